Background: an optimization exercise with open tools, aiming at small area. Do not read the settings as production practice.
Function was checked by simulation only, so behaviour that the tests miss may differ from the original.
Order is by start time. A run may have started before the one above it ended, and the first run may already hold edits.
Some runs may be left out. An edit can pass the tests and still lose a function that they never use.
In runs 12 to 14 the design's own scripts or RTL, not TritonCTS, make the clock network.
The clock port is modelled as an ideal driver, which makes a skipped or thinned clock tree look cheaper than it is; a real chip needs a root buffer or a tree.
Power and IR drop assume default switching activity.

--- flow/config.mk ---
export PLATFORM = sky130hd
export DESIGN_NAME = si570_compute
export DESIGN_NICKNAME = si570_compute
export VERILOG_FILES = /design/flow/design.v
export SDC_FILE = /design/flow/constraint.sdc
export NUM_CORES = 4
export LEC_CHECK = 0
export CAP_MARGIN = 20
export CORE_MARGIN = 2
export CORE_UTILIZATION = 30
export SLEW_MARGIN = 20
--- flow/constraint.sdc ---
create_clock -name core_clock -period 20.0 [get_ports {clk}]
set_input_delay 4.0000 -clock core_clock [delete_from_list [all_inputs] [get_ports {clk}]]
set_output_delay 4.0000 -clock core_clock [all_outputs]
set_load 0.01 [all_outputs]
--- flow/design.v ---
module si570_compute
(
    input         clk, resetn,
    input  [47:0] si570_regs_in,
    input         start,
    output        idle,
    output [47:0] si570_regs_out
);
    wire [2:0]  hs_reg = si570_regs_in[47:45];
    wire [6:0]  n1_reg = si570_regs_in[44:38];
    wire [37:0] rf     = si570_regs_in[37:0];
    reg        busy;
    reg [37:0] ring;           
    reg        carry;
    reg [5:0]  ph;             
    reg [5:0]  st;             
    reg [6:0]  rem1;           
    reg [3:0]  rem2;           
    wire pass1   = (st[5:1] == 5'd0);
    wire mask    = (st == 6'd1) && (ph >= 6'd32);
    wire ex      = ring[37];
    wire tap     = ring[32] & ~mask;
    wire step    = (ph == 6'd0) && (st >= 6'd2);
    wire wr      = (st >= 6'd3);
    wire [2:0] ridx = 3'd5 - st[2:0];    
    wire b = (st == 6'd2)  ? carry :
             (st <= 6'd40) ? ex    : rf[ridx];
    wire [7:0] t1  = {rem1, b};
    wire [8:0] d1  = {1'b0, t1} - {2'b0, n1_reg} - 9'd1;
    wire       q1  = ~d1[8];
    wire [6:0] r1n = q1 ? d1[6:0] : t1[6:0];
    wire [4:0] t2  = {rem2, q1};
    wire [5:0] d2  = {1'b0, t2} - {3'b0, hs_reg} - 6'd4;
    wire       q   = ~d2[5];
    wire [3:0] r2n = q ? d2[3:0] : t2[3:0];
    wire sum  = ex ^ tap ^ carry;
    wire cout = (ex & tap) | (ex & carry) | (tap & carry);
    wire ent = pass1 ? sum : (step && wr) ? q : ex;
    integer i;
    always @(posedge clk) begin
        if (!resetn) begin
            busy <= 1'b0;
        end else if (!busy) begin
            if (start) begin
                busy  <= 1'b1;
                for (i = 0; i < 38; i = i + 1) ring[37 - i] <= rf[i];
                carry <= 1'b0;
                ph    <= 6'd36;
                st    <= 6'd0;
                rem1  <= 7'd0;
                rem2  <= 4'd0;
            end
        end else begin
            ring  <= {ring[36:0], ent};
            carry <= cout;
            if (ph == 6'd36) begin
                ph <= 6'd0;
                st <= st + 6'd1;
            end else begin
                ph <= ph + 6'd1;
            end
            if (step) begin
                rem1 <= r1n;
                rem2 <= r2n;
                if (st == 6'd45) busy <= 1'b0;
            end
        end
    end
    assign idle = ~busy;
    genvar p;
    assign si570_regs_out[0] = ring[0];
    generate for (p = 1; p < 38; p = p + 1) begin : g_out
        assign si570_regs_out[p] = ring[38 - p];
    end endgenerate
    assign si570_regs_out[47:38] = {3'd0, 7'd3};
endmodule
--- flow/run.sh ---
#!/bin/bash
# synth_recipe.tcl (not shown) runs the flow's synth.tcl, then flattens the netlist and writes it again
# the make line also repeats each setting of config.mk as NAME=value (left out here)
make -C /OpenROAD-flow-scripts/flow DESIGN_CONFIG=/design/flow/config.mk WORK_HOME=/design/flow/orfs CLKGATE_MAP_FILE= SYNTH_SCRIPT=/design/flow/synth_recipe.tcl finish
==> metrics.cfg, run 1 <==
[finish]
multi_input_area_um2 = 1500
layout_commonest_cell = clkdlybuf4s50_1
seqCellArea_um2 = 1880
fin_area_um2 = 4870
fin_nets = 454
final_cells = 529
layout_common_cells = clkdlybuf4s50_1 (89), edfxtp_1 (62), mux2_2 (37)
fin_util_pct = 42.1
fillers = 1113
drive_gt1_share_pct = 16.8
area_growth_pct = 35.5
insertedDiodeCount = 0

[power_and_ir_drop]
switching_power_mw = 0.0962
ir_drop_uv = 48.9
leakage_nw = 1.80
power_frac_comb_pct = 16.6
p_int_mw = 0.290
pwr-share-seq_pct = 42.3
sw_frac_of_total_pct = 24.9
p_per_area_nw_per_um2 = 79.2
clkPwrFrac_pct = 41.1

[worst_setup_path]
path_cells = clkdlybuf4s50_1, mux4_2, nand2b_1, o211ai_1, nand2_1, ha_1, inv_1, fa_1, nor2b_1, o31a_1, o211a_1, nor2_1, ha_1, inv_1, ha_1, inv_1, fa_1, or2b_2, nand2_1, a211o_1, o2111ai_1, o311ai_1
startpoint = si570_regs_in[0]
worst_path_max_delay_cell = mux4_2
max_stage_delay_ns = 0.48
crit_path_end_kind = flop
regToRegSetupSlack_ns = 15.32
start_kind = input pin
cp_max_fo = 7
crit_buf_inv = 4
crit_type = input pin to flop
path_delay_family = compound AO/OA/AOI/OAI gates
r2r_start = st[1]$_SDFFCE_PN0P_
worstPathArrival_ns = 8.13
crit_required_ns = 20.06

[placed_design]
place_congestion = 0.810
portBuffers = 89
dp_hpwl_mm = 5.71
dp_slack_ns = 11.57
dp_cells = 513
postPlaceCellArea_um2 = 4560

[route]
ant_nets = 0
vias = 2512
drt_first_pass_iters = 4
detail_route.wl_per_cell_um = 14.9
drc = 0
first_iter_violations = 103
wl_mm = 7.88
vias_per_cell = 4.75

[timing]
fin_ws_ns = 11.93
worst_slew_pin_slew_ns = 0.701
fin_crit_sh_pct = 40.3
slew_headroom_pct = 53.2
skew_ns = 0.00880
rsz0062_at_grt = false
maxSlewViolCount = 0
timing.fmax_ghz = 0.124
tns_ns = 0
fin_crit_ns = 8.07
setup_violations = 0
finalHoldViolations = 0

[floorplan]
ios = 100
die_y_um = 113
core-area_um2 = 11600
dieWidth_um = 113
placementRows = 39
fp.dieArea_um2 = 12900
start_util_pct = 31.1

[clock_network]
htree_levels = 3
cts_sinks = 63
cts.reportedPaths.clkPinSlew_ns = 0.06
postCtsSetupRepairBufs = 0
cts-root-buf = clkbuf_16
cts.repair.resized = 0
clockBufferDepth = 2
worstSkewPairLatency_ns = 0.33
cts_buffers = 9
cts_tree = built
hold_buffers = 0

[worst_hold_path]
hold_class = flop to flop
hold_start = ring[22]$_DFFE_PP_

[global_routing]
globalRoute.totalOverflow = 0
grt_max_degree = 49
grt_pass1_vias = 2578
antenna_found_initial = 0
grt_pass1_wl_mm = 12.8
grt_use_total_pct = 12.8

[synthesis]
synthCells = 291
ys_types = 48
ys_warn_count = 1
ys.flop_type = edfxtp_1
synth_top_area_share_pct = 51.8
synth_area_leaders = edfxtp_1 (52%), mux2_2 (12%), ha_1 (6.6%)
yosysTopAreaCell = edfxtp_1
ys_seq_area_share_pct = 52.3
synth_area_um2 = 3590
ys_async_sr_fraction_pct = 0
synth_edf_count = 62
syn_avg_cell_area_um2 = 12.4
synth-seq-cells = 63

[run]
cap_violations = 0

[outcome]
status = complete, no violations

-- cell type report --
| cell class | instances | area share [%] |
|---|---|---|
| Timing Repair Buffer | 92 | 18.8 |
| Clock inverter | 7 | 1.64 |
| Tap cell | 143 | 3.67 |
| Multi-Input combinational cell | 191 | 30.8 |
| Sequential cell | 63 | 38.7 |
| Inverter | 24 | 1.85 |
| Clock buffer | 9 | 4.62 |
-- flip-flops by register name, summed over array words and instances, names as in the netlist --
name / cells
busy: 1
rem1: 7
st: 6
rem2: 4
carry: 1
ring: 38
ph: 6
-- kinds of logic after synthesis --
logic type               count (synthesis)  synth area share, %
AO/OA/AOI/OAI                           43                 7.69
XOR/XNOR                                11                 2.68
adder cells (fa/ha/maj)                 22                 8.28
buffers and inverters                   45                 6.79
flip-flops                              63                 52.3
multiplexers                            39                 12.8
other                                    2                0.209
AND/OR/NAND/NOR                         66                 9.15
-- routing by layer --
layer	vias up	wire, µm	global-route usage, %
met5	-	0	0
met3	8	717	5.69
met2	95	3560	19.5
met4	0	85	4.39
li1	1218	-	-
met1	1191	3520	16.2
-- cell usage after synthesis, types with 2 or more instances --
master and instances:
nand3_1 8, buf_4 11, a21oi_1 15, a211oi_1 2
edfxtp_1 62, and2_1 4, nor2_1 22, mux2_2 37
nand2_1 14, nand4_1 3, nor3_1 4, o21a_1 3
ha_1 19, xnor2_1 5, fa_1 3, conb_1 2
clkbuf_2 2, clkbuf_8 3, o21ai_0 11, nor4_1 2
xor2_1 6, inv_1 24, clkbuf_1 3, mux4_2 2
-- metrics by stage --
stage          hold WS [ns]  total power [mW]
3_3_place_gp          0.560             0.230
2_1_floorplan         0.559             0.203
6_report              0.577             0.386
3_5_place_dp          0.571             0.230
5_1_grt               0.603             0.404
4_1_cts               0.582             0.392
-- power by group through the flow --
| stage | clock [mW] | combinational, mW | sequential (mW) |
|---|---|---|---|
| finish | 0.158 | 0.0641 | 0.163 |
| global route | 0.168 | 0.0708 | 0.165 |
| CTS | 0.164 | 0.0648 | 0.163 |
| detailed placement | 0 | 0.0645 | 0.166 |
| global placement | 0 | 0.0639 | 0.166 |
| floorplan | 0 | 0.0366 | 0.166 |
-- worst paths after layout --
kind / to / cells after the start
worst max-delay path: ring[0]$_DFFE_PP_ / 22
worst min-delay path: ring[23]$_DFFE_PP_ / 1
worst max register to register: ring[0]$_DFFE_PP_ / 23
worst min register to register: ring[23]$_DFFE_PP_ / 1
==> inputs of run 2 (changes only) <==
==> flow/flow/run.sh (new file) <==
#!/bin/bash
set -euo pipefail
bash standard.sh synth > synth.log 2>&1
bash standard.sh \
  "BUFFER_PORTS_ARGS=-buffer_cell sky130_fd_sc_hd__buf_1" \
  "CTS_ARGS=-sink_clustering_enable -repair_clock_nets -dont_use_dummy_load -buf_list sky130_fd_sc_hd__clkbuf_4 -sink_clustering_size 20 -sink_clustering_max_diameter 60" \
  finish > layout.log 2>&1
==> flow/standard.sh (new file) <==
#!/bin/bash
# synth_recipe.tcl (not shown) runs the flow's synth.tcl, then flattens the netlist and writes it again
# the make line also repeats each setting of config.mk as NAME=value (left out here)
make -C /OpenROAD-flow-scripts/flow DESIGN_CONFIG=/design/flow/config.mk WORK_HOME=/design/flow/orfs CLKGATE_MAP_FILE= SYNTH_SCRIPT=/design/flow/synth_recipe.tcl "${@:-finish}"
removed: flow/run.sh
==> metrics.cfg, run 2 <==
[worst_hold_path]
worstHoldPathCells = 1  ; unchanged
hold_start = ring[13]$_DFFE_PP_
hold_class = flop to flop
holdPathEnd = ring[14]$_DFFE_PP_

[timing]
slew_headroom_pct = 53.6  ; +0.46 points
setup_violations = 0  ; unchanged
skew_ns = 0.0284  ; +0.0195 ns
tns_ns = 0  ; unchanged
worst_slew_pin_slew_ns = 0.695  ; -0.00693 ns
timing.fmax_ghz = 0.130  ; +5.0%
fin_crit_ns = 7.69  ; -0.383 ns
rsz0062_at_grt = false
finalHoldViolations = 0  ; unchanged
fin_crit_sh_pct = 38.4  ; -1.9 points
maxSlewViolCount = 0  ; unchanged

[clock_network]
cts.repair.resized = 0  ; unchanged
cts-root-buf = clkbuf_4
cts_buffers = 9  ; unchanged
postCtsSetupRepairBufs = 0  ; unchanged
clockBufferDepth = 2  ; unchanged
cts.reportedPaths.clkPinSlew_ns = 0.12  ; +0.06 ns
htree_levels = 3  ; unchanged
cts_tree = built
worstSkewPairLatency_ns = 0.40  ; +0.07 ns
cts_sinks = 63  ; unchanged
hold_buffers = 0  ; unchanged

[route]
detail_route.wl_per_cell_um = 14.1  ; -5.3%
drt_first_pass_iters = 4  ; unchanged
ant_nets = 0  ; unchanged
first_iter_violations = 113  ; +9.7%
wl_mm = 7.36  ; -6.5%
vias_per_cell = 4.75  ; +0.13%
vias = 2482  ; -1.2%
drc = 0  ; unchanged

[power_and_ir_drop]
totalPowerFinal_mw = 0.275  ; -29%
p_per_area_nw_per_um2 = 67.6  ; -15%
ir_drop_uv = 39.9  ; -18%
leakage_nw = 1.46  ; -19%

[finish]
drive_gt1_share_pct = 15.3  ; -1.5 points
fillers = 1153  ; +3.6%
multi_input_area_um2 = 1500  ; unchanged
layout_commonest_cell = buf_1
area_growth_pct = 13.4
layout_common_cells = buf_1 (89), edfxtp_1 (62), mux2_2 (37)
seqCellArea_um2 = 1880  ; unchanged
fin_nets = 454  ; unchanged
insertedDiodeCount = 0  ; unchanged
largest_reg_flops = 38  ; unchanged
regMostFlops = ring
largest_registers = ring: 38 flops, rem1: 7 flops

[synthesis]
ys_seq_area_share_pct = 52.3  ; unchanged
synthCells = 291  ; unchanged
synth-seq-cells = 63  ; unchanged
synth_edf_count = 62  ; unchanged
synth_most_common_cell = edfxtp_1
ys_types = 48  ; unchanged
ys.flop_type = edfxtp_1
ys_warn_count = 1  ; unchanged
syn_avg_cell_area_um2 = 12.4  ; unchanged
synth_top_area_share_pct = 51.8  ; unchanged
ys_async_sr_fraction_pct = 0  ; unchanged
synth_area_leaders = edfxtp_1 (52%), mux2_2 (12%), ha_1 (6.6%)
synth_common_cells = edfxtp_1 (62), mux2_2 (37), inv_1 (24), nor2_1 (22), ha_1 (19)
synth_area_um2 = 3590  ; unchanged
yosysTopAreaCell = edfxtp_1

[floorplan]
ios = 100  ; unchanged
start_util_pct = 31.1  ; unchanged
placementRows = 39  ; unchanged
core-area_um2 = 11600  ; unchanged
dieWidth_um = 113  ; unchanged
die_y_um = 113  ; unchanged
fp.dieArea_um2 = 12900  ; unchanged

[worst_setup_path]
start_kind = input pin
worst_path_max_delay_cell = mux4_2
max_stage_delay_ns = 0.46  ; -0.02 ns
crit_path_end_kind = flop
r2r_start = st[1]$_SDFFCE_PN0P_
path_cells = buf_1, mux4_2, nand2b_1, o211ai_1, nand2_1, ha_1, inv_1, fa_1, nor2b_1, o31a_1, o211a_1, nor2_1, ha_1, inv_1, ha_1, inv_1, fa_1, or2b_2, nand2_1, a211o_1, o2111ai_1, o311ai_1
worstPathArrival_ns = 7.80  ; -0.33 ns
worst_r2r_endpoint = ring[0]$_DFFE_PP_
crit_type = input pin to flop
regToRegSetupSlack_ns = 15.29  ; -0.03 ns
cp_max_fo = 7  ; unchanged
worstRegToRegCells = 23  ; unchanged
crit_required_ns = 20.11  ; +0.05 ns

[global_routing]
antenna_found_initial = 0  ; unchanged
grt_util_met1_pct = 16.5  ; +0.29 points
globalRoute.totalOverflow = 0  ; unchanged
grt_use_total_pct = 11.7  ; -1.1 points
grt_pass1_wl_mm = 11.9  ; -6.9%
gr-max-usage-layer = met2
met2_usage_pct = 17.5  ; -2.0 points
grtUsageMet3_pct = 2.60  ; -3.1 points
grt_max_degree = 49  ; unchanged
grt_pass1_vias = 2436  ; -5.5%

[run]
cap_violations = 0  ; unchanged

[placed_design]
dp_hpwl_mm = 5.40  ; -5.6%
portBuffers = 89  ; unchanged
place_congestion = 0.799  ; -1.4%

[outcome]
status = complete, no violations

[run 2: cell counts after synthesis]
Identical to the previous run, type by type.
[run 2: cell families after synthesis]
kind of cell | after synthesis | share of synthesized area [%]
fa+ha+maj | 22 | 8.28
buf+inv | 45 | 6.79
mux | 39 | 12.8
compound gates | 43 | 7.69
other cells | 2 | 0.209
xor+xnor | 11 | 2.68
simple gates | 66 | 9.15
flops | 63 | 52.3
[run 2: per-stage QoR]
stage	cells	utilization (%)	instance area (µm²)	hold slack (ns)	setup WS, ns
2_1_floorplan	299	-	3620	0.559	12.47
3_3_place_gp	513	34.7	4010	0.562	12.07
3_5_place_dp	513	34.7	4010	0.563	11.94
4_1_cts	522	35.2	4080	0.579	12.36
5_1_grt	522	35.2	4080	0.598	11.96
6_report	522	35.2	4080	0.583	12.31
[run 2: how the worst max path moves through the flow]
stage,start,endpoint
after floorplan,si570_regs_in[2],ring[0]$_DFFE_PP_
final,si570_regs_in[0],ring[0]$_DFFE_PP_
after CTS,si570_regs_in[0],ring[0]$_DFFE_PP_
after global placement,si570_regs_in[0],ring[0]$_DFFE_PP_
after detailed placement,si570_regs_in[0],ring[0]$_DFFE_PP_
after global routing,si570_regs_in[0],ring[0]$_DFFE_PP_
[run 2: layout make-up]
class / count / area share (%)
Clock buffer: 9 / 1.66
Inverter: 24 / 2.21
Multi-Input combinational cell: 191 / 36.8
Sequential cell: 63 / 46.2
Tap cell: 143 / 4.39
Timing Repair Buffer: 92 / 8.75
[run 2: worst max-delay path, delay by kind of cell]
kind,cells,cell delay [ns]
buffers and inverters,4,0.29
multiplexers,1,0.46
AND/OR/NAND/NOR,6,0.81
adder cells (fa/ha/maj),5,0.96
AO/OA/AOI/OAI,6,1.26
[run 2: metal layers]
metal	vias up	part of all wire [%]
li1	1208	-
met1	1175	49
met2	89	44
met3	10	5.3
met4	0	1.7
met5	-	0
[run 2: report_power, final]
part | switching, mW | total [mW] | internal [mW]
sequential | 0.00613 | 0.163 | 0.157
combinational | 0.0289 | 0.0513 | 0.0224
clock | 0.0403 | 0.0612 | 0.0209
==> inputs of run 3 (changes only) <==
==> flow/design.v (replaced) <==
module si570_compute
(
    input         clk, resetn,
    input  [47:0] si570_regs_in,
    input         start,
    output        idle,
    output [47:0] si570_regs_out
);
    wire [2:0]  hs_reg = si570_regs_in[47:45];
    wire [6:0]  n1_reg = si570_regs_in[44:38];
    wire [37:0] rf     = si570_regs_in[37:0];
    reg        busy;
    reg [37:0] ring;           
    reg        carry;
    reg [5:0]  ph;             
    reg [5:0]  st;             
    reg [6:0]  rem1;           
    reg [3:0]  rem2;           
    wire p1step = (ph == 6'd1) && (st != 6'd0) && (st <= 6'd38);     
    wire mask   = (st >= 6'd34);
    wire pb     = ((st == 6'd39) && (ph != 6'd0)) || ((st == 6'd40) && (ph <= 6'd7));    
    wire first  = (st == 6'd39) && (ph == 6'd1);                       
    wire wr     = pb && !first;
    wire port   = (st == 6'd40) && (ph >= 6'd3);
    wire done   = (st == 6'd40) && (ph == 6'd7);
    wire ex  = ring[37];
    wire tap = ring[4] & ~mask;
    wire b = first ? carry : port ? rf[~ph[2:0]] : ex;
    wire [7:0] t1 = {rem1, b};
    wire [7:0] y1 = {1'b1, ~n1_reg};
    wire [8:0] c1;
    wire [7:0] s1;
    assign c1[0] = 1'b0;
    genvar i;
    generate for (i = 0; i < 8; i = i + 1) begin : g_div1
        assign s1[i]   = t1[i] ^ y1[i] ^ c1[i];
        assign c1[i+1] = (t1[i] & y1[i]) | (t1[i] & c1[i]) | (y1[i] & c1[i]);
    end endgenerate
    wire       q1  = c1[8];
    wire [6:0] r1n = q1 ? s1[6:0] : t1[6:0];
    wire [4:0] t2 = {rem2, q1};
    wire [4:0] y2 = {1'b1, ~hs_reg[2], hs_reg[2], ~hs_reg[1], ~hs_reg[0]};
    wire [5:0] c2;
    wire [4:0] s2;
    assign c2[0] = 1'b1;
    generate for (i = 0; i < 5; i = i + 1) begin : g_div2
        assign s2[i]   = t2[i] ^ y2[i] ^ c2[i];
        assign c2[i+1] = (t2[i] & y2[i]) | (t2[i] & c2[i]) | (y2[i] & c2[i]);
    end endgenerate
    wire       q   = c2[5];
    wire [3:0] r2n = q ? s2[3:0] : t2[3:0];
    wire sum  = ex ^ tap ^ carry;
    wire cout = (ex & tap) | (ex & carry) | (tap & carry);
    wire ent = p1step ? sum : wr ? q : ex;
    wire ld = start & ~busy;
    wire [37:0] ring_sh = {ring[36:0], ent};
    wire [37:0] ring_n = ({38{busy}} & ring_sh) | ({38{ld}} & rf) | ({38{~busy & ~start}} & ring);
    always @(posedge clk) begin
        ring  <= ring_n;
        if (ld) carry <= 1'b0;
        else if (p1step) carry <= cout;
        if (ld || ph == 6'd36) ph <= ld ? 6'd1 : 6'd0;
        else ph <= ph + 6'd1;
        if (ld) st <= 6'd0;
        else if (ph == 6'd36) st <= st + 6'd1;
        rem1 <= pb ? r1n : 7'd0;
        rem2 <= pb ? r2n : 4'd0;
        if (!resetn) busy <= 1'b0;
        else if (ld) busy <= 1'b1;
        else if (done) busy <= 1'b0;
    end
    assign idle = ~busy;
    assign si570_regs_out[37:0] = ring;
    assign si570_regs_out[47:38] = {3'd0, 7'd3};
endmodule
--- a/flow/config.mk
+++ b/flow/config.mk
@@ -5,6 +5,7 @@
 export SDC_FILE = /design/flow/constraint.sdc
 export NUM_CORES = 4
 export LEC_CHECK = 0
+export ABC_AREA = 1
 export CAP_MARGIN = 20
 export CORE_MARGIN = 2
 export CORE_UTILIZATION = 30
==> metrics.cfg, run 3 <==
[finish]
fillers = 1151  ; -0.17%
seqCellArea_um2 = 1260  ; -33%
regMostFlops = ring
insertedDiodeCount = 0  ; unchanged
fin_nets = 589  ; +30%
largest_reg_flops = 38  ; unchanged
layout_common_cells = nand2_1 (136), buf_1 (89), dfxtp_1 (63)
multi_input_area_um2 = 1620  ; +7.8%
layout_commonest_cell = nand2_1
drive_gt1_share_pct = 5.61  ; -9.7 points
area_growth_pct = 15.0
largest_registers = ring: 38 flops, rem1: 7 flops
fin_area_um2 = 3650  ; -11%

[placed_design]
postPlaceCellArea_um2 = 3580  ; -11%
place_congestion = 0.899  ; +13%
portBuffers = 89  ; unchanged
dp_hpwl_mm = 5.88  ; +9.0%

[power_and_ir_drop]
switching_power_mw = 0.0950  ; +26%
ir_drop_uv = 51.7  ; +30%
p_per_area_nw_per_um2 = 76.5  ; +13%
pwr-share-seq_pct = 55.5  ; -3.6 points
p_int_mw = 0.184  ; -8.1%
sw_frac_of_total_pct = 34.1  ; +6.7 points
leakage_nw = 1.50  ; +2.8%
power_frac_comb_pct = 22.4  ; +3.8 points
clkPwrFrac_pct = 22.1  ; about the same

[floorplan]
ios = 100  ; unchanged
dieWidth_um = 107  ; -5.9%
fp.dieArea_um2 = 11400  ; -11%
start_util_pct = 30.8  ; -0.23 points
placementRows = 37  ; -5.1%
die_y_um = 107  ; -5.9%
core-area_um2 = 10300  ; -11%

[worst_setup_path]
start_kind = input pin
startpoint = si570_regs_in[2]
crit_required_ns = 20.29  ; +0.18 ns
crit_type = input pin to flop
r2r_start = ph[0]$_DFF_P_
regToRegSetupSlack_ns = 14.25  ; -1.04 ns
worstPathArrival_ns = 8.90  ; +1.10 ns
crit_path_end_kind = flop
cp_max_fo = 15  ; +8

[route]
wl_mm = 7.83  ; +6.3%
vias = 3001  ; +21%
vias_per_cell = 4.60  ; -3.3%
detail_route.wl_per_cell_um = 12.0  ; -15%
first_iter_violations = 157  ; +39%
ant_nets = 0  ; unchanged
drc = 0  ; unchanged
drt_first_pass_iters = 5  ; +1

[synthesis]
synth_area_leaders = dfxtp_1 (40%), nand2_1 (16%), nand3_1 (8.1%)
synth_area_um2 = 3170  ; -12%
syn_avg_cell_area_um2 = 7.32  ; -41%
synth_most_common_cell = nand2_1
ys_seq_area_share_pct = 39.8  ; -13 points
synthCells = 433  ; +49%
synth_top_area_share_pct = 39.8  ; -12 points
ys_types = 30  ; -38%
ys_async_sr_fraction_pct = 0  ; unchanged
synth_common_cells = nand2_1 (136), dfxtp_1 (63), nand3_1 (51), inv_1 (42), nor2_1 (24)
ys.flop_type = dfxtp_1
yosysTopAreaCell = dfxtp_1
ys_warn_count = 1  ; unchanged
synth_edf_count = 0  ; -100%
synth-seq-cells = 63  ; unchanged

[timing]
skew_ns = 0.0259  ; -0.00248 ns
setup_violations = 0  ; unchanged
finalHoldViolations = 0  ; unchanged
fin_crit_ns = 8.62  ; +0.929 ns
rsz0062_at_grt = false
slew_headroom_pct = 44.9  ; -8.8 points
fin_crit_sh_pct = 43.1  ; +4.6 points
timing.fmax_ghz = 0.116  ; -11%
maxSlewViolCount = 0  ; unchanged
whs_ns = 0.492  ; -0.0912 ns
worst_slew_pin_slew_ns = 0.824  ; +0.129 ns
tns_ns = 0  ; unchanged

[global_routing]
grtUsageMet3_pct = 6.63  ; +4.0 points
antenna_found_initial = 0  ; unchanged
grt_use_total_pct = 14.1  ; +2.4 points
grt_pass1_wl_mm = 12.6  ; +6.4%
gr-max-usage-layer = met2
grt_pass1_vias = 2692  ; +11%
grt_util_met1_pct = 18.5  ; +2.0 points
met2_usage_pct = 20.7  ; +3.2 points
grt_max_degree = 36  ; -27%
globalRoute.totalOverflow = 0  ; unchanged

[clock_network]
postCtsSetupRepairBufs = 0  ; unchanged
hold_buffers = 0  ; unchanged
cts.repair.resized = 0  ; unchanged
cts_sinks = 63  ; unchanged
cts-root-buf = clkbuf_4
htree_levels = 3  ; unchanged
cts.reportedPaths.clkPinSlew_ns = 0.08  ; -0.04 ns
clockBufferDepth = 2  ; unchanged
cts_tree = built
worstSkewPairLatency_ns = 0.40  ; about the same
cts_buffers = 9  ; unchanged

[outcome]
status = complete, no violations

[run]
cap_violations = 0  ; unchanged

[worst_hold_path]
hold_start = rem1[5]$_SDFF_PP0_
hold_class = flop to flop

[run 3: cell count changes in the layout (fill, tap and decap cells not counted), sizes merged, moves of 6 or more]
cell / change
a21oi: +8
dfxtp: +62
edfxtp: -62
fa: +7
ha: -10
inv: +24
mux2: -37
nand2: +126
nand3: +44
nor2: +7
xor2: -6
[run 3: cells by family (layout without fill, tap and decap cells)]
family	count (synthesis)	count (layout)	synth area share, %
compound gates	43	43	7.81
fa+ha+maj	19	19	9.87
buf+inv	72	148	10.2
simple gates	234	234	32.1
flops	63	63	39.8
other cells	2	10	0.237
[run 3: critical path, stage by stage]
cell	delay (ns)
buf_1	0.11
nand2_1	0.06
nand3_1	0.12
nand3_1	0.08
nand3b_1	0.10
nand2_1	0.08
nand2_1	0.08
ha_1	0.14
inv_1	0.05
fa_1	0.39
fa_1	0.40
fa_1	0.39
fa_1	0.39
fa_1	0.37
inv_1	0.08
fa_1	0.17
nor2_1	0.18
ha_1	0.26
fa_1	0.35
inv_1	0.07
fa_1	0.15
inv_1	0.05
fa_1	0.45
nand2_1	0.17
nor2_1	0.05
o21a_1	0.17
[run 3: worst paths after layout]
| check | end | cells past startpoint |
|---|---|---|
| worst min-delay path | rem1[6]$_SDFF_PP0_ | 2 |
| worst max-delay path | rem2[1]$_SDFF_PP0_ | 26 |
| worst max register to register | rem2[1]$_SDFF_PP0_ | 26 |
| worst min register to register | rem1[6]$_SDFF_PP0_ | 2 |
[run 3: power groups by stage]
| stage | Clock [mW] | Combinational, mW | Sequential [mW] |
|---|---|---|---|
| 5_1_grt | 0.0715 | 0.0718 | 0.157 |
| 3_3_place_gp | 0 | 0.0625 | 0.157 |
| 6_report | 0.0616 | 0.0625 | 0.155 |
| 4_1_cts | 0.0654 | 0.0631 | 0.155 |
| 3_5_place_dp | 0 | 0.0628 | 0.157 |
| 2_1_floorplan | 0 | 0.0411 | 0.157 |
[run 3: layer usage]
layer,share of wire [%],up-vias
li1,-,1525
met5,0,-
met3,8.3,9
met2,43,101
met1,47,1366
met4,1.7,0
[run 3: final cells by class]
cell class	instances	share of cell area, %
clock buffer	9	1.85
inverter	47	4.84
multi-input combinational	306	44.3
sequential	63	34.6
tap	136	4.67
timing repair buffer	92	9.78
[run 3: metrics by stage]
stage	total power [mW]	worst slack [ns]	util [%]	instances
after floorplan	0.199	11.46	-	441
after global placement	0.219	11.13	34.8	644
after detailed placement	0.220	11.01	34.8	644
after CTS	0.283	11.42	35.5	653
after global routing	0.301	11.09	35.5	653
final	0.279	11.39	35.5	653
==> inputs of run 4 (changes only) <==
==> flow/design.v (replaced) <==
module si570_compute
(
    input         clk, resetn,
    input  [47:0] si570_regs_in,
    input         start,
    output        idle,
    output [47:0] si570_regs_out
);
    wire [2:0]  hs_reg = si570_regs_in[47:45];
    wire [6:0]  n1_reg = si570_regs_in[44:38];
    wire [37:0] rf     = si570_regs_in[37:0];
    reg        busy;
    reg [37:0] ring;           
    reg        carry;
    reg [5:0]  ph;             
    reg [5:0]  st;             
    reg [6:0]  rem1n;          
    reg [3:0]  rem2n;          
    wire p2     = (st == 6'd63);
    wire e27    = (ph == 6'd27);
    wire p1step = e27 && !p2;
    wire first  = e27 && p2;
    wire mask   = (st >= 6'd58);
    wire wr     = p2 && !e27;
    wire port   = p2 && (ph[5:3] == 3'd0) && (ph[2:1] != 2'd0);
    wire done   = p2 && (ph == 6'd6);
    wire wrap   = (ph == 6'd63) && !p2;
    wire ex  = ring[37];
    wire tap = ring[4] & ~mask;
    wire b = first ? carry : port ? rf[3'd6 - ph[2:0]] : ex;
    wire [7:0] v1 = {rem1n, ~b};
    wire [7:0] y1 = {1'b0, n1_reg};
    wire [8:0] c1;
    wire [7:0] s1;
    assign c1[0] = 1'b1;
    genvar i;
    generate for (i = 0; i < 8; i = i + 1) begin : g_div1
        assign s1[i]   = v1[i] ^ y1[i] ^ c1[i];
        assign c1[i+1] = (v1[i] & y1[i]) | (v1[i] & c1[i]) | (y1[i] & c1[i]);
    end endgenerate
    wire       q1n = c1[8];
    wire [6:0] r1n = q1n ? v1[6:0] : s1[6:0];
    wire [4:0] v2 = {rem2n, q1n};
    wire [4:0] y2 = {1'b0, hs_reg[2], ~hs_reg[2], hs_reg[1], hs_reg[0]};
    wire [5:0] c2;
    wire [4:0] s2;
    assign c2[0] = 1'b0;
    generate for (i = 0; i < 5; i = i + 1) begin : g_div2
        assign s2[i]   = v2[i] ^ y2[i] ^ c2[i];
        assign c2[i+1] = (v2[i] & y2[i]) | (v2[i] & c2[i]) | (y2[i] & c2[i]);
    end endgenerate
    wire       q   = ~c2[5];
    wire [3:0] r2n = c2[5] ? v2[3:0] : s2[3:0];
    wire sum  = ex ^ tap ^ carry;
    wire cout = (ex & tap) | (ex & carry) | (tap & carry);
    wire ent = p1step ? sum : wr ? q : ex;
    wire ld = start & ~busy;
    wire [37:0] ring_sh = {ring[36:0], ent};
    wire [37:0] ring_n = ({38{busy}} & ring_sh) | ({38{ld}} & {rf[36:0], rf[37]}) | ({38{~busy & ~start}} & ring);
    always @(posedge clk) begin
        ring  <= ring_n;
        if (ld) carry <= 1'b0;
        else if (p1step) carry <= cout;
        if (ld) ph <= 6'd28;
        else ph <= (ph + 6'd1) | {1'b0, wrap, wrap, 1'b0, wrap, wrap};
        if (ld) st <= 6'd24;
        else st <= st + {5'd0, wrap};
        rem1n <= p2 ? r1n : 7'h7f;
        rem2n <= p2 ? r2n : 4'hf;
        if (!resetn) busy <= 1'b0;
        else if (ld) busy <= 1'b1;
        else if (done) busy <= 1'b0;
    end
    assign idle = ~busy;
    assign si570_regs_out[37:0] = ring;
    assign si570_regs_out[47:38] = {3'd0, 7'd3};
endmodule
==> metrics.cfg, run 4 <==
[timing]
maxSlewViolCount = 0  ; unchanged
fin_crit_sh_pct = 45.3  ; +2.3 points
finalHoldViolations = 0  ; unchanged
whs_ns = 0.494  ; +0.00186 ns
setup_violations = 0  ; unchanged
skew_ns = 0.0259  ; +0.0000159 ns
tns_ns = 0  ; unchanged
rsz0062_at_grt = false
fin_crit_ns = 9.07  ; +0.451 ns
timing.fmax_ghz = 0.110  ; -5.0%

[placed_design]
dp_hpwl_mm = 5.13  ; -13%
place_congestion = 0.799  ; -11%
portBuffers = 89  ; unchanged

[synthesis]
synth_area_leaders = dfxtp_1 (42%), nand2_1 (17%), nand3_1 (8.4%)
ys_warn_count = 1  ; unchanged
syn_avg_cell_area_um2 = 7.65  ; +4.5%
synth_common_cells = nand2_1 (137), dfxtp_1 (63), nand3_1 (50), inv_1 (36), buf_4 (15)
synth_edf_count = 0  ; unchanged
yosysTopAreaCell = dfxtp_1
synthCells = 390  ; -9.9%
synth_top_area_share_pct = 42.3  ; +2.5 points
ys.flop_type = dfxtp_1
ys_seq_area_share_pct = 42.3  ; +2.5 points
ys_types = 28  ; -6.7%
synth-seq-cells = 63  ; unchanged
synth_area_um2 = 2980  ; -5.9%
ys_async_sr_fraction_pct = 0  ; unchanged
synth_most_common_cell = nand2_1

[clock_network]
cts_buffers = 9  ; unchanged
htree_levels = 3  ; unchanged
postCtsSetupRepairBufs = 0  ; unchanged
cts-root-buf = clkbuf_4
hold_buffers = 0  ; unchanged
cts.repair.resized = 0  ; unchanged
cts.reportedPaths.clkPinSlew_ns = 0.11  ; +0.03 ns
cts_tree = built
worstSkewPairLatency_ns = 0.41  ; about the same
cts_sinks = 63  ; unchanged
clockBufferDepth = 2  ; unchanged

[worst_setup_path]
r2r_start = ph[0]$_SDFF_PP0_
start_kind = input pin
crit_path_end_kind = flop
crit_type = input pin to flop
regToRegSetupSlack_ns = 13.58  ; -0.67 ns
worstRegToRegCells = 29  ; +12%
cp_max_fo = 9  ; -6
worstPathArrival_ns = 9.41  ; +0.51 ns
worst_r2r_endpoint = ring[0]$_DFF_P_
crit_required_ns = 20.35  ; +0.06 ns

[finish]
insertedDiodeCount = 0  ; unchanged
drive_gt1_share_pct = 4.43  ; -1.2 points
regMostFlops = ring
fin_nets = 543  ; -7.8%
largest_registers = ring: 38 flops, rem1n: 7 flops
area_growth_pct = 16.3
layout_common_cells = nand2_1 (137), buf_1 (89), dfxtp_1 (63)
largest_reg_flops = 38  ; unchanged
layout_commonest_cell = nand2_1

[route]
vias_per_cell = 4.53  ; -1.4%
drc = 0  ; unchanged
vias = 2751  ; -8.3%
detail_route.wl_per_cell_um = 11.4  ; -5.0%
drt_first_pass_iters = 4  ; -1
ant_nets = 0  ; unchanged
wl_mm = 6.91  ; -12%
first_iter_violations = 117  ; -25%

[global_routing]
grt_max_degree = 49  ; +36%
grt_pass1_wl_mm = 11.6  ; -8.3%
grt_pass1_vias = 2529  ; -6.1%
antenna_found_initial = 0  ; unchanged
globalRoute.totalOverflow = 0  ; unchanged
grt_use_total_pct = 13.1  ; -1.0 points

[floorplan]
fp.dieArea_um2 = 10800  ; -5.7%
start_util_pct = 30.7  ; -0.19 points
die_y_um = 104  ; -2.9%
core-area_um2 = 9730  ; -5.3%
placementRows = 36  ; -2.7%
dieWidth_um = 104  ; -2.9%
ios = 100  ; unchanged

[run]
cap_violations = 0  ; unchanged

[power_and_ir_drop]
ir_drop_uv = 34.4  ; -33%
p_per_area_nw_per_um2 = 83.5  ; +9.2%
leakage_nw = 1.52  ; +1.7%

[worst_hold_path]
hold_start = ring[6]$_DFF_P_
worstHoldPathCells = 2  ; unchanged
hold_class = flop to flop
holdPathEnd = ring[7]$_DFF_P_

[outcome]
status = complete, no violations

[run 4: worst max-delay path by stage]
stage	startpoint	endpoint	slack [ns]	cells after the start
global route	si570_regs_in[6]	ring[0]$_DFF_P_	10.56	28
global placement	si570_regs_in[7]	ring[0]$_DFF_P_	10.61	28
floorplan	si570_regs_in[7]	ring[0]$_DFF_P_	11.08	27
finish	si570_regs_in[5]	ring[0]$_DFF_P_	10.93	28
CTS	si570_regs_in[5]	ring[0]$_DFF_P_	10.96	28
detailed placement	si570_regs_in[5]	ring[0]$_DFF_P_	10.49	28
[run 4: power by group]
part	switching, mW	internal (mW)	total (mW)
sequential	0.0154	0.143	0.158
combinational	0.0433	0.0271	0.0704
clock	0.0404	0.0209	0.0613
total	0.0990	0.191	0.290
[run 4: area by class of cell]
type / count / area [µm²]
Tap cell: 133 / 166
Multi-Input combinational cell: 272 / 1460
Timing Repair Buffer: 92 / 373
Clock buffer: 9 / 67.6
Inverter: 38 / 143
Fill cell: 1074 / 6260
Sequential cell: 63 / 1260
[run 4: through the flow]
step	worst slack, ns	util (%)	total power [mW]	cells	area (µm²)
finish	10.93	35.6	0.290	607	3470
global route	10.56	35.6	0.309	607	3470
CTS	10.96	35.4	0.293	606	3450
detailed placement	10.49	34.7	0.231	597	3380
global placement	10.61	34.6	0.229	596	3370
floorplan	11.08	-	0.208	398	3010
[run 4: cell families (layout without fill, tap and decap cells)]
family | Yosys count | in the layout | share of synthesized area, %
compound gates | 31 | 31 | 6.80
xor+xnor | 5 | 5 | 1.47
fa+ha+maj | 16 | 16 | 9.23
buf+inv | 63 | 139 | 10.1
flops | 63 | 63 | 42.3
other cells | 2 | 10 | 0.252
simple gates | 210 | 210 | 29.9
[run 4: per-layer routing]
layer,track usage (%),wire length [µm],vias to the layer above
li1,-,-,1392
met1,16.6,3250,1260
met2,21.1,3140,86
met3,4.28,425,13
met4,4.44,98,0
met5,0,0,-
[run 4: worst max-delay path: stages]
cell and delay [ns]:
buf_1 0.10, nand2_1 0.06, nand3_1 0.09, nand3_1 0.08, nand3_1 0.13, nand2_1 0.08, nand2_1 0.07, ha_1 0.13
inv_1 0.05, fa_1 0.38, fa_1 0.39, fa_1 0.39, fa_1 0.39, fa_1 0.39, fa_1 0.37, nand2_1 0.21
clkinv_1 0.27, ha_1 0.28, fa_1 0.35, inv_1 0.07, fa_1 0.15, inv_1 0.05, fa_1 0.40, nand2_1 0.20
nor3_1 0.09, o21ai_1 0.13, nand2_1 0.06, nand2_1 0.05
==> inputs of run 5 (changes only) <==
==> flow/flow/run.sh (replaced) <==
#!/bin/bash
set -euo pipefail
bash standard.sh synth > synth.log 2>&1
bash standard.sh \
  "SKIP_REPAIR_TIE_FANOUT=1" \
  "BUFFER_PORTS_ARGS=-buffer_cell sky130_fd_sc_hd__buf_1" \
  "CTS_ARGS=-sink_clustering_enable -repair_clock_nets -dont_use_dummy_load -buf_list sky130_fd_sc_hd__clkbuf_8 -sink_clustering_size 32 -sink_clustering_max_diameter 200" \
  finish > layout.log 2>&1
==> metrics.cfg, run 5 <==
[worst_setup_path]
max_stage_delay_ns = 0.40  ; about the same
regToRegSetupSlack_ns = 13.68  ; +0.10 ns
start_kind = input pin
worst_r2r_endpoint = ring[0]$_DFF_P_
r2r_start = ph[0]$_SDFF_PP0_
worstRegToRegCells = 29  ; unchanged
worst_path_most_repeated_cell = fa_1
cp_max_fo = 9  ; unchanged
startpoint = si570_regs_in[7]
crit_required_ns = 20.28  ; -0.07 ns
cp-endpoint = ring[0]$_DFF_P_
crit_buf_inv = 5  ; unchanged
path_delay_family = adder cells
crit_path_end_kind = flop
worstPathArrival_ns = 9.41  ; about the same
cp_num_cells = 28  ; unchanged
crit_type = input pin to flop
worst_path_max_delay_cell = fa_1

[route]
vias = 2676  ; -2.7%
vias_per_cell = 4.47  ; -1.3%
ant_nets = 0  ; unchanged
wl_mm = 6.98  ; +0.94%
detail_route.wl_per_cell_um = 11.7  ; +2.5%
first_iter_violations = 129  ; +10%
drt_first_pass_iters = 4  ; unchanged
drc = 0  ; unchanged

[synthesis]
ys_async_sr_fraction_pct = 0  ; unchanged
yosysTopAreaCell = dfxtp_1
synth_area_um2 = 2980  ; unchanged
ys_types = 28  ; unchanged
ys.flop_type = dfxtp_1
synth_area_leaders = dfxtp_1 (42%), nand2_1 (17%), nand3_1 (8.4%)
syn_avg_cell_area_um2 = 7.65  ; unchanged
synthCells = 390  ; unchanged
ys_seq_area_share_pct = 42.3  ; unchanged
synth-seq-cells = 63  ; unchanged
synth_most_common_cell = nand2_1
synth_top_area_share_pct = 42.3  ; unchanged
ys_warn_count = 1  ; unchanged
synth_edf_count = 0  ; unchanged
synth_common_cells = nand2_1 (137), dfxtp_1 (63), nand3_1 (50), inv_1 (36), buf_4 (15)

[timing]
fin_crit_ns = 9.13  ; +0.0654 ns
timing.fmax_ghz = 0.110  ; -0.72%
tns_ns = 0  ; unchanged
rsz0062_at_grt = false
finalHoldViolations = 0  ; unchanged
setup_violations = 0  ; unchanged
fin_ws_ns = 10.87  ; -0.0654 ns
worst_slew_pin_slew_ns = 0.677
maxSlewViolCount = 0  ; unchanged
slew_headroom_pct = 54.8
fin_crit_sh_pct = 45.7  ; +0.33 points
skew_ns = 0.0212  ; -0.00471 ns

[floorplan]
fp.dieArea_um2 = 10800  ; unchanged
start_util_pct = 30.7  ; unchanged
ios = 100  ; unchanged
core-area_um2 = 9730  ; unchanged
dieWidth_um = 104  ; unchanged
placementRows = 36  ; unchanged
die_y_um = 104  ; unchanged

[clock_network]
worstSkewPairLatency_ns = 0.34  ; -0.07 ns
cts_sinks = 63  ; unchanged
cts.repair.resized = 0  ; unchanged
clockBufferDepth = 2  ; unchanged
cts-root-buf = clkbuf_8
hold_buffers = 0  ; unchanged
htree_levels = 3  ; unchanged
cts_tree = built
cts.reportedPaths.clkPinSlew_ns = 0.07  ; -0.04 ns
postCtsSetupRepairBufs = 0  ; unchanged
cts_buffers = 9  ; unchanged

[global_routing]
antenna_found_initial = 0  ; unchanged
grt_use_total_pct = 13.2  ; +0.10 points
grt_pass1_wl_mm = 11.7  ; +0.59%
globalRoute.totalOverflow = 0  ; unchanged
grt_pass1_vias = 2464  ; -2.6%
grt_max_degree = 49  ; unchanged

[worst_hold_path]
hold_class = flop to flop
hold_start = ring[7]$_DFF_P_
worstHoldPathCells = 2  ; unchanged

[placed_design]
postPlaceCellArea_um2 = 3340  ; -1.2%
place_congestion = 0.773  ; -3.2%
dp_hpwl_mm = 5.08  ; -0.97%
dp_slack_ns = 10.46  ; -0.0245 ns
portBuffers = 89  ; unchanged

[finish]
fin_nets = 534  ; -1.7%
regMostFlops = ring
fin_util_pct = 35.9  ; +0.28 points
layout_commonest_cell = nand2_1
drive_gt1_share_pct = 4.30  ; -0.13 points
largest_registers = ring: 38 flops, rem1n: 7 flops
fin_area_um2 = 3500  ; +0.79%
largest_reg_flops = 38  ; unchanged
area_growth_pct = 17.2
insertedDiodeCount = 0  ; unchanged
layout_common_cells = nand2_1 (137), buf_1 (89), dfxtp_1 (63)

[run]
cap_violations = 0  ; unchanged

[power_and_ir_drop]
ir_drop_uv = 32.5  ; -5.6%
leakage_nw = 1.52  ; -0.29%
p_per_area_nw_per_um2 = 88.7  ; +6.3%

[outcome]
status = complete, no violations

-- run 5: cell counts after synthesis --
No cell type changed its count.
-- run 5: worst reg2reg max path, delay by kind of cell (launching register included) --
kind	cells	cell delay, ns
compound gates	1	0.13
simple gates	10	1.02
fa+ha+maj	12	4.00
flops	1	0.47
buf+inv	6	0.68
-- run 5: how the worst min path moves through the flow --
stage                             endpoint  slack [ns]
after floorplan           ph[5]$_SDFF_PP0_        0.47
after global placement    ring[28]$_DFF_P_        0.48
after detailed placement   ring[2]$_DFF_P_        0.49
after CTS                 ring[28]$_DFF_P_        0.50
after global routing      ring[28]$_DFF_P_        0.51
final                      ring[8]$_DFF_P_        0.49
-- run 5: layout make-up --
type / count / area, µm²
fillers: 1053 / 6230
well taps: 133 / 166
repair buffers: 91 / 369
multi-input cells: 264 / 1430
flip-flops and latches: 63 / 1260
inverters: 38 / 143
clock buffers: 9 / 124
-- run 5: per-stage QoR --
stage / power, mW / std cells / hold WS, ns
after floorplan: 0.208 / 390 / 0.466
after global placement: 0.229 / 588 / 0.476
after detailed placement: 0.229 / 588 / 0.486
after CTS: 0.313 / 597 / 0.500
after global routing: 0.330 / 598 / 0.508
final: 0.310 / 598 / 0.491
-- run 5: logic make-up (layout without fill, tap and decap cells) --
group,count (synthesis),count (layout),share of synthesized area (%)
other cells,2,2,0.252
compound gates,31,31,6.80
buf+inv,63,138,10.1
flops,63,63,42.3
simple gates,210,210,29.9
xor+xnor,5,5,1.47
fa+ha+maj,16,16,9.23
-- run 5: layer usage --
metal | share of wire (%) | track usage [%] | up-vias | wire, µm
li1 | - | - | 1372 | -
met1 | 46 | 16.8 | 1210 | 3240
met2 | 45 | 21.1 | 85 | 3150
met3 | 6.9 | 4.66 | 9 | 485
met4 | 1.4 | 4.34 | 0 | 99
met5 | 0 | 0 | - | 0
-- run 5: power by group --
part / internal, mW / switching [mW] / total (mW)
Clock: 0.0400 / 0.0423 / 0.0823
Sequential: 0.143 / 0.0153 / 0.158
Combinational: 0.0270 / 0.0429 / 0.0699
==> inputs of run 6 (changes only) <==
==> flow/flow/run.sh (replaced) <==
#!/bin/bash
set -euo pipefail
bash standard.sh synth > synth.log 2>&1
bash standard.sh \
  "SKIP_REPAIR_TIE_FANOUT=1" \
  "BUFFER_PORTS_ARGS=-buffer_cell sky130_fd_sc_hd__buf_1" \
  "CTS_ARGS=-sink_clustering_enable -repair_clock_nets -dont_use_dummy_load -buf_list sky130_fd_sc_hd__clkbuf_4" \
  finish > layout.log 2>&1
--- a/flow/config.mk
+++ b/flow/config.mk
@@ -8,5 +8,6 @@
 export ABC_AREA = 1
 export CAP_MARGIN = 20
 export CORE_MARGIN = 2
-export CORE_UTILIZATION = 30
+export CORE_UTILIZATION = 60
+export PLACE_DENSITY = 0.75
 export SLEW_MARGIN = 20
==> metrics.cfg, run 6 <==
[floorplan]
die_y_um = 74.5  ; -28%
ios = 100  ; unchanged
core-area_um2 = 4750  ; -51%
fp.dieArea_um2 = 5550  ; -48%
placementRows = 25  ; -31%
start_util_pct = 62.7  ; +32 points
dieWidth_um = 74.5  ; -28%

[placed_design]
postPlaceCellArea_um2 = 3260  ; -2.2%
dp_hpwl_mm = 4.73  ; -7.0%
place_congestion = 0.870  ; +12%
dp_cells = 523  ; -11%
portBuffers = 89  ; unchanged

[worst_setup_path]
crit_required_ns = 20.32  ; +0.04 ns
start_kind = input pin
worstPathArrival_ns = 9.54  ; +0.13 ns
r2r_start = ph[0]$_SDFF_PP0_
max_stage_delay_ns = 0.42  ; +0.02 ns
startpoint = si570_regs_in[7]
worst_path_max_delay_cell = fa_1
worst_path_most_repeated_cell = fa_1
crit_path_end_kind = flop
crit_type = input pin to flop
cp_max_fo = 9  ; unchanged

[finish]
largest_reg_flops = 38  ; unchanged
largest_registers = ring: 38 flops, rem1n: 7 flops
insertedDiodeCount = 0  ; unchanged
drive_gt1_share_pct = 4.30  ; unchanged
fin_area_um2 = 3330  ; -4.7%
final_cells = 532  ; -11%
regMostFlops = ring
layout_common_cells = nand2_1 (137), buf_1 (89), dfxtp_1 (63)
area_growth_pct = 11.7
fin_nets = 534  ; unchanged
layout_commonest_cell = nand2_1

[route]
vias_per_cell = 5.02  ; +12%
detail_route.wl_per_cell_um = 12.2  ; +4.2%
vias = 2673  ; -0.11%
drc = 0  ; unchanged
wl_mm = 6.47  ; -7.3%
first_iter_violations = 102  ; -21%
ant_nets = 0  ; unchanged
drt_first_pass_iters = 4  ; unchanged

[outcome]
status = complete, no violations

[synthesis]
synth_edf_count = 0  ; unchanged
yosysTopAreaCell = dfxtp_1
ys.flop_type = dfxtp_1
synth_top_area_share_pct = 42.3  ; unchanged
ys_warn_count = 1  ; unchanged
synth_area_um2 = 2980  ; unchanged
syn_avg_cell_area_um2 = 7.65  ; unchanged
ys_types = 28  ; unchanged
synth_most_common_cell = nand2_1
synth-seq-cells = 63  ; unchanged
synthCells = 390  ; unchanged
synth_area_leaders = dfxtp_1 (42%), nand2_1 (17%), nand3_1 (8.4%)
ys_seq_area_share_pct = 42.3  ; unchanged
synth_common_cells = nand2_1 (137), dfxtp_1 (63), nand3_1 (50), inv_1 (36), buf_4 (15)
ys_async_sr_fraction_pct = 0  ; unchanged

[timing]
skew_ns = 0.0320  ; +0.0108 ns
timing.fmax_ghz = 0.108  ; -1.0%
maxSlewViolCount = 0  ; unchanged
fin_crit_ns = 9.22  ; +0.0918 ns
fin_crit_sh_pct = 46.1  ; +0.46 points
rsz0062_at_grt = false
slew_headroom_pct = 30.7  ; -24 points
setup_violations = 0  ; unchanged
worst_slew_pin_slew_ns = 1.04  ; +0.361 ns
finalHoldViolations = 0  ; unchanged
tns_ns = 0  ; unchanged

[global_routing]
gr-max-usage-layer = met2
grt_use_total_pct = 24.8  ; +12 points
antenna_found_initial = 0  ; unchanged
grt_pass1_wl_mm = 10.4  ; -11%
grt_max_degree = 49  ; unchanged
grtUsageMet3_pct = 5.01  ; +0.36 points
grt_pass1_vias = 2403  ; -2.5%
grt_util_met1_pct = 32.1  ; +15 points
met2_usage_pct = 38.9  ; +18 points
globalRoute.totalOverflow = 0  ; unchanged

[power_and_ir_drop]
p_per_area_nw_per_um2 = 85.7  ; -3.5%
ir_drop_uv = 46.8  ; +44%
leakage_nw = 1.49  ; -2.1%

[clock_network]
cts-root-buf = clkbuf_4
cts_sinks = 63  ; unchanged
cts_buffers = 9  ; unchanged
hold_buffers = 0  ; unchanged
htree_levels = 3  ; unchanged
cts_tree = built
worstSkewPairLatency_ns = 0.39  ; +0.05 ns
postCtsSetupRepairBufs = 0  ; unchanged
clockBufferDepth = 2  ; unchanged
cts.repair.resized = 0  ; unchanged
cts.reportedPaths.clkPinSlew_ns = 0.11  ; +0.04 ns

[worst_hold_path]
hold_start = ring[24]$_DFF_P_
hold_class = flop to flop

[run]
cap_violations = 0  ; unchanged

run 6: changes by cell type in the layout (fill, tap and decap cells not counted):
cell and delta:
clkbuf_4 +9, buf_16 -1, nor2_4 -1, clkbuf_8 -9
buf_4 +1, nor2_2 +1
run 6: cell families after synthesis:
kind of cell | synth area share [%]
AOI/OAI and AO/OA | 6.80
xor gates and xnor gates | 1.47
adders and majority gates | 9.23
buffers and inverters | 10.1
DFF | 42.3
other | 0.252
and+or+nand+nor | 29.9
run 6: power breakdown:
part / leakage, nW / internal, mW / switching, mW
combinational: 0.923 / 0.0265 / 0.0437
sequential: 0.523 / 0.143 / 0.0146
clock: 0.0414 / 0.0209 / 0.0372
total: 1.49 / 0.190 / 0.0955
run 6: area by class of cell:
class,count,area [µm²]
flip-flops and latches,63,1260
well taps,67,83.8
repair buffers,91,349
multi-input cells,264,1430
fillers,439,1420
inverters,38,143
clock buffers,9,67.6
run 6: metrics by stage:
step	power, mW	util [%]	setup WS (ns)	hold WS [ns]
floorplan	0.208	-	11.08	0.466
global placement	0.228	68.7	10.61	0.474
detailed placement	0.230	68.7	10.44	0.479
CTS	0.288	70.1	10.85	0.476
global route	0.306	70.1	10.31	0.505
finish	0.285	70.1	10.78	0.475
run 6: routing by layer:
layer  wire length, µm  part of all wire (%)
met5                 0                     0
met4               102                   1.6
met3               452                   7.0
met2              2950                    46
met1              2970                    46
run 6: final timing paths:
kind                      endpoint  slack, ns  depth (start not counted)
setup / recovery   ring[0]$_DFF_P_      10.78                         28
hold / removal    ring[25]$_DFF_P_       0.47                          2
setup reg to reg   ring[0]$_DFF_P_      13.36                         29
hold reg to reg   ring[25]$_DFF_P_       0.47                          2
run 6: critical path, delay by kind of cell:
family	cells	cell delay, ns
adders and majority gates	11	3.68
AOI/OAI and AO/OA	1	0.14
buffers and inverters	5	0.58
and+or+nand+nor	11	1.15
==> inputs of run 7 (changes only) <==
--- a/flow/config.mk
+++ b/flow/config.mk
@@ -8,6 +8,5 @@
 export ABC_AREA = 1
 export CAP_MARGIN = 20
 export CORE_MARGIN = 2
-export CORE_UTILIZATION = 60
-export PLACE_DENSITY = 0.75
+export CORE_UTILIZATION = 30
 export SLEW_MARGIN = 20
==> metrics.cfg, run 7 <==
[worst_setup_path]
start_kind = input pin
startpoint = si570_regs_in[7]
regToRegSetupSlack_ns = 13.65  ; +0.29 ns
max_stage_delay_ns = 0.40  ; -0.02 ns
worstRegToRegCells = 29  ; unchanged
r2r_start = ph[0]$_SDFF_PP0_
worst_r2r_endpoint = ring[0]$_DFF_P_
cp_max_fo = 9  ; unchanged
crit_path_end_kind = flop
crit_required_ns = 20.34  ; +0.02 ns
worst_path_max_delay_cell = fa_1
worstPathArrival_ns = 9.43  ; -0.11 ns
worst_path_most_repeated_cell = fa_1
crit_type = input pin to flop

[finish]
regMostFlops = ring
fin_nets = 534  ; unchanged
drive_gt1_share_pct = 4.30  ; unchanged
area_growth_pct = 15.3
multi_input_area_um2 = 1430  ; +0.35%
insertedDiodeCount = 0  ; unchanged
fin_area_um2 = 3440  ; +3.2%
layout_common_cells = nand2_1 (137), buf_1 (89), dfxtp_1 (63)
largest_registers = ring: 38 flops, rem1n: 7 flops
layout_commonest_cell = nand2_1
largest_reg_flops = 38  ; unchanged
seqCellArea_um2 = 1260  ; unchanged
fillers = 1066  ; +140%

[synthesis]
synth_area_um2 = 2980  ; unchanged
synth_top_area_share_pct = 42.3  ; unchanged
ys_seq_area_share_pct = 42.3  ; unchanged
synth-seq-cells = 63  ; unchanged
synth_edf_count = 0  ; unchanged
yosysTopAreaCell = dfxtp_1
synth_most_common_cell = nand2_1
ys_types = 28  ; unchanged
synthCells = 390  ; unchanged
ys_async_sr_fraction_pct = 0  ; unchanged
synth_common_cells = nand2_1 (137), dfxtp_1 (63), nand3_1 (50), inv_1 (36), buf_4 (15)
synth_area_leaders = dfxtp_1 (42%), nand2_1 (17%), nand3_1 (8.4%)
ys_warn_count = 1  ; unchanged
syn_avg_cell_area_um2 = 7.65  ; unchanged
ys.flop_type = dfxtp_1

[timing]
tns_ns = 0  ; unchanged
slew_headroom_pct = 54.8  ; +24 points
finalHoldViolations = 0  ; unchanged
rsz0062_at_grt = false
fin_crit_ns = 9.09  ; -0.131 ns
fin_ws_ns = 10.91  ; +0.131 ns
worst_slew_pin_slew_ns = 0.676  ; -0.361 ns
skew_ns = 0.0356  ; +0.00355 ns
maxSlewViolCount = 0  ; unchanged
fin_crit_sh_pct = 45.5  ; -0.65 points
setup_violations = 0  ; unchanged
timing.fmax_ghz = 0.110  ; +1.4%

[clock_network]
postCtsSetupRepairBufs = 0  ; unchanged
cts_sinks = 63  ; unchanged
cts_tree = built
cts.repair.resized = 0  ; unchanged
hold_buffers = 0  ; unchanged
htree_levels = 3  ; unchanged
cts_buffers = 9  ; unchanged
cts-root-buf = clkbuf_4
worstSkewPairLatency_ns = 0.39  ; about the same
clockBufferDepth = 2  ; unchanged
cts.reportedPaths.clkPinSlew_ns = 0.10  ; about the same

[route]
vias_per_cell = 4.50  ; -10%
topRoutingLayerUsed = met4
wl_mm = 6.95  ; +7.4%
wl_met2_mm = 3.20  ; +8.3%
first_iter_violations = 137  ; +34%
wl_met3_um = 544  ; +20%
drt_first_pass_iters = 5  ; +1
drc = 0  ; unchanged
ant_nets = 0  ; unchanged
vias = 2690  ; +0.64%
wl_met1_mm = 3.14  ; +5.8%
detail_route.wl_per_cell_um = 11.6  ; -4.4%

[global_routing]
globalRoute.totalOverflow = 0  ; unchanged
grt_pass1_vias = 2465  ; +2.6%
grt_pass1_wl_mm = 11.6  ; +11%
grt_use_total_pct = 13.1  ; -12 points
grt_max_degree = 49  ; unchanged
antenna_found_initial = 0  ; unchanged

[power_and_ir_drop]
ir_drop_uv = 31.5  ; -33%
p_per_area_nw_per_um2 = 83.3  ; -2.7%
leakage_nw = 1.50  ; +0.55%
totalPowerFinal_mw = 0.287  ; +0.40%

[placed_design]
dp_slack_ns = 10.46  ; +0.0191 ns
dp_hpwl_mm = 5.08  ; +7.5%
portBuffers = 89  ; unchanged
postPlaceCellArea_um2 = 3340  ; +2.3%
place_congestion = 0.773  ; -11%

[floorplan]
ios = 100  ; unchanged
start_util_pct = 30.7  ; -32 points
placementRows = 36  ; +44%
die_y_um = 104  ; +39%
fp.dieArea_um2 = 10800  ; +94%
core-area_um2 = 9730  ; +100%
dieWidth_um = 104  ; +39%

[worst_hold_path]
holdPathEnd = ring[11]$_DFF_P_
worstHoldPathCells = 2  ; unchanged
hold_class = flop to flop
hold_start = ring[11]$_DFF_P_

[run]
cap_violations = 0  ; unchanged

[outcome]
status = complete, no violations

-- run 7: cell counts after synthesis --
No cell type changed its count.
-- run 7: metrics by stage --
stage	hold WS, ns	utilization (%)	std cells
final	0.499	35.4	598
after floorplan	0.466	-	390
after global placement	0.476	34.3	588
after global routing	0.512	35.4	598
after CTS	0.504	35.0	597
after detailed placement	0.486	34.3	588
-- run 7: report_power, final --
group	internal, mW	total, mW	switching, mW	leakage, nW
logic	0.0270	0.0696	0.0425	0.931
clock network	0.0209	0.0593	0.0384	0.0414
registers	0.143	0.158	0.0152	0.523
-- run 7: worst max-delay path by stage --
| stage | end | cells past startpoint |
|---|---|---|
| final | ring[0]$_DFF_P_ | 28 |
| after global routing | ring[0]$_DFF_P_ | 28 |
| after CTS | ring[0]$_DFF_P_ | 28 |
| after detailed placement | ring[0]$_DFF_P_ | 28 |
| after global placement | ring[0]$_DFF_P_ | 28 |
| after floorplan | ring[0]$_DFF_P_ | 27 |
-- run 7: area by class of cell --
class	instances	share of cell area, %
inverters	38	4.15
clock buffers	9	1.96
well taps	133	4.84
multi-input cells	264	41.7
repair buffers	91	10.7
flip-flops and latches	63	36.7
-- run 7: critical path: cells and delay by family --
| family | cells | cell delay, ns |
|---|---|---|
| AO/OA/AOI/OAI | 1 | 0.13 |
| adder cells (fa/ha/maj) | 11 | 3.62 |
| buffers and inverters | 5 | 0.56 |
| AND/OR/NAND/NOR | 11 | 1.11 |
-- run 7: kinds of logic after synthesis --
group	share of synthesized area [%]
flops	42.3
simple gates	29.9
buf+inv	10.1
compound gates	6.80
xor+xnor	1.47
other cells	0.252
fa+ha+maj	9.23
-- run 7: per-layer routing --
layer  vias to the layer above  GRT usage [%]
met5                         -              0
met4                         0           3.76
met3                         6           4.66
met2                       102           21.1
met1                      1206           16.5
li1                       1376              -
==> inputs of run 8 (changes only) <==
--- a/flow/design.v
+++ b/flow/design.v
@@ -17,18 +17,19 @@
     reg [6:0]  rem1n;          
     reg [3:0]  rem2n;          
     wire p2     = (st == 6'd63);
-    wire e27    = (ph == 6'd27);
-    wire p1step = e27 && !p2;
-    wire first  = e27 && p2;
+    wire e0f    = (ph == 6'h0f);
+    wire p1step = e0f && !p2;
+    wire first  = e0f && p2;
     wire mask   = (st >= 6'd58);
-    wire wr     = p2 && !e27;
-    wire port   = p2 && (ph[5:3] == 3'd0) && (ph[2:1] != 2'd0);
-    wire done   = p2 && (ph == 6'd6);
-    wire wrap   = (ph == 6'd63) && !p2;
+    wire wr     = p2 && !e0f;
+    wire port   = p2 && (ph == 6'h3f || ph == 6'h3e || ph == 6'h3c || ph == 6'h38 || ph == 6'h30);
+    wire done   = p2 && (ph == 6'h30);
+    wire wrap   = (ph == 6'h17) && !p2;
+    wire [5:0] ph_n = {ph[4] & ~wrap, ph[3:0], ph[5] ^ ph[4]};
     wire ex  = ring[37];
     wire tap = ring[4] & ~mask;
-    wire b = first ? carry : port ? rf[3'd6 - ph[2:0]] : ex;
-    wire [7:0] v1 = {rem1n, ~b};
+    wire b = first ? carry : port ? (ph[0] ? rf[4] : ph[1] ? rf[3] : ph[2] ? rf[2] : ph[3] ? rf[1] : rf[0]) : ex;
+    wire [7:0] v1 = {rem1n, ~(b & p2)};
     wire [7:0] y1 = {1'b0, n1_reg};
     wire [8:0] c1;
     wire [7:0] s1;
@@ -38,7 +39,7 @@
         assign s1[i]   = v1[i] ^ y1[i] ^ c1[i];
         assign c1[i+1] = (v1[i] & y1[i]) | (v1[i] & c1[i]) | (y1[i] & c1[i]);
     end endgenerate
-    wire       q1n = c1[8];
+    wire       q1n = c1[8] | ~p2;    
     wire [6:0] r1n = q1n ? v1[6:0] : s1[6:0];
     wire [4:0] v2 = {rem2n, q1n};
     wire [4:0] y2 = {1'b0, hs_reg[2], ~hs_reg[2], hs_reg[1], hs_reg[0]};
@@ -49,8 +50,9 @@
         assign s2[i]   = v2[i] ^ y2[i] ^ c2[i];
         assign c2[i+1] = (v2[i] & y2[i]) | (v2[i] & c2[i]) | (y2[i] & c2[i]);
     end endgenerate
-    wire       q   = ~c2[5];
-    wire [3:0] r2n = c2[5] ? v2[3:0] : s2[3:0];
+    wire       q2n = c2[5] | ~p2;
+    wire       q   = ~q2n;
+    wire [3:0] r2n = q2n ? v2[3:0] : s2[3:0];
     wire sum  = ex ^ tap ^ carry;
     wire cout = (ex & tap) | (ex & carry) | (tap & carry);
     wire ent = p1step ? sum : wr ? q : ex;
@@ -61,12 +63,12 @@
         ring  <= ring_n;
         if (ld) carry <= 1'b0;
         else if (p1step) carry <= cout;
-        if (ld) ph <= 6'd28;
-        else ph <= (ph + 6'd1) | {1'b0, wrap, wrap, 1'b0, wrap, wrap};
+        if (ld) ph <= 6'h1e;
+        else ph <= ph_n;
         if (ld) st <= 6'd24;
         else st <= st + {5'd0, wrap};
-        rem1n <= p2 ? r1n : 7'h7f;
-        rem2n <= p2 ? r2n : 4'hf;
+        rem1n <= r1n;
+        rem2n <= r2n;
         if (!resetn) busy <= 1'b0;
         else if (ld) busy <= 1'b1;
         else if (done) busy <= 1'b0;
--- a/flow/config.mk
+++ b/flow/config.mk
@@ -8,5 +8,6 @@
 export ABC_AREA = 1
 export CAP_MARGIN = 20
 export CORE_MARGIN = 2
-export CORE_UTILIZATION = 30
+export CORE_UTILIZATION = 60
+export PLACE_DENSITY = 0.75
 export SLEW_MARGIN = 20
==> metrics.cfg, run 8 <==
[clock_network]
cts_tree = built
clockBufferDepth = 2  ; unchanged
cts_sinks = 63  ; unchanged
cts.repair.resized = 0  ; unchanged
cts-root-buf = clkbuf_4
cts_buffers = 9  ; unchanged
worstSkewPairLatency_ns = 0.39  ; about the same
htree_levels = 3  ; unchanged
postCtsSetupRepairBufs = 0  ; unchanged
cts.reportedPaths.clkPinSlew_ns = 0.08  ; -0.02 ns
hold_buffers = 0  ; unchanged

[worst_hold_path]
hold_class = flop to flop

[route]
vias = 2518  ; -6.4%
drt_first_pass_iters = 4  ; -1
wl_mm = 5.81  ; -16%
drc = 0  ; unchanged
ant_nets = 0  ; unchanged
detail_route.wl_per_cell_um = 11.5  ; -1.2%
vias_per_cell = 4.98  ; +11%
wl_met1_mm = 2.75  ; -12%
topRoutingLayerUsed = met4
wl_met3_um = 343  ; -37%
first_iter_violations = 119  ; -13%
wl_met2_mm = 2.61  ; -18%

[synthesis]
ys_seq_area_share_pct = 43.4  ; +1.1 points
synth_adder_area_share_pct = 9.89  ; +0.66 points
ys_warn_count = 1  ; unchanged
synth_edf_count = 0  ; unchanged
synth_top_family_by_area = simple AND/OR/NAND/NOR gates
synth_area_um2 = 2910  ; -2.5%
yosysTopAreaCell = dfxtp_1
ys_types = 35  ; +25%
synth-seq-cells = 63  ; unchanged
syn_avg_cell_area_um2 = 7.80  ; +2.0%
synth_simple_gate_area_share_pct = 27.7  ; -2.2 points
ys_async_sr_fraction_pct = 0  ; unchanged
post_synth_xor_area_fraction_pct = 0.602  ; -0.87 points
synth_most_common_cell = nand2_1
synthCells = 373  ; -4.4%
muxShareOfSynthArea_pct = 1.12  ; +1.1 points
synth_common_cells = nand2_1 (141), dfxtp_1 (63), inv_1 (39), nand3_1 (30), buf_4 (11)
synth_top_area_share_pct = 43.4  ; +1.1 points
synth_area_leaders = dfxtp_1 (43%), nand2_1 (18%), fa_1 (6.9%)
ys.flop_type = dfxtp_1
synth-compound-area-share_pct = 7.10  ; +0.30 points

[global_routing]
grt_pass1_vias = 2259  ; -8.4%
globalRoute.totalOverflow = 0  ; unchanged
grt_use_total_pct = 22.6  ; +9.5 points
grt_max_degree = 32  ; -35%
antenna_found_initial = 0  ; unchanged
grt_pass1_wl_mm = 9.50  ; -18%

[finish]
insertedDiodeCount = 0  ; unchanged
fillers = 433  ; -59%
fin_util_pct = 69.8  ; +34 points
largest_reg_flops = 38  ; unchanged
drive_gt1_share_pct = 5.31  ; +1.0 points
largest_registers = ring: 38 flops, rem1n: 7 flops
area_growth_pct = 12.5
seqCellArea_um2 = 1260  ; unchanged
fin_area_um2 = 3270  ; -4.8%
fin_nets = 522  ; -2.2%
layout_common_cells = nand2_1 (141), buf_1 (89), dfxtp_1 (63)
final_cells = 506  ; -15%
regMostFlops = ring
multi_input_area_um2 = 1360  ; -5.1%
layout_commonest_cell = nand2_1

[worst_setup_path]
start_kind = input pin
crit_type = input pin to flop
crit_path_end_kind = flop
crit_required_ns = 20.27  ; -0.07 ns
crit_buf_inv = 7  ; +2
worst_path_max_delay_cell = fa_1
path_delay_family = adder cells
cp_max_fo = 10  ; +1
worstPathArrival_ns = 9.16  ; -0.27 ns
max_stage_delay_ns = 0.39  ; about the same

[floorplan]
start_util_pct = 62.0  ; +31 points
fp.dieArea_um2 = 5420  ; -50%
dieWidth_um = 73.6  ; -29%
core-area_um2 = 4690  ; -52%
die_y_um = 73.6  ; -29%
ios = 100  ; unchanged
placementRows = 25  ; -31%

[timing]
fin_crit_ns = 8.89  ; -0.202 ns
finalHoldViolations = 0  ; unchanged
fin_crit_sh_pct = 44.5  ; -1.0 points
skew_ns = 0.0393  ; +0.00373 ns
maxSlewViolCount = 0  ; unchanged
tns_ns = 0  ; unchanged
rsz0062_at_grt = false
timing.fmax_ghz = 0.112  ; +2.3%
slew_headroom_pct = 32.1  ; -23 points
fin_ws_ns = 11.11  ; +0.202 ns
worst_slew_pin_slew_ns = 1.02  ; +0.341 ns
whs_ns = 0.461  ; -0.0378 ns
setup_violations = 0  ; unchanged

[power_and_ir_drop]
ir_drop_uv = 42.9  ; +36%
p_per_area_nw_per_um2 = 78.3  ; -6.0%
leakage_nw = 1.52  ; +1.6%
totalPowerFinal_mw = 0.256  ; -11%

[placed_design]
portBuffers = 89  ; unchanged
dp_slack_ns = 10.72  ; +0.255 ns
postPlaceCellArea_um2 = 3210  ; -4.0%
dp_hpwl_mm = 4.24  ; -17%
place_congestion = 0.798  ; +3.2%
dp_cells = 497  ; -15%

[run]
cap_violations = 0  ; unchanged

[outcome]
status = complete, no violations

## run 8: changes by cell type after synthesis, moves of 4 or more
cell / delta
buf_4: -4
nand2_1: +4
nand3_1: -20
o211ai_1: -4
## run 8: area by class of cell
class	count	area share, %
Clock buffer	9	2.06
Sequential cell	63	38.5
Multi-Input combinational cell	246	41.6
Timing Repair Buffer	92	10.9
Inverter	42	4.89
Tap cell	54	2.06
## run 8: worst paths after layout
check	from	cells past startpoint	to	slack, ns
hold / removal	rem1n[1]$_DFF_P_	2	rem1n[2]$_DFF_P_	0.46
hold reg to reg	rem1n[1]$_DFF_P_	2	rem1n[2]$_DFF_P_	0.46
setup / recovery	si570_regs_in[2]	31	rem2n[3]$_DFF_P_	11.11
setup reg to reg	ph[2]$_SDFF_PP1_	27	rem2n[3]$_DFF_P_	14.22
## run 8: logic make-up after synthesis
logic type | Yosys count
AOI/OAI and AO/OA | 30
and+or+nand+nor | 192
DFF | 63
other | 2
muxes | 3
xor gates and xnor gates | 2
buffers and inverters | 64
adders and majority gates | 17
## run 8: where the power goes
group | leakage (nW) | switching [mW] | internal [mW]
clock | 0.0414 | 0.0378 | 0.0209
sequential | 0.524 | 0.0103 | 0.139
combinational | 0.955 | 0.0301 | 0.0183
total | 1.52 | 0.0782 | 0.178
## run 8: metal layers
layer | vias up | GRT usage, %
met2 | 74 | 35.2
met5 | - | 0
met1 | 1112 | 29.0
met3 | 9 | 5.21
met4 | 0 | 12.1
li1 | 1323 | -
## run 8: worst reg2reg max path: stages (launching register included)
cell,delay (ns)
dfxtp_1,0.35
nor2_1,0.19
nand3_1,0.16
a21oi_1,0.18
nand2_1,0.06
nand3_1,0.07
nand2_1,0.08
inv_1,0.06
ha_1,0.13
inv_1,0.05
fa_1,0.37
fa_1,0.39
fa_1,0.39
fa_1,0.39
fa_1,0.39
fa_1,0.37
nand2_1,0.12
nand2_4,0.10
ha_1,0.20
fa_1,0.36
inv_1,0.08
fa_1,0.16
inv_1,0.05
fa_1,0.35
nand2_1,0.09
inv_1,0.06
nor2_4,0.16
mux2_2,0.34
==> inputs of run 9 (changes only) <==
--- a/flow/config.mk
+++ b/flow/config.mk
@@ -8,6 +8,6 @@
 export ABC_AREA = 1
 export CAP_MARGIN = 20
 export CORE_MARGIN = 2
-export CORE_UTILIZATION = 60
-export PLACE_DENSITY = 0.75
+export CORE_UTILIZATION = 80
+export PLACE_DENSITY = 0.9
 export SLEW_MARGIN = 20
==> metrics.cfg, run 9 <==
[outcome]
status = stopped before the end
stop_stage = global placement (3_3_place_gp)
error = [ERROR GPL-0301] Utilization 100.326 % exceeds 100%.

[synthesis]
synth_top_area_share_pct = 43.4  ; unchanged
ys_warn_count = 1  ; unchanged
synth-seq-cells = 63  ; unchanged
ys_types = 35  ; unchanged
syn_avg_cell_area_um2 = 7.80  ; unchanged
ys_async_sr_fraction_pct = 0  ; unchanged
synthCells = 373  ; unchanged
synth_most_common_cell = nand2_1
synth_common_cells = nand2_1 (141), dfxtp_1 (63), inv_1 (39), nand3_1 (30), buf_4 (11)
yosysTopAreaCell = dfxtp_1
ys.flop_type = dfxtp_1
synth_area_um2 = 2910  ; unchanged
synth_edf_count = 0  ; unchanged
ys_seq_area_share_pct = 43.4  ; unchanged
synth_area_leaders = dfxtp_1 (43%), nand2_1 (18%), fa_1 (6.9%)

[floorplan]
die_y_um = 64.3  ; -13%
ios = 100  ; unchanged
dieWidth_um = 64.3  ; -13%
start_util_pct = 85.2  ; +23 points
placementRows = 21  ; -16%

[placed_design]
portBuffers = 89  ; unchanged

==> run 9: cell counts after synthesis <==
No cell type changed its count.
==> run 9: cell families after synthesis <==
kind of cell	share of synthesized area (%)
buf+inv	9.98
flops	43.4
mux	1.12
xor+xnor	0.602
simple gates	27.7
compound gates	7.10
other cells	0.258
fa+ha+maj	9.89
==> inputs of run 10 (changes only) <==
--- a/flow/config.mk
+++ b/flow/config.mk
@@ -8,6 +8,6 @@
 export ABC_AREA = 1
 export CAP_MARGIN = 20
 export CORE_MARGIN = 2
-export CORE_UTILIZATION = 80
-export PLACE_DENSITY = 0.9
+export CORE_UTILIZATION = 72
+export PLACE_DENSITY = 0.85
 export SLEW_MARGIN = 20
==> metrics.cfg, run 10 <==
[synthesis]
synth_area_leaders = dfxtp_1 (43%), nand2_1 (18%), fa_1 (6.9%)
ys_warn_count = 1  ; unchanged
ys.flop_type = dfxtp_1
synth_most_common_cell = nand2_1
syn_avg_cell_area_um2 = 7.80  ; unchanged
ys_types = 35  ; unchanged
synth_common_cells = nand2_1 (141), dfxtp_1 (63), inv_1 (39), nand3_1 (30), buf_4 (11)
ys_async_sr_fraction_pct = 0  ; unchanged
yosysTopAreaCell = dfxtp_1
synth_edf_count = 0  ; unchanged
ys_seq_area_share_pct = 43.4  ; unchanged
synth_area_um2 = 2910  ; unchanged
synth-seq-cells = 63  ; unchanged
synthCells = 373  ; unchanged
synth_top_area_share_pct = 43.4  ; unchanged

[run]
cap_violations = 0

[timing]
finalHoldViolations = 0
fin_crit_ns = 8.97
timing.fmax_ghz = 0.111
fin_ws_ns = 11.03
worst_slew_pin_slew_ns = 0.578
slew_headroom_pct = 61.5
fin_crit_sh_pct = 44.8
setup_violations = 0
skew_ns = 0.0336
maxSlewViolCount = 0
rsz0062_at_grt = false
tns_ns = 0
whs_ns = 0.456

[global_routing]
grt_max_degree = 41
grt_pass1_wl_mm = 9.32
globalRoute.totalOverflow = 0
grt_use_total_pct = 27.3
antenna_found_initial = 0
grt_pass1_vias = 2231

[finish]
largest_registers = ring: 38 flops, rem1n: 7 flops
insertedDiodeCount = 0
area_growth_pct = 12.1
regMostFlops = ring
drive_gt1_share_pct = 5.32
layout_common_cells = nand2_1 (141), buf_1 (89), dfxtp_1 (62)
fin_nets = 521
layout_commonest_cell = nand2_1
fin_util_pct = 82.7
largest_reg_flops = 38
fillers = 268

[route]
vias = 2551
drc = 0
vias_per_cell = 5.09
drt_first_pass_iters = 7
detail_route.wl_per_cell_um = 11.9
wl_mm = 5.95
first_iter_violations = 130
ant_nets = 0

[worst_setup_path]
worst_path_max_delay_cell = fa_1
crit_required_ns = 20.25
worstPathArrival_ns = 9.22
crit_type = input pin to flop
cp_max_fo = 10
max_stage_delay_ns = 0.40
crit_path_end_kind = flop
start_kind = input pin

[placed_design]
dp_slack_ns = 10.64
portBuffers = 89  ; unchanged
dp_hpwl_mm = 4.40
place_congestion = 0.775

[power_and_ir_drop]
power_frac_comb_pct = 18.4
clkPwrFrac_pct = 22.9
leakage_nw = 1.52
p_int_mw = 0.178
switching_power_mw = 0.0790
ir_drop_uv = 46.4
sw_frac_of_total_pct = 30.7
pwr-share-seq_pct = 58.7
totalPowerFinal_mw = 0.257
p_per_area_nw_per_um2 = 78.8

[floorplan]
start_util_pct = 73.8  ; -11 points
fp.dieArea_um2 = 4570
ios = 100  ; unchanged
dieWidth_um = 67.6  ; +5.1%
die_y_um = 67.6  ; +5.1%
placementRows = 23  ; +9.5%
core-area_um2 = 3940

[worst_hold_path]
hold_class = flop to flop

[clock_network]
cts-root-buf = clkbuf_4
cts_sinks = 63
cts_tree = built
cts.reportedPaths.clkPinSlew_ns = 0.08
clockBufferDepth = 2
hold_buffers = 0
htree_levels = 3
postCtsSetupRepairBufs = 0
cts.repair.resized = 0
cts_buffers = 9
worstSkewPairLatency_ns = 0.39

[outcome]
status = complete, no violations

==> run 10: cells by family after synthesis <==
kind of cell,after synthesis,share of synthesized area (%)
XOR/XNOR,2,0.602
AO/OA/AOI/OAI,30,7.10
AND/OR/NAND/NOR,192,27.7
buffers and inverters,64,9.98
adder cells (fa/ha/maj),17,9.89
multiplexers,3,1.12
flip-flops,63,43.4
other,2,0.258
==> run 10: stage by stage <==
step,cells,area (µm²)
after global routing,501,3260
final,501,3260
after CTS,501,3260
after detailed placement,492,3190
after global placement,492,3190
after floorplan,373,2910
==> run 10: path summary, 6_finish.rpt <==
| path | slack, ns | from | cells past startpoint | to |
|---|---|---|---|---|
| worst min-delay path | 0.46 | rem1n[2]$_DFF_P_ | 2 | rem1n[3]$_DFF_P_ |
| worst min register to register | 0.46 | rem1n[2]$_DFF_P_ | 2 | rem1n[3]$_DFF_P_ |
| worst max-delay path | 11.03 | si570_regs_in[2] | 31 | rem2n[3]$_DFF_P_ |
| worst max register to register | 14.11 | ph[2]$_SDFF_PP1_ | 27 | rem2n[3]$_DFF_P_ |
==> run 10: cell type report <==
class,instances,area (µm²),share of cell area (%)
inverters,42,160,4.91
flip-flops and latches,63,1260,38.7
multi-input cells,246,1360,41.7
repair buffers,91,349,10.7
clock buffers,9,67.6,2.07
well taps,50,62.6,1.92
==> run 10: power by group through the flow <==
stage | combinational, mW | clock [mW] | sequential (mW)
after floorplan | 0.0271 | 0 | 0.156
after global placement | 0.0460 | 0 | 0.153
after detailed placement | 0.0474 | 0 | 0.153
after CTS | 0.0477 | 0.0601 | 0.151
after global routing | 0.0535 | 0.0654 | 0.153
final | 0.0473 | 0.0589 | 0.151
==> run 10: routing by layer <==
| metal | vias to the layer above | share of wire (%) | global-route usage, % |
|---|---|---|---|
| met2 | 102 | 48 | 46.1 |
| met4 | 0 | 1.3 | 12.8 |
| li1 | 1317 | - | - |
| met5 | - | 0 | 0 |
| met1 | 1121 | 44 | 32.7 |
| met3 | 11 | 6.6 | 6.17 |
==> run 10: critical path: cells and delay by family <==
family                     cells  cell delay, ns
adders and majority gates     11            3.52
and+or+nand+nor               12            0.91
buffers and inverters          7            0.42
muxes                          1            0.36
==> inputs of run 11 (changes only) <==
--- a/flow/config.mk
+++ b/flow/config.mk
@@ -8,6 +8,6 @@
 export ABC_AREA = 1
 export CAP_MARGIN = 20
 export CORE_MARGIN = 2
-export CORE_UTILIZATION = 72
-export PLACE_DENSITY = 0.85
+export CORE_UTILIZATION = 66
+export PLACE_DENSITY = 0.8
 export SLEW_MARGIN = 20
==> metrics.cfg, run 11 <==
[finish]
seqCellArea_um2 = 1260  ; unchanged
fillers = 357  ; +33%
multi_input_area_um2 = 1360  ; unchanged
layout_common_cells = nand2_1 (141), buf_1 (89), dfxtp_1 (62)
layout_commonest_cell = nand2_1
fin_nets = 521  ; unchanged
largest_registers = ring: 38 flops, rem1n: 7 flops
area_growth_pct = 12.3
drive_gt1_share_pct = 5.32  ; unchanged
largest_reg_flops = 38  ; unchanged
regMostFlops = ring
insertedDiodeCount = 0  ; unchanged

[worst_hold_path]
hold_class = flop to flop

[placed_design]
dp_hpwl_mm = 4.38  ; -0.35%
portBuffers = 89  ; unchanged
place_congestion = 0.818  ; +5.5%

[floorplan]
die_y_um = 70.4  ; +4.2%
placementRows = 24  ; +4.3%
core-area_um2 = 4290  ; +8.9%
dieWidth_um = 70.4  ; +4.2%
fp.dieArea_um2 = 4950  ; +8.5%
ios = 100  ; unchanged
start_util_pct = 67.7  ; -6.0 points

[global_routing]
grt_pass1_wl_mm = 10.0  ; +7.3%
grt_max_degree = 33  ; -20%
grt_pass1_vias = 2296  ; +2.9%
globalRoute.totalOverflow = 0  ; unchanged
grt_use_total_pct = 25.3  ; -2.0 points
antenna_found_initial = 0  ; unchanged

[clock_network]
worstSkewPairLatency_ns = 0.37  ; -0.02 ns
postCtsSetupRepairBufs = 0  ; unchanged
cts.reportedPaths.clkPinSlew_ns = 0.09  ; about the same
cts_buffers = 9  ; unchanged
hold_buffers = 0  ; unchanged
clockBufferDepth = 2  ; unchanged
cts_tree = built
cts_sinks = 63  ; unchanged
cts.repair.resized = 0  ; unchanged
cts-root-buf = clkbuf_4
htree_levels = 3  ; unchanged

[power_and_ir_drop]
p_per_area_nw_per_um2 = 78.3  ; -0.65%
totalPowerFinal_mw = 0.256  ; -0.45%
ir_drop_uv = 67.7  ; +46%
leakage_nw = 1.52  ; about the same

[timing]
setup_violations = 0  ; unchanged
rsz0062_at_grt = false
worst_slew_pin_slew_ns = 0.855  ; +0.277 ns
tns_ns = 0  ; unchanged
maxSlewViolCount = 0  ; unchanged
slew_headroom_pct = 42.9  ; -19 points
skew_ns = 0.0163  ; -0.0173 ns
timing.fmax_ghz = 0.111  ; -0.18%
finalHoldViolations = 0  ; unchanged
fin_crit_sh_pct = 44.9  ; +0.080 points
fin_crit_ns = 8.99  ; +0.0159 ns

[synthesis]
synth_common_cells = nand2_1 (141), dfxtp_1 (63), inv_1 (39), nand3_1 (30), buf_4 (11)
synth_edf_count = 0  ; unchanged
ys_warn_count = 1  ; unchanged
synth_most_common_cell = nand2_1
syn_avg_cell_area_um2 = 7.80  ; unchanged
ys_seq_area_share_pct = 43.4  ; unchanged
synth_top_area_share_pct = 43.4  ; unchanged
synth-seq-cells = 63  ; unchanged
synthCells = 373  ; unchanged
ys_async_sr_fraction_pct = 0  ; unchanged
synth_area_leaders = dfxtp_1 (43%), nand2_1 (18%), fa_1 (6.9%)
ys_types = 35  ; unchanged
ys.flop_type = dfxtp_1
yosysTopAreaCell = dfxtp_1
synth_area_um2 = 2910  ; unchanged

[route]
ant_nets = 0  ; unchanged
drc = 0  ; unchanged
wl_mm = 5.95  ; about the same
vias_per_cell = 5.07  ; -0.48%
first_iter_violations = 168  ; +29%
drt_first_pass_iters = 6  ; -1
vias = 2549  ; -0.078%
detail_route.wl_per_cell_um = 11.8  ; -0.43%

[worst_setup_path]
crit_required_ns = 20.27  ; +0.02 ns
crit_type = input pin to flop
crit_path_end_kind = flop
worst_path_max_delay_cell = fa_1
max_stage_delay_ns = 0.40  ; about the same
start_kind = input pin
cp_max_fo = 10  ; unchanged
worst_path_most_repeated_cell = fa_1
worstPathArrival_ns = 9.25  ; +0.03 ns

[outcome]
status = complete, no violations

[run]
cap_violations = 0  ; unchanged

## run 11: cell types whose count changed in the layout (fill, tap and decap cells not counted)
cell	change
buf_6	+1
buf_4	-1
## run 11: stage by stage
step / cell area, µm² / utilization (%) / hold WS, ns / worst slack (ns) / std cells
after floorplan: 2910 / - / 0.452 / 11.07 / 373
after global placement: 3190 / 74.2 / 0.470 / 10.83 / 493
after detailed placement: 3200 / 74.5 / 0.471 / 10.57 / 494
after CTS: 3270 / 76.1 / 0.467 / 11.01 / 503
after global routing: 3270 / 76.1 / 0.506 / 10.77 / 503
final: 3270 / 76.1 / 0.468 / 11.01 / 503
## run 11: critical path: cells and delay by family
family / cells / cell delay, ns
and+or+nand+nor: 9 / 0.78
AOI/OAI and AO/OA: 1 / 0.13
adders and majority gates: 11 / 3.53
muxes: 1 / 0.34
buffers and inverters: 7 / 0.46
## run 11: cell type report
| class | count | share of cell area (%) |
|---|---|---|
| flip-flops and latches | 63 | 38.6 |
| inverters | 42 | 4.90 |
| repair buffers | 91 | 10.8 |
| clock buffers | 9 | 2.07 |
| multi-input cells | 246 | 41.6 |
| well taps | 52 | 1.99 |
## run 11: cell families (layout without fill, tap and decap cells)
logic type                 Yosys count  after routing  synth area share (%)
other                                2              2                 0.258
buffers and inverters               64            142                  9.98
DFF                                 63             63                  43.4
muxes                                3              3                  1.12
adders and majority gates           17             17                  9.89
AOI/OAI and AO/OA                   30             30                  7.10
xor gates and xnor gates             2              2                 0.602
and+or+nand+nor                    192            192                  27.7
## run 11: final timing paths
kind	startpoint	endpoint	slack [ns]	cells after the start
worst min register to register	rem1n[0]$_DFF_P_	rem1n[1]$_DFF_P_	0.47	2
worst min-delay path	rem1n[0]$_DFF_P_	rem1n[1]$_DFF_P_	0.47	2
worst max register to register	ph[2]$_SDFF_PP1_	rem2n[3]$_DFF_P_	14.13	27
worst max-delay path	si570_regs_in[0]	rem2n[3]$_DFF_P_	11.01	29
## run 11: where the power goes
part	leakage, nW	internal [mW]	total (mW)	switching (mW)
Combinational	0.951	0.0182	0.0474	0.0291
Clock	0.0414	0.0210	0.0581	0.0371
Sequential	0.524	0.139	0.150	0.0114
## run 11: routing by layer
metal | track usage, % | part of all wire, % | vias to the layer above
met3 | 6.35 | 6.6 | 10
li1 | - | - | 1315
met4 | 8.97 | 1.5 | 0
met1 | 34.3 | 45 | 1139
met2 | 39.3 | 47 | 85
met5 | 0 | 0 | -
==> inputs of run 12 (changes only) <==
==> flow/flow/run.sh (replaced) <==
#!/bin/bash
set -euo pipefail
bash standard.sh synth > synth.log 2>&1
bash standard.sh \
  "SKIP_REPAIR_TIE_FANOUT=1" \
  "BUFFER_PORTS_ARGS=-buffer_cell sky130_fd_sc_hd__buf_1" \
  "PRE_CTS_TCL=$PWD/flow/leaf_clock.tcl" \
  finish > layout.log 2>&1
==> flow/flow/leaf_clock.tcl (new file) <==
# Clock distribution for a small design: the clock port drives a few leaf clock buffers directly,
# each placed at the centre of a k-means cluster of the flip-flops it drives. Sourced as
# PRE_CTS_TCL; clock_tree_synthesis is then replaced by a no-op that only sets the clock
# propagated, and the rest of ORFS's cts.tcl (placement legalisation, timing repair) runs as usual.
set leaf_k 4
set leaf_master_name sky130_fd_sc_hd__clkbuf_8

set block [ord::get_db_block]
set leaf_master [[ord::get_db] findMaster $leaf_master_name]
set clknet [$block findNet clk]
set pts {}
foreach it [$clknet getITerms] {
  set bb [[$it getInst] getBBox]
  lappend pts [list $it [expr {([$bb xMin] + [$bb xMax]) / 2}] [expr {([$bb yMin] + [$bb yMax]) / 2}]]
}
set n [llength $pts]
set sorted [lsort -integer -index 1 $pts]
set cent {}
for {set k 0} {$k < $leaf_k} {incr k} {
  set p [lindex $sorted [expr {int(($k + 0.5) * $n / $leaf_k)}]]
  lappend cent [list [lindex $p 1] [lindex $p 2]]
}
for {set iter 0} {$iter < 50} {incr iter} {
  set asg {}
  set sx [lrepeat $leaf_k 0]; set sy [lrepeat $leaf_k 0]; set cnt [lrepeat $leaf_k 0]
  foreach p $pts {
    set best 0; set bd 1e18
    for {set k 0} {$k < $leaf_k} {incr k} {
      set c [lindex $cent $k]
      set d [expr {abs([lindex $p 1] - [lindex $c 0]) + abs([lindex $p 2] - [lindex $c 1])}]
      if {$d < $bd} { set bd $d; set best $k }
    }
    lappend asg $best
    lset sx $best [expr {[lindex $sx $best] + [lindex $p 1]}]
    lset sy $best [expr {[lindex $sy $best] + [lindex $p 2]}]
    lset cnt $best [expr {[lindex $cnt $best] + 1}]
  }
  set cent {}
  for {set k 0} {$k < $leaf_k} {incr k} {
    set c [lindex $cnt $k]
    if {$c == 0} { set c 1 }
    lappend cent [list [expr {[lindex $sx $k] / $c}] [expr {[lindex $sy $k] / $c}]]
  }
}
puts "leaf clock clusters: $cnt"
for {set k 0} {$k < $leaf_k} {incr k} {
  set net [odb::dbNet_create $block clknet_leaf_$k]
  $net setSigType CLOCK
  set inst [odb::dbInst_create $block $leaf_master clkbuf_leaf_$k]
  set c [lindex $cent $k]
  $inst setLocation [lindex $c 0] [lindex $c 1]
  $inst setPlacementStatus PLACED
  [$inst findITerm A] connect $clknet
  [$inst findITerm X] connect $net
  set leaf_net($k) $net
}
set idx 0
foreach p $pts {
  set it [lindex $p 0]
  $it disconnect
  $it connect $leaf_net([lindex $asg $idx])
  incr idx
}
rename clock_tree_synthesis orig_clock_tree_synthesis
proc clock_tree_synthesis {args} {
  puts "clock_tree_synthesis skipped: leaf clock buffers placed by leaf_clock.tcl"
  set_propagated_clock [all_clocks]
}
--- a/flow/config.mk
+++ b/flow/config.mk
@@ -8,6 +8,6 @@
 export ABC_AREA = 1
 export CAP_MARGIN = 20
 export CORE_MARGIN = 2
-export CORE_UTILIZATION = 66
-export PLACE_DENSITY = 0.8
+export CORE_UTILIZATION = 60
+export PLACE_DENSITY = 0.75
 export SLEW_MARGIN = 20
==> metrics.cfg, run 12 <==
[synthesis]
ys_seq_area_share_pct = 43.4  ; unchanged
yosysTopAreaCell = dfxtp_1
synthCells = 373  ; unchanged
ys_warn_count = 1  ; unchanged
ys_types = 35  ; unchanged
synth_edf_count = 0  ; unchanged
synth_area_um2 = 2910  ; unchanged
synth_adder_area_share_pct = 9.89  ; unchanged
synth_top_family_by_area = simple AND/OR/NAND/NOR gates
synth_most_common_cell = nand2_1
ys.flop_type = dfxtp_1
ys_async_sr_fraction_pct = 0  ; unchanged
synth-seq-cells = 63  ; unchanged
post_synth_xor_area_fraction_pct = 0.602  ; unchanged
synth_top_area_share_pct = 43.4  ; unchanged
synth-compound-area-share_pct = 7.10  ; unchanged
syn_avg_cell_area_um2 = 7.80  ; unchanged
synth_area_leaders = dfxtp_1 (43%), nand2_1 (18%), fa_1 (6.9%)
muxShareOfSynthArea_pct = 1.12  ; unchanged
synth_common_cells = nand2_1 (141), dfxtp_1 (63), inv_1 (39), nand3_1 (30), buf_4 (11)
synth_simple_gate_area_share_pct = 27.7  ; unchanged

[finish]
final_cells = 501  ; -0.40%
fin_nets = 517  ; -0.77%
regMostFlops = ring
largest_registers = ring: 38 flops, rem1n: 7 flops
insertedDiodeCount = 0  ; unchanged
area_growth_pct = 12.1
fin_area_um2 = 3260  ; -0.23%
layout_common_cells = nand2_1 (141), buf_1 (89), dfxtp_1 (63)
layout_commonest_cell = nand2_1
drive_gt1_share_pct = 4.25  ; -1.1 points
largest_reg_flops = 38  ; unchanged
fin_util_pct = 69.5  ; -6.6 points

[global_routing]
grt_use_total_pct = 20.7  ; -4.6 points
grt_pass1_vias = 2225  ; -3.1%
globalRoute.totalOverflow = 0  ; unchanged
grt_max_degree = 32  ; -3.0%
antenna_found_initial = 0  ; unchanged
grt_pass1_wl_mm = 9.38  ; -6.1%

[timing]
setup_violations = 0  ; unchanged
fin_crit_ns = 9.08  ; +0.0976 ns
rsz0062_at_grt = false
maxSlewViolCount = 0  ; unchanged
worst_slew_pin_slew_ns = 0.993  ; +0.138 ns
finalHoldViolations = 0  ; unchanged
timing.fmax_ghz = 0.110  ; -1.1%
tns_ns = 0  ; unchanged
fin_crit_sh_pct = 45.4  ; +0.49 points
slew_headroom_pct = 33.7  ; -9.2 points
skew_ns = 0.0386  ; +0.0223 ns

[clock_network]
worstSkewPairLatency_ns = 0.17  ; -0.20 ns
cts.repair.resized = 0  ; unchanged
hold_buffers = 0  ; unchanged
cts.reportedPaths.clkPinSlew_ns = 0.11  ; +0.02 ns
postCtsSetupRepairBufs = 0  ; unchanged

[floorplan]
fp.dieArea_um2 = 5420  ; +9.4%
start_util_pct = 62.0  ; -5.7 points
dieWidth_um = 73.6  ; +4.6%
ios = 100  ; unchanged
core-area_um2 = 4690  ; +9.3%
placementRows = 25  ; +4.2%
die_y_um = 73.6  ; +4.6%

[route]
ant_nets = 0  ; unchanged
drc = 0  ; unchanged
wl_mm = 5.67  ; -4.7%
first_iter_violations = 97  ; -42%
vias_per_cell = 4.97  ; -1.9%
drt_first_pass_iters = 4  ; -2
detail_route.wl_per_cell_um = 11.3  ; -4.3%
vias = 2491  ; -2.3%

[worst_setup_path]
startpoint = si570_regs_in[2]
regToRegSetupSlack_ns = 14.22  ; +0.09 ns
worstPathArrival_ns = 9.13  ; -0.12 ns
start_kind = input pin
cp-endpoint = rem2n[3]$_DFF_P_
crit_type = input pin to flop
worstRegToRegCells = 27  ; unchanged
worst_path_max_delay_cell = fa_1
worst_r2r_endpoint = rem2n[3]$_DFF_P_
r2r_start = ph[2]$_SDFF_PP1_
crit_required_ns = 20.05  ; -0.22 ns
cp_max_fo = 10  ; unchanged
max_stage_delay_ns = 0.39  ; about the same
crit_path_end_kind = flop

[run]
cap_violations = 0  ; unchanged

[power_and_ir_drop]
p_per_area_nw_per_um2 = 75.8  ; -3.1%
clkPwrFrac_pct = 20.1  ; -2.6 points
p_int_mw = 0.176  ; -1.3%
ir_drop_uv = 46.2  ; -32%
power_frac_comb_pct = 19.5  ; +1.0 points
totalPowerFinal_mw = 0.247  ; -3.4%
switching_power_mw = 0.0714  ; -8.0%
leakage_nw = 1.51  ; -0.59%
sw_frac_of_total_pct = 28.9  ; -1.5 points
pwr-share-seq_pct = 60.4  ; +1.6 points

[placed_design]
postPlaceCellArea_um2 = 3210  ; +0.20%
place_congestion = 0.798  ; -2.4%
dp_hpwl_mm = 4.24  ; -3.3%
dp_cells = 497  ; +0.61%
portBuffers = 89  ; unchanged

[worst_hold_path]
hold_class = flop to flop

[outcome]
status = complete, no violations

-- run 12: cell counts after synthesis --
No cell type changed its count.
-- run 12: metrics by stage --
stage	worst slack (ns)	hold WS, ns
finish	10.92	0.475
global route	10.53	0.501
CTS	10.89	0.483
detailed placement	10.72	0.475
global placement	10.85	0.467
floorplan	11.07	0.452
-- run 12: area by class of cell --
| class | count | area, µm² |
|---|---|---|
| Multi-Input combinational cell | 246 | 1360 |
| Timing Repair Buffer | 92 | 357 |
| Inverter | 42 | 160 |
| Buffer | 4 | 55.1 |
| Fill cell | 430 | 1430 |
| Sequential cell | 63 | 1260 |
| Tap cell | 54 | 67.6 |
-- run 12: cells by family (layout without fill, tap and decap cells) --
| family | after synthesis | count (layout) |
|---|---|---|
| compound gates | 30 | 30 |
| xor+xnor | 2 | 2 |
| fa+ha+maj | 17 | 17 |
| buf+inv | 64 | 138 |
| flops | 63 | 63 |
| mux | 3 | 3 |
| other cells | 2 | 2 |
| simple gates | 192 | 192 |
-- run 12: power by group through the flow --
stage / sequential [mW] / clock [mW] / combinational, mW
finish: 0.149 / 0.0498 / 0.0482
global route: 0.152 / 0.0560 / 0.0554
floorplan: 0.156 / 0 / 0.0271
CTS: 0.149 / 0.0507 / 0.0488
global placement: 0.152 / 0 / 0.0476
detailed placement: 0.152 / 0 / 0.0487
-- run 12: worst min-delay path by stage --
stage                          start          endpoint  slack (ns)  cells past startpoint
floorplan           rem1n[0]$_DFF_P_  rem1n[1]$_DFF_P_        0.45                      2
global placement    rem1n[0]$_DFF_P_  rem1n[1]$_DFF_P_        0.47                      2
detailed placement  rem1n[2]$_DFF_P_  rem1n[3]$_DFF_P_        0.47                      2
CTS                  ring[1]$_DFF_P_   ring[2]$_DFF_P_        0.48                      2
global route        rem1n[0]$_DFF_P_  rem1n[1]$_DFF_P_        0.50                      2
finish               ring[1]$_DFF_P_   ring[2]$_DFF_P_        0.48                      2
-- run 12: critical path, delay by kind of cell --
family,cells,cell delay [ns]
adder cells (fa/ha/maj),11,3.49
buffers and inverters,7,0.42
multiplexers,1,0.34
AND/OR/NAND/NOR,12,0.92
-- run 12: per-layer routing --
| metal | part of all wire, % | global-route usage [%] | up-vias |
|---|---|---|---|
| met2 | 47 | 35.9 | 65 |
| met3 | 6.0 | 2.74 | 5 |
| li1 | - | - | 1313 |
| met4 | 0.65 | 2.42 | 0 |
| met1 | 47 | 28.2 | 1108 |
| met5 | 0 | 0 | - |
==> inputs of run 13 (changes only) <==
--- a/flow/design.v
+++ b/flow/design.v
@@ -13,14 +13,14 @@
     reg [37:0] ring;           
     reg        carry;
     reg [5:0]  ph;             
-    reg [5:0]  st;             
+    reg        p2;             
+    reg        mask;           
     reg [6:0]  rem1n;          
     reg [3:0]  rem2n;          
-    wire p2     = (st == 6'd63);
+    wire [10:0] chain = {rem2n, rem1n};
     wire e0f    = (ph == 6'h0f);
     wire p1step = e0f && !p2;
     wire first  = e0f && p2;
-    wire mask   = (st >= 6'd58);
     wire wr     = p2 && !e0f;
     wire port   = p2 && (ph == 6'h3f || ph == 6'h3e || ph == 6'h3c || ph == 6'h38 || ph == 6'h30);
     wire done   = p2 && (ph == 6'h30);
@@ -29,7 +29,7 @@
     wire ex  = ring[37];
     wire tap = ring[4] & ~mask;
     wire b = first ? carry : port ? (ph[0] ? rf[4] : ph[1] ? rf[3] : ph[2] ? rf[2] : ph[3] ? rf[1] : rf[0]) : ex;
-    wire [7:0] v1 = {rem1n, ~(b & p2)};
+    wire [7:0] v1 = {rem1n, p2 ? ~b : chain[10] ^ chain[8]};
     wire [7:0] y1 = {1'b0, n1_reg};
     wire [8:0] c1;
     wire [7:0] s1;
@@ -41,7 +41,7 @@
     end endgenerate
     wire       q1n = c1[8] | ~p2;    
     wire [6:0] r1n = q1n ? v1[6:0] : s1[6:0];
-    wire [4:0] v2 = {rem2n, q1n};
+    wire [4:0] v2 = {rem2n, p2 ? q1n : rem1n[6]};
     wire [4:0] y2 = {1'b0, hs_reg[2], ~hs_reg[2], hs_reg[1], hs_reg[0]};
     wire [5:0] c2;
     wire [4:0] s2;
@@ -65,10 +65,17 @@
         else if (p1step) carry <= cout;
         if (ld) ph <= 6'h1e;
         else ph <= ph_n;
-        if (ld) st <= 6'd24;
-        else st <= st + {5'd0, wrap};
-        rem1n <= r1n;
-        rem2n <= r2n;
+        if (ld) begin
+            rem1n <= 7'h6d;
+            rem2n <= 4'h3;
+            p2    <= 1'b0;
+            mask  <= 1'b0;
+        end else begin
+            rem1n <= r1n;
+            rem2n <= r2n;
+            if (wrap && !chain[10] && chain[9] && chain[5] && chain[2]) p2 <= 1'b1;
+            if (p1step && chain[10] && chain[3] && chain[1]) mask <= 1'b1;
+        end
         if (!resetn) busy <= 1'b0;
         else if (ld) busy <= 1'b1;
         else if (done) busy <= 1'b0;
==> metrics.cfg, run 13 <==
[synthesis]
synth_area_leaders = dfxtp_1 (43%), nand2_1 (20%), nand3_1 (8.4%)
synth_most_common_cell = nand2_1
synth_edf_count = 0  ; unchanged
syn_avg_cell_area_um2 = 7.35  ; -5.8%
ys_seq_area_share_pct = 43.1  ; -0.25 points
yosysTopAreaCell = dfxtp_1
synth_top_area_share_pct = 43.1  ; -0.25 points
synth_area_um2 = 2740  ; -5.8%
ys_async_sr_fraction_pct = 0  ; unchanged
synthCells = 373  ; unchanged
ys_warn_count = 1  ; unchanged
synth-seq-cells = 59  ; -6.3%
ys.flop_type = dfxtp_1
synth_common_cells = nand2_1 (147), dfxtp_1 (59), nand3_1 (46), inv_1 (31), nor2_1 (16)
ys_types = 25  ; -29%

[worst_setup_path]
path_delay_family = adder cells
crit_buf_inv = 8  ; +1
worst_path_most_repeated_cell = nand2_1
worstPathArrival_ns = 9.37  ; +0.24 ns
start_kind = input pin
worstRegToRegCells = 33  ; +22%
r2r_start = ph[4]$_SDFF_PP1_
cp_max_fo = 8  ; -2
regToRegSetupSlack_ns = 14.05  ; -0.17 ns
crit_type = input pin to flop
crit_path_end_kind = flop
worst_path_max_delay_cell = fa_1
worst_r2r_endpoint = rem2n[2]$_SDFF_PP0_
crit_required_ns = 20.09  ; +0.04 ns
max_stage_delay_ns = 0.42  ; +0.03 ns

[route]
detail_route.wl_per_cell_um = 12.1  ; +7.4%
ant_nets = 0  ; unchanged
wl_mm = 6.01  ; +6.1%
drc = 0  ; unchanged
drt_first_pass_iters = 4  ; unchanged
vias = 2495  ; +0.16%
vias_per_cell = 5.04  ; +1.4%
first_iter_violations = 135  ; +39%

[timing]
setup_violations = 0  ; unchanged
slew_headroom_pct = 57.0  ; +23 points
skew_ns = 0.0241  ; -0.0144 ns
fin_ws_ns = 10.72  ; -0.195 ns
maxSlewViolCount = 0  ; unchanged
fin_crit_sh_pct = 46.4  ; +0.97 points
timing.fmax_ghz = 0.108  ; -2.1%
worst_slew_pin_slew_ns = 0.644  ; -0.348 ns
finalHoldViolations = 0  ; unchanged
tns_ns = 0  ; unchanged
rsz0062_at_grt = false
fin_crit_ns = 9.28  ; +0.195 ns
whs_ns = 0.464  ; -0.0114 ns

[placed_design]
postPlaceCellArea_um2 = 3010  ; -6.1%
dp_slack_ns = 10.56  ; -0.161 ns
place_congestion = 0.869  ; +8.9%
dp_hpwl_mm = 4.46  ; +5.2%
portBuffers = 89  ; unchanged
dp_cells = 491  ; -1.2%

[finish]
layout_commonest_cell = nand2_1
insertedDiodeCount = 0  ; unchanged
final_cells = 495  ; -1.2%
regMostFlops = ring
area_growth_pct = 11.9
fin_util_pct = 69.9  ; +0.43 points
fin_nets = 511  ; -1.2%
drive_gt1_share_pct = 2.26  ; -2.0 points
layout_common_cells = nand2_1 (147), buf_1 (89), dfxtp_1 (59)
fin_area_um2 = 3070  ; -6.0%
largest_reg_flops = 38  ; unchanged
largest_registers = ring: 38 flops, rem1n: 7 flops, ph: 6 flops

[clock_network]
cts.reportedPaths.clkPinSlew_ns = 0.10  ; about the same
hold_buffers = 0  ; unchanged
worstSkewPairLatency_ns = 0.15  ; -0.02 ns
cts.repair.resized = 0  ; unchanged
postCtsSetupRepairBufs = 0  ; unchanged

[power_and_ir_drop]
p_per_area_nw_per_um2 = 83.0  ; +9.5%
totalPowerFinal_mw = 0.254  ; +2.9%
leakage_nw = 1.39  ; -7.5%
sw_frac_of_total_pct = 31.0  ; +2.1 points
pwr-share-seq_pct = 58.4  ; -2.0 points
p_int_mw = 0.176  ; -0.16%
clkPwrFrac_pct = 18.7  ; -1.4 points
power_frac_comb_pct = 23.0  ; +3.5 points
switching_power_mw = 0.0789  ; +10%
ir_drop_uv = 71.9  ; +56%

[global_routing]
globalRoute.totalOverflow = 0  ; unchanged
grt_pass1_vias = 2279  ; +2.4%
antenna_found_initial = 0  ; unchanged
grt_max_degree = 41  ; +28%
grt_pass1_wl_mm = 10.1  ; +8.1%
grt_use_total_pct = 23.7  ; +3.0 points

[floorplan]
start_util_pct = 62.5  ; +0.50 points
core-area_um2 = 4380  ; -6.6%
placementRows = 24  ; -4.0%
die_y_um = 71.6  ; -2.8%
ios = 100  ; unchanged
fp.dieArea_um2 = 5120  ; -5.5%
dieWidth_um = 71.6  ; -2.8%

[run]
cap_violations = 0  ; unchanged

[worst_hold_path]
holdPathEnd = mask$_SDFFE_PP0P_
hold_start = mask$_SDFFE_PP0P_
hold_class = flop to flop
worstHoldPathCells = 2  ; unchanged

[outcome]
status = complete, no violations

-- run 13: cell count changes after synthesis, sizes merged, moves of 3 or more --
cell,delta
nand3,+16
dfxtp,-4
nor2,+5
nand2,+4
inv,-9
o221ai,-8
buf,+3
-- run 13: power by group through the flow --
stage	Combinational [mW]	Sequential, mW	Clock [mW]
6_report	0.0584	0.149	0.0475
5_1_grt	0.0680	0.151	0.0519
4_1_cts	0.0592	0.148	0.0486
3_5_place_dp	0.0589	0.151	0
3_3_place_gp	0.0572	0.151	0
2_1_floorplan	0.0351	0.154	0
-- run 13: worst register-to-register path, delay by kind of cell, from the launching register on --
family	cells	cell delay, ns
AO/OA/AOI/OAI	3	0.35
flip-flops	1	0.34
buffers and inverters	9	0.80
AND/OR/NAND/NOR	9	0.89
adder cells (fa/ha/maj)	12	3.50
-- run 13: worst max-delay path by stage --
stage                startpoint             endpoint  cells past startpoint
6_report       si570_regs_in[0]  rem2n[2]$_SDFF_PP0_                     34
3_5_place_dp   si570_regs_in[0]  rem2n[2]$_SDFF_PP0_                     34
2_1_floorplan  si570_regs_in[0]  rem2n[2]$_SDFF_PP0_                     33
5_1_grt        si570_regs_in[4]  rem2n[2]$_SDFF_PP0_                     32
4_1_cts        si570_regs_in[0]  rem2n[2]$_SDFF_PP0_                     34
3_3_place_gp   si570_regs_in[4]  rem2n[2]$_SDFF_PP0_                     32
-- run 13: routing by layer --
layer  up-vias  wire, µm  part of all wire (%)  global-route usage, %
li1       1290         -                     -                      -
met1      1109      2840                    47                   33.9
met2        86      2620                    44                   40.0
met3        10       432                   7.2                   2.11
met4         0       114                   1.9                   3.77
met5         -         0                     0                      0
-- run 13: cells by family after synthesis --
group / count (synthesis) / synth area share (%)
buf+inv: 57 / 9.73
fa+ha+maj: 15 / 9.59
other cells: 2 / 0.274
simple gates: 217 / 32.5
compound gates: 23 / 4.84
flops: 59 / 43.1
-- run 13: final cells by class --
type / count / area (µm²)
fillers: 389 / 1320
multi-input cells: 257 / 1290
flip-flops and latches: 59 / 1180
repair buffers: 91 / 349
inverters: 32 / 120
well taps: 52 / 65.1
plain buffers: 4 / 55.1
==> inputs of run 14 (changes only) <==
--- a/flow/flow/leaf_clock.tcl
+++ b/flow/flow/leaf_clock.tcl
@@ -4,9 +4,12 @@
 # propagated, and the rest of ORFS's cts.tcl (placement legalisation, timing repair) runs as usual.
 set leaf_k 4
 set leaf_master_name sky130_fd_sc_hd__clkbuf_8
+# clusters of at most this many flip-flops get the smaller clkbuf_4
+set small_cluster 10
 
 set block [ord::get_db_block]
 set leaf_master [[ord::get_db] findMaster $leaf_master_name]
+set small_master [[ord::get_db] findMaster sky130_fd_sc_hd__clkbuf_4]
 set clknet [$block findNet clk]
 set pts {}
 foreach it [$clknet getITerms] {
@@ -46,7 +49,9 @@
 for {set k 0} {$k < $leaf_k} {incr k} {
   set net [odb::dbNet_create $block clknet_leaf_$k]
   $net setSigType CLOCK
-  set inst [odb::dbInst_create $block $leaf_master clkbuf_leaf_$k]
+  set master $leaf_master
+  if {[lindex $cnt $k] <= $small_cluster} { set master $small_master }
+  set inst [odb::dbInst_create $block $master clkbuf_leaf_$k]
   set c [lindex $cent $k]
   $inst setLocation [lindex $c 0] [lindex $c 1]
   $inst setPlacementStatus PLACED
==> metrics.cfg, run 14 <==
[floorplan]
core-area_um2 = 4380  ; unchanged
die_y_um = 71.6  ; unchanged
ios = 100  ; unchanged
start_util_pct = 62.5  ; unchanged
placementRows = 24  ; unchanged
dieWidth_um = 71.6  ; unchanged
fp.dieArea_um2 = 5120  ; unchanged

[placed_design]
portBuffers = 89  ; unchanged
dp_hpwl_mm = 4.46  ; unchanged
dp_slack_ns = 10.56  ; unchanged
place_congestion = 0.869  ; unchanged
dp_cells = 491  ; unchanged
postPlaceCellArea_um2 = 3010  ; unchanged

[worst_hold_path]
hold_class = flop to flop

[timing]
timing.fmax_ghz = 0.108  ; about the same
worst_slew_pin_slew_ns = 0.648  ; +0.00416 ns
tns_ns = 0  ; unchanged
setup_violations = 0  ; unchanged
maxSlewViolCount = 0  ; unchanged
rsz0062_at_grt = false
skew_ns = 0.0120  ; -0.0122 ns
fin_ws_ns = 10.72  ; +0.000300 ns
fin_crit_sh_pct = 46.4  ; about the same
fin_crit_ns = 9.28  ; -0.000300 ns
slew_headroom_pct = 56.7  ; -0.28 points
finalHoldViolations = 0  ; unchanged

[global_routing]
gr-max-usage-layer = met2
grt_use_total_pct = 23.7  ; +0.030 points
globalRoute.totalOverflow = 0  ; unchanged
grt_max_degree = 41  ; unchanged
grt_pass1_vias = 2285  ; +0.26%
grtUsageMet3_pct = 2.25  ; +0.14 points
grt_util_met1_pct = 33.9  ; unchanged
antenna_found_initial = 0  ; unchanged
met2_usage_pct = 40.0  ; unchanged
grt_pass1_wl_mm = 10.2  ; +0.13%

[route]
wl_mm = 6.03  ; +0.35%
drt_first_pass_iters = 4  ; unchanged
first_iter_violations = 143  ; +5.9%
vias = 2494  ; -0.040%
detail_route.wl_per_cell_um = 12.2  ; +0.35%
vias_per_cell = 5.04  ; about the same
ant_nets = 0  ; unchanged
drc = 0  ; unchanged

[run]
cap_violations = 0  ; unchanged

[worst_setup_path]
start_kind = input pin
worst_path_most_repeated_cell = nand2_1
cp_max_fo = 8  ; unchanged
max_stage_delay_ns = 0.42  ; about the same
worstPathArrival_ns = 9.37  ; about the same
crit_type = input pin to flop
regToRegSetupSlack_ns = 14.05  ; about the same
crit_path_end_kind = flop
crit_required_ns = 20.09  ; about the same
worst_path_max_delay_cell = fa_1

[synthesis]
synth_common_cells = nand2_1 (147), dfxtp_1 (59), nand3_1 (46), inv_1 (31), nor2_1 (16)
synth_area_leaders = dfxtp_1 (43%), nand2_1 (20%), nand3_1 (8.4%)
yosysTopAreaCell = dfxtp_1
ys_warn_count = 1  ; unchanged
synth_top_area_share_pct = 43.1  ; unchanged
synthCells = 373  ; unchanged
syn_avg_cell_area_um2 = 7.35  ; unchanged
ys_types = 25  ; unchanged
synth-seq-cells = 59  ; unchanged
synth_most_common_cell = nand2_1
ys_async_sr_fraction_pct = 0  ; unchanged
ys_seq_area_share_pct = 43.1  ; unchanged
ys.flop_type = dfxtp_1
synth_edf_count = 0  ; unchanged
synth_area_um2 = 2740  ; unchanged

[clock_network]
worstSkewPairLatency_ns = 0.16  ; about the same
postCtsSetupRepairBufs = 0  ; unchanged
cts.reportedPaths.clkPinSlew_ns = 0.10  ; about the same
hold_buffers = 0  ; unchanged
cts.repair.resized = 0  ; unchanged

[finish]
regMostFlops = ring
fillers = 390  ; +0.26%
final_cells = 495  ; unchanged
fin_area_um2 = 3060  ; -0.20%
layout_common_cells = nand2_1 (147), buf_1 (89), dfxtp_1 (59)
largest_registers = ring: 38 flops, rem1n: 7 flops, ph: 6 flops
largest_reg_flops = 38  ; unchanged
insertedDiodeCount = 0  ; unchanged
area_growth_pct = 11.6
drive_gt1_share_pct = 2.26  ; unchanged
layout_commonest_cell = nand2_1
fin_nets = 511  ; unchanged

[outcome]
status = complete, no violations

[power_and_ir_drop]
p_per_area_nw_per_um2 = 82.5  ; -0.57%
ir_drop_uv = 71.9  ; about the same
leakage_nw = 1.39  ; -0.19%

## run 14: worst max-delay path, delay by kind of cell
family	cells	cell delay, ns
buffers and inverters	8	0.75
AND/OR/NAND/NOR	13	1.03
AO/OA/AOI/OAI	2	0.23
adder cells (fa/ha/maj)	11	3.35
## run 14: layer usage
metal	part of all wire [%]	wire length, µm
met5	0	0
met4	1.9	114
met3	7.4	445
met2	44	2630
met1	47	2840
## run 14: path summary, 6_finish.rpt
| kind | from | endpoint | depth (start not counted) |
|---|---|---|---|
| worst max-delay path | si570_regs_in[0] | rem2n[2]$_SDFF_PP0_ | 34 |
| worst min-delay path | mask$_SDFFE_PP0P_ | mask$_SDFFE_PP0P_ | 2 |
| worst max register to register | ph[4]$_SDFF_PP1_ | rem2n[2]$_SDFF_PP0_ | 33 |
| worst min register to register | mask$_SDFFE_PP0P_ | mask$_SDFFE_PP0P_ | 2 |
## run 14: final cells by class
type	instances	area (µm²)	area share [%]
Tap cell	52	65.1	2.13
Sequential cell	59	1180	38.6
Multi-Input combinational cell	257	1290	42.3
Timing Repair Buffer	91	349	11.4
Buffer	4	48.8	1.60
Inverter	32	120	3.93
## run 14: logic make-up after synthesis
logic type / share of synthesized area [%]
simple gates: 32.5
flops: 43.1
buf+inv: 9.73
compound gates: 4.84
fa+ha+maj: 9.59
other cells: 0.274
## run 14: through the flow
stage | utilization [%] | total power [mW] | hold WS, ns
after detailed placement | 68.7 | 0.210 | 0.452
after floorplan | - | 0.189 | 0.435
after CTS | 69.8 | 0.254 | 0.467
after global routing | 69.8 | 0.269 | 0.494
final | 69.8 | 0.252 | 0.464
after global placement | 68.7 | 0.208 | 0.448
## run 14: where the power goes
group | switching [mW] | internal (mW)
sequential | 0.0143 | 0.134
combinational | 0.0356 | 0.0229
clock | 0.0292 | 0.0163

afterwards: timing with drivers on the ports:
How much do the figures lean on ideal ports? The routed layouts below were timed once more, with nothing changed but the port constraints. Step 1, drivers: a clkbuf_16 drives clk and a buf_2 each remaining input, both assumed. Step 2 times the ports against the registers' clock, not the clock port: input delays grow and output delays shrink by t, the midpoint of the rising clock arrivals with the driver on. Three values: ideal, step 1, step 2; two values: the first two.
| run | t, ns | setup slack, ns | worst setup path at the end | clock arrival spread, ns | worst data-port slew with drivers (ns) |
|---|---|---|---|---|---|
| run 1 | 0.360 | 11.930 / 11.943 / 11.582 | input to register | 0.009 / 0.009 | 0.05 |
| run 2 | 0.413 | 12.314 / 12.317 / 11.904 | input to register | 0.036 / 0.036 | 0.04 |
| run 3 | 0.420 | 11.385 / 11.375 / 10.955 | input to register | 0.037 / 0.036 | 0.05 |
| run 4 | 0.419 | 10.934 / 10.938 / 10.519 | input to register | 0.026 / 0.026 | 0.04 |
| run 5 | 0.356 | 10.868 / 10.870 / 10.513 | input to register | 0.021 / 0.021 | 0.05 |
| run 6 | 0.404 | 10.776 / 10.772 / 10.368 | input to register | 0.033 / 0.033 | 0.05 |
| run 7 | 0.402 | 10.907 / 10.904 / 10.502 | input to register | 0.036 / 0.035 | 0.05 |
| run 8 | 0.394 | 11.109 / 11.114 / 10.720 | input to register | 0.040 / 0.039 | 0.04 |
| run 10 | 0.400 | 11.030 / 11.017 / 10.617 | input to register | 0.033 / 0.034 | 0.04 |
| run 11 | 0.386 | 11.014 / 11.016 / 10.630 | input to register | 0.016 / 0.016 | 0.05 |
| run 12 | 0.206 | 10.917 / 10.951 / 10.746 | input to register | 0.039 / 0.039 | 0.05 |
| run 13 | 0.200 | 10.722 / 10.755 / 10.556 | input to register | 0.029 / 0.029 | 0.04 |
| run 14 | 0.212 | 10.722 / 10.756 / 10.543 | input to register | 0.013 / 0.013 | 0.04 |
After both steps every run listed still meets setup and hold. For run 3, which loses most, drivers alone change the setup slack by -0.010 ns; drivers and shift together by -0.430 ns.
